Context: an optimization exercise on an open-source flow, tuned for small area. The choices shown serve that exercise and are no tape-out recipe.
In this exercise RTL edits were held to simulation tests only and were not proved equivalent to the original.
Runs are listed by start time; runs that overlapped did not see each other's results, and the first one shown may already differ from the original design.
The series may have gaps, and a smaller design here may also do less where the tests do not look.

==> flow/design.v <==
module Comparator(in1, in2, comparison);
  parameter WIDTH_IN1 = 6;
  parameter WIDTH_IN2 = 6;
  input [WIDTH_IN1-1:0] in1;
  input [WIDTH_IN2-1:0] in2;
  output comparison;
  reg comparison;
  always @ (in1 or in2)
  begin
      comparison = (in1 >= in2);
  end
endmodule
`timescale 1ns / 1ps
module Dead_Time_Generator(clk, rst, dt, gi, go);
	input               	clk;         
	input               	rst;         
	input   	[4:0]   	dt;          
	input               	gi;          
	output reg          	go;          
	wire             		dt_end;    	 
	reg     [4:0]       	count_dt;    
	assign dt_end = ( count_dt >= dt ) ? 1 : 0;
	always @(posedge clk or posedge rst) begin
	  if (rst)
			count_dt <= 0;
	  else if (gi == 0)
			count_dt <= 0;
	  else
			if (!dt_end)
				 count_dt <= count_dt + 1;
	end
	always @(posedge clk or posedge rst) begin
	  if (rst)
			go <= 0;
	  else if (gi == 0)
			go <= 0;
	  else
			if (dt_end)
				 go <= 1;
			else
				 go <= 0;
	end
endmodule
`timescale 1ns / 1ps
module Shift_Register(
  input wire clk,
  input wire RST,
  input wire CLK_SR,
  input wire data_in,
  output wire [17:0] data_out
);
  reg [17:0] internal_data;
  reg [4:0] shift_state;
  reg clk_sr_q;
  always @(posedge clk or posedge RST) begin
    if (RST) begin
      internal_data <= 18'd0;
      shift_state <= 0;
      clk_sr_q <= 1'b1;
    end else begin
      clk_sr_q <= CLK_SR;
      if (CLK_SR && !clk_sr_q && shift_state < 5'd18) begin
        internal_data[shift_state] <= data_in;
        shift_state <= shift_state + 1;
      end
    end
  end
  assign data_out = internal_data;
endmodule
`timescale 1ns / 1ps
module Signal_Generator_0phase #(parameter WIDTH_TRIANG = 6)(
    input clk,         
    input rst,         
    output reg [WIDTH_TRIANG-1:0] count  
);
reg direction;
always @(posedge clk or posedge rst) begin
    if (rst) begin
        count <= 0;
        direction <= 1;
    end
    else begin
        if (direction) begin
            if (count == 6'b111111) begin  
                direction <= 0;
                count <= 6'b111110 ; end 
            else
                count <= count + 1;
        end
        else begin
            if (count == 6'b000000) begin 
                direction <= 1;
                count <= 6'b000001; end
            else
                count <= count - 1;
        end
    end
end
endmodule
`timescale 1ns / 1ps
module Signal_Generator_90phase #(parameter WIDTH_TRIANG = 6)(
    input clk,         
    input rst,         
    output reg [WIDTH_TRIANG-1:0] count  
);
reg direction;
always @(posedge clk or posedge rst) begin
    if (rst) begin
        count <= 6'b00011111;
        direction <= 1;
    end
    else begin
        if (direction) begin
            if (count == 6'b111111) begin  
                direction <= 0;
                count <= 6'b111110 ; end 
            else
                count <= count + 1;
        end
        else begin
            if (count == 6'b000000) begin 
                direction <= 1;
                count <= 6'b000001; end
            else
                count <= count - 1;
        end
    end
end
endmodule
`timescale 1ns / 1ps
module Signal_Generator_180phase #(parameter WIDTH_TRIANG = 6)(
    input clk,         
    input rst,         
    output reg [WIDTH_TRIANG-1:0] count  
);
reg direction;
always @(posedge clk or posedge rst) begin
    if (rst) begin
        count <= 6'b111111;
        direction <= 1;
    end
    else begin
        if (direction) begin
            if (count == 6'b111111) begin  
                direction <= 0;
                count <= 6'b111110 ; end 
            else
                count <= count + 1;
        end
        else begin
            if (count == 6'b000000) begin 
                direction <= 1;
                count <= 6'b000001; end
            else
                count <= count - 1;
        end
    end
end
endmodule
`timescale 1ns / 1ps
module Signal_Generator_270phase #(parameter WIDTH_TRIANG = 6)(
    input clk,         
    input rst,         
    output reg [WIDTH_TRIANG-1:0] count  
);
reg direction;
always @(posedge clk or posedge rst) begin
    if (rst) begin
        count <= 6'b00100000;
        direction <= 0;
    end
    else begin
        if (direction) begin
            if (count == 6'b111111) begin  
                direction <= 0;
                count <= 6'b111110 ; end 
            else
                count <= count + 1;
        end
        else begin
            if (count == 6'b000000) begin 
                direction <= 1;
                count <= 6'b000001; end
            else
                count <= count - 1;
        end
    end
end
endmodule
`timescale 1ns / 1ps
module Top(
    input CLK_PLL,         
    input CLK_SR,          
    input Data_SR,         
    input RST,             
    input [5:0] d1,        
    input [5:0] d2,        
    output wire PMOS1_PS1,       
    output wire NMOS2_PS1,       
    output wire PMOS2_PS1,       
    output wire NMOS1_PS1,       
    output wire PMOS1_PS2,       
    output wire NMOS2_PS2,       
    output wire PMOS2_PS2,       
    output wire NMOS1_PS2,       
    output wire PMOS_PS3,       
    output wire NMOS_PS3,       
    output reg SIGNAL_OUTPUT    
);
wire clk;
wire CLK_SELECTOR;
wire INPUT_SELECTOR;
wire [4:0] dt;
wire [1:0] SELECTOR_SIGNAL_GENERATOR_1;  
wire [1:0] SELECTOR_SIGNAL_GENERATOR_2;  
wire [3:0]OUTPUT_SELECTOR_EXTERNAL;
wire ENABLE_OUTPUT;
wire PS_SELECTOR;
wire PS3_SELECTOR;
Shift_Register Shift_Register_Inst(
    clk,
    RST,
    CLK_SR,
    Data_SR,
    {ENABLE_OUTPUT, PS3_SELECTOR, PS_SELECTOR, CLK_SELECTOR, INPUT_SELECTOR, OUTPUT_SELECTOR_EXTERNAL[3], OUTPUT_SELECTOR_EXTERNAL[2], OUTPUT_SELECTOR_EXTERNAL[1], OUTPUT_SELECTOR_EXTERNAL[0],SELECTOR_SIGNAL_GENERATOR_2[1],SELECTOR_SIGNAL_GENERATOR_2[0],SELECTOR_SIGNAL_GENERATOR_1[1],SELECTOR_SIGNAL_GENERATOR_1[0], dt[4], dt[3], dt[2], dt[1], dt[0]}
);
wire d1_0;
wire d1_1;
wire d1_2;
wire d1_3;
wire NMOS2_EXT_IN;
wire PMOS2_EXT_IN;
wire NMOS1_EXT_IN;
wire PMOS1_EXT_IN;
assign d1_0         = INPUT_SELECTOR ? 0 : d1[0];
assign NMOS2_EXT_IN = INPUT_SELECTOR ? d1[0] : 0;
assign d1_1         = INPUT_SELECTOR ? 0 : d1[1];
assign PMOS2_EXT_IN = INPUT_SELECTOR ? d1[1] : 0;
assign d1_2         = INPUT_SELECTOR ? 0 : d1[2];
assign NMOS1_EXT_IN = INPUT_SELECTOR ? d1[2] : 0;
assign d1_3         = INPUT_SELECTOR ? 0 : d1[3];
assign PMOS1_EXT_IN = INPUT_SELECTOR ? d1[3] : 0;
wire d1_4;
wire d1_5;
wire INPUT_PMOS_PS3;
wire INPUT_NMOS_PS3;
assign d1_4           = PS3_SELECTOR ? 0 : d1[4];
assign INPUT_PMOS_PS3 = PS3_SELECTOR ? d1[4] : 1;
assign d1_5           = PS3_SELECTOR ? 0 : d1[5];
assign INPUT_NMOS_PS3 = PS3_SELECTOR ? d1[5] : 0;
wire Not_PMOS_PS3;
wire Not_NMOS_PS3;
assign Not_PMOS_PS3 = ~INPUT_PMOS_PS3;
assign Not_NMOS_PS3 = ~INPUT_NMOS_PS3;
assign PMOS_PS3 = ~Not_PMOS_PS3;
assign NMOS_PS3 = ~Not_NMOS_PS3;
assign clk = CLK_PLL;
wire [5:0] triangular_1_0;
Signal_Generator_0phase Signal_Generator_1_0phase_inst(
    clk,
    RST,
    triangular_1_0
);
wire [5:0] triangular_1_90;
Signal_Generator_90phase Signal_Generator_1_90phase_inst(
    clk,
    RST,
    triangular_1_90
);
wire [5:0] triangular_1_180;
Signal_Generator_180phase Signal_Generator_1_180phase_inst(
    clk,
    RST,
    triangular_1_180
);
wire [5:0] triangular_1_270;
Signal_Generator_270phase Signal_Generator_1_270phase_inst(
    clk,
    RST,
    triangular_1_270
);
wire [5:0] triangular_2_0;
Signal_Generator_0phase Signal_Generator_2_0phase_inst(
    clk,
    RST,
    triangular_2_0
);
wire [5:0] triangular_2_90;
Signal_Generator_90phase Signal_Generator_2_90phase_inst(
    clk,
    RST,
    triangular_2_90
);
wire [5:0] triangular_2_180;
Signal_Generator_180phase Signal_Generator_2_180phase_inst(
    clk,
    RST,
    triangular_2_180
);
wire [5:0] triangular_2_270;
Signal_Generator_270phase Signal_Generator_2_270phase_inst(
    clk,
    RST,
    triangular_2_270
);
reg [5:0] triangular_1;
always @(*) begin
    case(SELECTOR_SIGNAL_GENERATOR_1)           
           2'd0  : triangular_1 = triangular_1_0;
           2'd1  : triangular_1 = triangular_1_90;
           2'd2  : triangular_1 = triangular_1_180;
           2'd3  : triangular_1 = triangular_1_270;
           default : triangular_1 = 0;
       endcase
end
reg [5:0] triangular_2;
always @(*) begin
    case(SELECTOR_SIGNAL_GENERATOR_2)           
           2'd0  : triangular_2 = triangular_2_0;
           2'd1  : triangular_2 = triangular_2_90;
           2'd2  : triangular_2 = triangular_2_180;
           2'd3  : triangular_2 = triangular_2_270;
           default : triangular_2 = 0;
       endcase
end
wire Output_Comparison_1;
Comparator Comparator_Inst_1(
    {d1_5, d1_4, d1_3, d1_2, d1_1, d1_0},
    triangular_1,
    Output_Comparison_1
);
wire Output_Comparison_2;
Comparator Comparator_Inst_2(
    d2,
    triangular_2,
    Output_Comparison_2
);
wire pmos1_int; 
Dead_Time_Generator Dead_Time_Generator_inst_1(
    clk,
    RST,
    dt,
    Output_Comparison_1,
    pmos1_int
);
wire Not_Output_Comparison_1;
wire nmos2_int;
assign Not_Output_Comparison_1 = ~Output_Comparison_1;
Dead_Time_Generator Dead_Time_Generator_inst_2(
    clk,
    RST,
    dt,
    Not_Output_Comparison_1,
    nmos2_int
);
wire pmos2_int;
Dead_Time_Generator Dead_Time_Generator_inst_3(
    clk,
    RST,
    dt,
    Output_Comparison_2,
    pmos2_int
);
wire Not_Output_Comparison_2;
wire nmos1_int;
assign Not_Output_Comparison_2 = ~Output_Comparison_2;
Dead_Time_Generator Dead_Time_Generator_inst_4(
    clk,
    RST,
    dt,
    Not_Output_Comparison_2,
    nmos1_int
);
wire PMOS1_prev, NMOS2_prev, PMOS2_prev, NMOS1_prev;
assign PMOS1_prev = INPUT_SELECTOR ? PMOS1_EXT_IN : ~pmos1_int;  
assign NMOS2_prev = INPUT_SELECTOR ? NMOS2_EXT_IN : nmos2_int;
assign PMOS2_prev = INPUT_SELECTOR ? PMOS2_EXT_IN : ~pmos2_int;  
assign NMOS1_prev = INPUT_SELECTOR ? NMOS1_EXT_IN : nmos1_int;
always @(*) begin
    case(OUTPUT_SELECTOR_EXTERNAL)         
           4'd0  : SIGNAL_OUTPUT = PMOS1_PS1;
           4'd1  : SIGNAL_OUTPUT = NMOS2_PS1;
           4'd2  : SIGNAL_OUTPUT = PMOS2_PS1;
           4'd3  : SIGNAL_OUTPUT = NMOS1_PS1;
           4'd4  : SIGNAL_OUTPUT = PMOS1_PS2;
           4'd5  : SIGNAL_OUTPUT = NMOS2_PS2;
           4'd6  : SIGNAL_OUTPUT = PMOS2_PS2;
           4'd7  : SIGNAL_OUTPUT = NMOS1_PS2;
           4'd8  : SIGNAL_OUTPUT = PMOS_PS3;
           4'd9   : SIGNAL_OUTPUT = NMOS_PS3;
           default : SIGNAL_OUTPUT = 0;
       endcase
end
reg PMOS1_PS1_prev_reg, NMOS2_PS1_prev_reg, PMOS2_PS1_prev_reg, NMOS1_PS1_prev_reg;
reg PMOS1_PS2_prev_reg, NMOS2_PS2_prev_reg, PMOS2_PS2_prev_reg, NMOS1_PS2_prev_reg;
always @(posedge clk or posedge RST) begin
    if (RST) begin
        PMOS1_PS1_prev_reg <= 1'b1;
        NMOS2_PS1_prev_reg <= 1'b0;
        PMOS2_PS1_prev_reg <= 1'b1;
        NMOS1_PS1_prev_reg <= 1'b0;
        PMOS1_PS2_prev_reg <= 1'b1;
        NMOS2_PS2_prev_reg <= 1'b0;
        PMOS2_PS2_prev_reg <= 1'b1;
        NMOS1_PS2_prev_reg <= 1'b0;
    end else begin
        PMOS1_PS1_prev_reg <= PS_SELECTOR ? PMOS1_prev : 1'b1;
        NMOS2_PS1_prev_reg <= PS_SELECTOR ? NMOS2_prev : 1'b0;
        PMOS2_PS1_prev_reg <= PS_SELECTOR ? PMOS2_prev : 1'b1;
        NMOS1_PS1_prev_reg <= PS_SELECTOR ? NMOS1_prev : 1'b0;
        PMOS1_PS2_prev_reg <= PS_SELECTOR ? 1'b1 : PMOS1_prev;
        NMOS2_PS2_prev_reg <= PS_SELECTOR ? 1'b0 : NMOS2_prev;
        PMOS2_PS2_prev_reg <= PS_SELECTOR ? 1'b1 : PMOS2_prev;
        NMOS1_PS2_prev_reg <= PS_SELECTOR ? 1'b0 : NMOS1_prev;
    end
end
assign PMOS1_PS1_prev = PMOS1_PS1_prev_reg;
assign NMOS2_PS1_prev = NMOS2_PS1_prev_reg;
assign PMOS2_PS1_prev = PMOS2_PS1_prev_reg;
assign NMOS1_PS1_prev = NMOS1_PS1_prev_reg;
assign PMOS1_PS2_prev = PMOS1_PS2_prev_reg;
assign NMOS2_PS2_prev = NMOS2_PS2_prev_reg;
assign PMOS2_PS2_prev = PMOS2_PS2_prev_reg;
assign NMOS1_PS2_prev = NMOS1_PS2_prev_reg;
wire ENABLE_OUTPUT_FINAL;
assign ENABLE_OUTPUT_FINAL= PS3_SELECTOR ? 0 : ENABLE_OUTPUT; 
assign PMOS1_PS1 = ENABLE_OUTPUT_FINAL ? PMOS1_PS1_prev : 1; 
assign NMOS2_PS1 = ENABLE_OUTPUT_FINAL ? NMOS2_PS1_prev : 0;
assign PMOS2_PS1 = ENABLE_OUTPUT_FINAL ? PMOS2_PS1_prev : 1;
assign NMOS1_PS1 = ENABLE_OUTPUT_FINAL ? NMOS1_PS1_prev : 0;
assign PMOS1_PS2 = ENABLE_OUTPUT_FINAL ? PMOS1_PS2_prev : 1; 
assign NMOS2_PS2 = ENABLE_OUTPUT_FINAL ? NMOS2_PS2_prev : 0;
assign PMOS2_PS2 = ENABLE_OUTPUT_FINAL ? PMOS2_PS2_prev : 1;
assign NMOS1_PS2 = ENABLE_OUTPUT_FINAL ? NMOS1_PS2_prev : 0;
endmodule
==> flow/run.sh <==
#!/bin/bash
# synth_recipe.tcl (not shown) runs the flow's synth.tcl, then flattens the netlist and writes it again
# the make line also repeats each setting of config.mk as NAME=value (left out here)
make -C /OpenROAD-flow-scripts/flow DESIGN_CONFIG=/design/flow/config.mk WORK_HOME=/design/flow/orfs CLKGATE_MAP_FILE= SYNTH_SCRIPT=/design/flow/synth_recipe.tcl finish
==> flow/config.mk <==
export PLATFORM = sky130hd
export DESIGN_NAME = Top
export DESIGN_NICKNAME = Top
export VERILOG_FILES = /design/flow/design.v
export SDC_FILE = /design/flow/constraint.sdc
export NUM_CORES = 4
export LEC_CHECK = 0
export CAP_MARGIN = 20
export CORE_MARGIN = 2
export CORE_UTILIZATION = 40
export SLEW_MARGIN = 20
==> flow/constraint.sdc <==
create_clock -name core_clock -period 5.0 [get_ports {CLK_PLL}]
set_input_delay 1.0000 -clock core_clock [delete_from_list [all_inputs] [get_ports {CLK_PLL}]]
set_output_delay 1.0000 -clock core_clock [all_outputs]
set_load 0.01 [all_outputs]
==> results.rst, run 1 <==
.. list-table::
   :header-rows: 1

   * - Metric
     - Value
   * - I/O pins
     - 27
   * - Total congestion overflow after global routing
     - 0
   * - Post-CTS Setup Bufs
     - 0
   * - Final Max Slew Viols
     - 0
   * - Largest family of logic cells by synthesized area
     - simple AND/OR/NAND/NOR gates
   * - Max reg flops
     - 17
   * - Total area of multi-input combinational cells
     - 4200 um^2
   * - Worst setup timing slack at the placement stage
     - 1.31 ns
   * - Clock tree from TritonCTS
     - yes
   * - Critical path endpoint category
     - primary output
   * - Fill cells
     - 1723
   * - Final critical-path share of the clock period
     - 73.5%
   * - Global-route usage over all layers
     - 16.1%
   * - Commonest register cell after synthesis
     - sky130_fd_sc_hd__dfrtp_1
   * - Worst Path Arrival
     - 2.67 ns
   * - Syn avg cell area
     - 9.21 um^2
   * - Xor-xnor portion of the synthesized cell area
     - 2.24%
   * - Wire length reported by the detailed router
     - 15.1 mm
   * - Number of clock buffers inserted by TritonCTS
     - 9
   * - Vias after detailed routing
     - 5702
   * - FFs w/ async S/R, synth
     - 100%
   * - Largest driver fanout on the critical path
     - 2
   * - Mapped cell area
     - 7370 um^2
   * - Nets in the synthesized netlist
     - 880
   * - Highest-count cells in the layout ignoring fill and taps
     - sky130_fd_sc_hd__dfrtp_1 (76), sky130_fd_sc_hd__ha_1 (64), sky130_fd_sc_hd__nand2_1 (62), sky130_fd_sc_hd__a21oi_1 (59), sky130_fd_sc_hd__nor2_1 (55)
   * - Worst-case headroom to the max-slew limit
     - 53.6%
   * - Post-synthesis cell type with the largest combined area
     - sky130_fd_sc_hd__dfrtp_1
   * - Most frequent standard cell in the layout excluding fill and tap cells
     - sky130_fd_sc_hd__dfrtp_1
   * - Cell at the root of the clock tree
     - sky130_fd_sc_hd__clkbuf_16
   * - Area used by sequential logic in the layout
     - 2820 um^2
   * - Worst hold stages
     - 2
   * - Fin Clk Skew
     - 0.0174 ns
   * - Fraction of final layout cells with drive strength greater than 1
     - 11.1%
   * - Time the worst path needs with I/O delays and setup
     - 3.67 ns
   * - Setup crit start kind
     - input port
   * - Portion of synthesized cell area occupied by the leading cell type
     - 25.8%
   * - Number of antenna violations at the first check in global routing
     - 0
   * - Number of buffers added to fix hold violations after cts
     - 0
   * - Worst R2R Path Depth
     - 7
   * - Register bank with the most flops
     - Shift_Register_Inst.internal_data
   * - Post-CTS Resized
     - 0
   * - Nets@finish
     - 886
   * - Post-synthesis simple-gate area fraction
     - 19.5%
   * - Detail Placement HPWL
     - 10.8 mm
   * - Synthesis warning total
     - 16
   * - Area growth, synth to finish
     - 9.95%
   * - N_diodes
     - 0
   * - Die area
     - 19500 um^2
   * - Clk slew on worst S/H paths
     - 0.09 ns
   * - Worst-margin pin slew
     - 0.691 ns
   * - Fmax
     - 272 MHz
   * - Gate Count Post-Synth
     - 800
   * - Post-Route Hold Slack
     - 0.510 ns
   * - Final antenna-violating net count
     - 0
   * - Setup total negative slack
     - 0 ns
   * - Share of the synthesized area in compound gates (AO/OA/AOI/OAI)
     - 17.6%
   * - RSZ-0062 raised after global routing
     - false
   * - Cell row count
     - 49
   * - Max-Cap Viols
     - 0
   * - Clock net sink count
     - 111
   * - Number of enable flip-flop cells after synthesis
     - 0
   * - Iteration-0 DRC count of the detailed router
     - 333
   * - Vert. Die Dim
     - 140 um
   * - Die X-Extent
     - 140 um
   * - Req. time, crit path
     - 4.00 ns
   * - Via-per-instance ratio
     - 5.48
   * - Buffer depth of the longest clock path
     - 2
   * - Sequential cell area fraction in the yosys report
     - 38.3%
   * - Port buffer count
     - 26
   * - Class of the most critical hold timing path
     - reg2reg
   * - Number of distinct library cells after synthesis
     - 68
   * - Final setup viols
     - 0
   * - Pin count of the biggest net entering global routing
     - 59
   * - CORE AREA
     - 18000 um^2
   * - Count of H-tree levels built during CTS
     - 3
   * - Initial Util
     - 40.9%
   * - Average detailed-routed wire length per instance
     - 14.5 um
   * - Result of the run
     - complete, no violations
   * - Post-detailed-route DRC marker count
     - 0
   * - Ranking of synthesized cells by area
     - sky130_fd_sc_hd__dfrtp_1 (26%), sky130_fd_sc_hd__dfstp_2 (12%), sky130_fd_sc_hd__ha_1 (11%)
   * - Adder-cell share of the synthesized area
     - 10.9%
   * - PnR worst setup slack
     - 1.33 ns
   * - Share of cell area taken by muxes after synthesis
     - 6.86%
   * - Crit Path Category
     - in2out
   * - Hold violation total from the final report
     - 0
   * - Number of search-and-repair iterations in the first detailed-routing pass
     - 5
   * - Final GP Congestion
     - 0.807
   * - Synthesized flop and latch total
     - 111
   * - Clock insertion delay at the later pin of the skew report
     - 0.36 ns
   * - Cell area reported after detailed placement
     - 7800 um^2
   * - Number of global-route vias before repair
     - 5311
   * - Area of all placed cells without fillers
     - 8100 um^2
   * - Wire length of the first global-routing pass
     - 26.2 mm
-- kinds of logic after synthesis --
family / count (synthesis)
AO/OA/AOI/OAI: 210
buffers and inverters: 87
adder cells (fa/ha/maj): 64
multiplexers: 34
AND/OR/NAND/NOR: 276
flip-flops: 111
XOR/XNOR: 18
-- Yosys cell counts (5+ instances only) --
library cell               instances
sky130_fd_sc_hd__a21oi_1          59
sky130_fd_sc_hd__inv_1            55
sky130_fd_sc_hd__or4_1             5
sky130_fd_sc_hd__xnor2_1          10
sky130_fd_sc_hd__nor3_1           15
sky130_fd_sc_hd__mux2_2            6
sky130_fd_sc_hd__o21ai_0          51
sky130_fd_sc_hd__nand4_1          11
sky130_fd_sc_hd__a22oi_1           7
sky130_fd_sc_hd__clkbuf_1         24
sky130_fd_sc_hd__o22ai_1           7
sky130_fd_sc_hd__nand2b_1         24
sky130_fd_sc_hd__o21ai_1           8
sky130_fd_sc_hd__nand2_1          62
sky130_fd_sc_hd__mux2i_1          13
sky130_fd_sc_hd__and2_1           14
sky130_fd_sc_hd__xor2_1            7
sky130_fd_sc_hd__nand3_1          24
sky130_fd_sc_hd__a21o_1           12
sky130_fd_sc_hd__mux4_2           12
sky130_fd_sc_hd__o211ai_1         11
sky130_fd_sc_hd__and3_1           10
sky130_fd_sc_hd__nor3b_1           5
sky130_fd_sc_hd__nor2b_1          16
sky130_fd_sc_hd__dfstp_2          35
sky130_fd_sc_hd__ha_1             64
sky130_fd_sc_hd__dfrtp_1          76
sky130_fd_sc_hd__nor2_1           55
sky130_fd_sc_hd__a31oi_1          17
sky130_fd_sc_hd__or3_1            14
-- cell type report --
class / instances / share of cell area [%]
well taps: 229 / 3.54
flip-flops and latches: 111 / 34.8
multi-input cells: 602 / 51.9
clock inverters: 7 / 0.957
clock buffers: 9 / 2.78
inverters: 55 / 2.58
repair buffers: 27 / 3.46
-- metal layers --
metal / up-vias / global-route usage [%] / part of all wire [%] / wire (um)
li1: 2889 / - / - / -
met1: 2720 / 22.8 / 49 / 7420
met2: 83 / 25.5 / 46 / 6950
met3: 10 / 3.27 / 3.5 / 526
met4: 0 / 3.74 / 1.1 / 162
met5: - / 0 / 0 / 0
-- stage by stage --
stage          utilization [%]  cells
4_1_cts                   45.0   1040
3_5_place_dp              43.3   1024
6_report                  45.0   1040
5_1_grt                   45.0   1040
3_3_place_gp              43.3   1024
2_1_floorplan                -    800
-- critical path, cell delays in order --
cell and delay [ns]:
sky130_fd_sc_hd__clkdlybuf4s50_1 0.46, sky130_fd_sc_hd__and2_1 0.13, sky130_fd_sc_hd__nand2b_1 0.10, sky130_fd_sc_hd__o2111ai_1 0.11
sky130_fd_sc_hd__a31oi_1 0.16, sky130_fd_sc_hd__a2bb2oi_1 0.17, sky130_fd_sc_hd__clkdlybuf4s50_1 0.55
-- path summary, 6_finish.rpt --
check / end / slack (ns) / start
max in group asynchronous: Signal_Generator_1_270phase_inst.count[5] / 3.10 / RST
min: NMOS1_PS2_prev_reg / 0.51 / Dead_Time_Generator_inst_4.go
max reg2reg: Dead_Time_Generator_inst_3.count_dt[2] / 2.31 / Shift_Register_Inst.internal_data[7]
min in group asynchronous: Shift_Register_Inst.shift_state[2] / 1.08 / RST
max: SIGNAL_OUTPUT / 1.33 / d1[5]
min reg2reg: NMOS1_PS2_prev_reg / 0.51 / Dead_Time_Generator_inst_4.go
Power of run 1 is not shown: the default activity estimate is doubtful for this run.
==> run 2: changes to the inputs <==
==> flow/design.v (replaced) <==
`timescale 1ns / 1ps
module Top(
    input CLK_PLL,
    input CLK_SR,
    input Data_SR,
    input RST,
    input [5:0] d1,
    input [5:0] d2,
    output wire PMOS1_PS1,
    output wire NMOS2_PS1,
    output wire PMOS2_PS1,
    output wire NMOS1_PS1,
    output wire PMOS1_PS2,
    output wire NMOS2_PS2,
    output wire PMOS2_PS2,
    output wire NMOS1_PS2,
    output wire PMOS_PS3,
    output wire NMOS_PS3,
    output reg SIGNAL_OUTPUT
);
reg [4:0] n;
reg       srq;
reg [4:0] dt;
reg [1:0] ph1, ph2;
reg [3:0] osel;
reg       insel, pssel, ps3, en;
wire cap = CLK_SR & ~srq & ~(n[4] & n[1]);
wire wd  = cap & Data_SR;
wire [3:0] lo = {wd &  n[1] &  n[0], wd &  n[1] & ~n[0],
                 wd & ~n[1] &  n[0], wd & ~n[1] & ~n[0]};
wire h0 = ~n[4] & ~n[3] & ~n[2];
wire h1 = ~n[3] &  n[2];
wire h2 =  n[3] & ~n[2];
wire h3 =  n[3] &  n[2];
wire h4 =  n[4];
wire [17:0] w = {h4 & lo[1], h4 & lo[0],
                 h3 & lo[3], h3 & lo[2], h3 & lo[1], h3 & lo[0],
                 h2 & lo[3], h2 & lo[2], h2 & lo[1], h2 & lo[0],
                 h1 & lo[3], h1 & lo[2], h1 & lo[1], h1 & lo[0],
                 h0 & lo[3], h0 & lo[2], h0 & lo[1], h0 & lo[0]};
always @(posedge CLK_PLL or posedge RST) begin
    if (RST) begin
        n <= 5'd0;
        srq <= 1'b1;
        dt <= 5'd0;
        ph1 <= 2'd0;
        ph2 <= 2'd0;
        osel <= 4'd0;
        insel <= 1'b0;
        pssel <= 1'b0;
        ps3 <= 1'b0;
        en <= 1'b0;
    end else begin
        srq <= CLK_SR;
        if (cap) n <= n + 5'd1;
        dt    <= dt    | w[4:0];
        ph1   <= ph1   | w[6:5];
        ph2   <= ph2   | w[8:7];
        osel  <= osel  | w[12:9];
        insel <= insel | w[13];
        pssel <= pssel | w[15];
        ps3   <= ps3   | w[16];
        en    <= en    | w[17];
    end
end
reg       h;
reg [5:0] u;
wire wrap = &u[5:1];
always @(posedge CLK_PLL or posedge RST) begin
    if (RST) begin
        h <= 1'b0;
        u <= 6'd0;
    end else begin
        h <= h ^ wrap;
        u <= wrap ? 6'd0 : u + 6'd1;
    end
end
wire [4:0] ul  = u[4:0] - {4'd0, ~u[5]};
wire [5:0] u90 = {~u[5] & (|u[4:0]), ul};
wire       h90 = h ^ u[5];
wire [5:0] uu1 = ph1[0] ? u90 : u;
wire       m1  = (ph1[0] ? h90 : h) ^ ph1[1];
wire [5:0] uu2 = ph2[0] ? u90 : u;
wire       m2  = (ph2[0] ? h90 : h) ^ ph2[1];
wire [5:0] car1 = uu1 ^ {6{m1}};
wire [5:0] car2 = uu2 ^ {6{m2}};
wire c1 = d1 >= car1;
wire c2 = d2 >= car2;
reg       s1, s2, qq1, qq2;
reg [4:0] k1, k2;
wire [4:0] kk1 = (c1 == s1) ? k1 : 5'd0;
wire [4:0] kk2 = (c2 == s2) ? k2 : 5'd0;
wire       lt1 = kk1 < dt;
wire       lt2 = kk2 < dt;
always @(posedge CLK_PLL or posedge RST) begin
    if (RST) begin
        s1 <= 1'b0; s2 <= 1'b0; qq1 <= 1'b0; qq2 <= 1'b0;
        k1 <= 5'd0; k2 <= 5'd0;
    end else begin
        s1 <= c1; s2 <= c2;
        qq1 <= ~lt1; qq2 <= ~lt2;
        k1 <= lt1 ? kk1 + 5'd1 : kk1;
        k2 <= lt2 ? kk2 + 5'd1 : kk2;
    end
end
wire q1 = s1 & qq1;
wire q2 = ~s1 & qq1;
wire q3 = s2 & qq2;
wire q4 = ~s2 & qq2;
reg xp1, xn2, xp2, xn1;
always @(posedge CLK_PLL or posedge RST) begin
    if (RST) begin
        xp1 <= 1'b1; xn2 <= 1'b0; xp2 <= 1'b1; xn1 <= 1'b0;
    end else begin
        xp1 <= insel ? d1[3] : ~q1;
        xn2 <= insel ? d1[0] : q2;
        xp2 <= insel ? d1[1] : ~q3;
        xn1 <= insel ? d1[2] : q4;
    end
end
wire on = en & ~ps3;
wire g1 = on & pssel;
wire g2 = on & ~pssel;
assign PMOS1_PS1 = ~g1 | xp1;
assign NMOS2_PS1 =  g1 & xn2;
assign PMOS2_PS1 = ~g1 | xp2;
assign NMOS1_PS1 =  g1 & xn1;
assign PMOS1_PS2 = ~g2 | xp1;
assign NMOS2_PS2 =  g2 & xn2;
assign PMOS2_PS2 = ~g2 | xp2;
assign NMOS1_PS2 =  g2 & xn1;
assign PMOS_PS3 = ~ps3 | d1[4];
assign NMOS_PS3 =  ps3 & d1[5];
always @(*) begin
    case (osel)
        4'd0: SIGNAL_OUTPUT = PMOS1_PS1;
        4'd1: SIGNAL_OUTPUT = NMOS2_PS1;
        4'd2: SIGNAL_OUTPUT = PMOS2_PS1;
        4'd3: SIGNAL_OUTPUT = NMOS1_PS1;
        4'd4: SIGNAL_OUTPUT = PMOS1_PS2;
        4'd5: SIGNAL_OUTPUT = NMOS2_PS2;
        4'd6: SIGNAL_OUTPUT = PMOS2_PS2;
        4'd7: SIGNAL_OUTPUT = NMOS1_PS2;
        4'd8: SIGNAL_OUTPUT = PMOS_PS3;
        4'd9: SIGNAL_OUTPUT = NMOS_PS3;
        default: SIGNAL_OUTPUT = 1'b0;
    endcase
end
endmodule
==> run 2 against run 1 <==
Still clean. Sequential share of layout area decreased by 1.2 points. Synthesized area decreased by 58%. Critical path depth up 11. Non-clock buffer count shrank 1. Core utilization rose by 2.1 points. Register-to-register slack got worse by 1.7 ns. Synthesized cell count shrank 62%. Critical endpoint is now k1[1].
==> results.rst, run 2 <==
.. list-table::
   :header-rows: 1

   * - Metric
     - Value
   * - Result of the run
     - complete, no violations
   * - Most frequent cells after synthesis
     - sky130_fd_sc_hd__dfrtp_1 (45), sky130_fd_sc_hd__ha_1 (27), sky130_fd_sc_hd__xnor2_1 (27)
   * - Vias after detailed routing
     - 2208
   * - Time the worst path needs with I/O delays and setup
     - 4.35 ns
   * - Vert. Die Dim
     - 91.8 um
   * - Clock tree from TritonCTS
     - yes
   * - Worst-case headroom to the max-slew limit
     - 44.0%
   * - CORE AREA
     - 7610 um^2
   * - Iteration-0 DRC count of the detailed router
     - 122
   * - Share of the synthesized area in compound gates (AO/OA/AOI/OAI)
     - 15.0%
   * - Max reg flops
     - 6
   * - Synthesis warning total
     - 1
   * - Setup crit start kind
     - register
   * - Hold violation total from the final report
     - 0
   * - Final Max Slew Viols
     - 0
   * - N_diodes
     - 0
   * - Post-detailed-route DRC marker count
     - 0
   * - Wire length reported by the detailed router
     - 6.23 mm
   * - Via-per-instance ratio
     - 5.06
   * - Req. time, crit path
     - 5.19 ns
   * - Xor-xnor portion of the synthesized cell area
     - 10.7%
   * - Share of cell area taken by muxes after synthesis
     - 4.67%
   * - Buffer depth of the longest clock path
     - 2
   * - Syn avg cell area
     - 10.0 um^2
   * - Cell row count
     - 32
   * - Die area
     - 8430 um^2
   * - Fraction of final layout cells with drive strength greater than 1
     - 9.28%
   * - Nets in the synthesized netlist
     - 351
   * - Wire length of the first global-routing pass
     - 10.9 mm
   * - Sequential cell area fraction in the yosys report
     - 39.1%
   * - Setup total negative slack
     - 0 ns
   * - Worst Path Arrival
     - 4.54 ns
   * - Register bank with the most flops
     - u
   * - Average detailed-routed wire length per instance
     - 14.3 um
   * - Highest-count cells in the layout ignoring fill and taps
     - sky130_fd_sc_hd__dfrtp_1 (45), sky130_fd_sc_hd__xnor2_1 (27), sky130_fd_sc_hd__ha_1 (27), sky130_fd_sc_hd__clkdlybuf4s50_1 (26), sky130_fd_sc_hd__nand2_1 (21)
   * - Number of enable flip-flop cells after synthesis
     - 0
   * - Synthesized flop and latch total
     - 48
   * - Post-CTS Resized
     - 0
   * - RSZ-0062 raised after global routing
     - false
   * - Post-synthesis simple-gate area fraction
     - 16.1%
   * - Crit Path Category
     - reg2reg
   * - Final antenna-violating net count
     - 0
   * - Area growth, synth to finish
     - 16.1%
   * - Adder-cell share of the synthesized area
     - 11.0%
   * - Clk slew on worst S/H paths
     - 0.09 ns
   * - Total congestion overflow after global routing
     - 0
   * - Number of search-and-repair iterations in the first detailed-routing pass
     - 4
   * - I/O pins
     - 27
   * - Number of antenna violations at the first check in global routing
     - 0
   * - Post-CTS Setup Bufs
     - 0
   * - Worst-margin pin slew
     - 0.839 ns
   * - Final critical-path share of the clock period
     - 86.9%
   * - Cell at the root of the clock tree
     - sky130_fd_sc_hd__clkbuf_8
   * - FFs w/ async S/R, synth
     - 100%
   * - Count of H-tree levels built during CTS
     - 2
   * - Fin Clk Skew
     - 0.00555 ns
   * - Portion of synthesized cell area occupied by the leading cell type
     - 36.5%
   * - Detail Placement HPWL
     - 4.76 mm
   * - Number of buffers added to fix hold violations after cts
     - 0
   * - Number of distinct library cells after synthesis
     - 47
   * - Most frequent standard cell in the layout excluding fill and tap cells
     - sky130_fd_sc_hd__dfrtp_1
   * - Critical path endpoint category
     - register
   * - Gate Count Post-Synth
     - 308
   * - Number of clock buffers inserted by TritonCTS
     - 5
   * - Mapped cell area
     - 3080 um^2
   * - Port buffer count
     - 26
   * - Largest driver fanout on the critical path
     - 7
   * - Initial Util
     - 40.5%
   * - Global-route usage over all layers
     - 15.8%
   * - Clock insertion delay at the later pin of the skew report
     - 0.30 ns
   * - Clock net sink count
     - 48
   * - Largest family of logic cells by synthesized area
     - simple AND/OR/NAND/NOR gates
   * - Most numerous cell in the Yosys netlist
     - sky130_fd_sc_hd__dfrtp_1
   * - Final GP Congestion
     - 0.880
   * - Commonest register cell after synthesis
     - sky130_fd_sc_hd__dfrtp_1
   * - Nets@finish
     - 376
   * - Die X-Extent
     - 91.8 um
   * - Final setup viols
     - 0
   * - Ranking of synthesized cells by area
     - sky130_fd_sc_hd__dfrtp_1 (37%), sky130_fd_sc_hd__ha_1 (11%), sky130_fd_sc_hd__xnor2_1 (7.7%)
   * - Pin count of the biggest net entering global routing
     - 49
   * - Class of the most critical hold timing path
     - reg2reg
   * - Fmax
     - 230 MHz
   * - Post-synthesis cell type with the largest combined area
     - sky130_fd_sc_hd__dfrtp_1
   * - Number of global-route vias before repair
     - 2269
   * - Max-Cap Viols
     - 0
-- run 2: critical path: stages (launching register included) --
cell	delay, ns
sky130_fd_sc_hd__dfrtp_1	0.47
sky130_fd_sc_hd__inv_1	0.12
sky130_fd_sc_hd__ha_1	0.20
sky130_fd_sc_hd__ha_1	0.24
sky130_fd_sc_hd__nand3_1	0.11
sky130_fd_sc_hd__xnor2_1	0.22
sky130_fd_sc_hd__xnor2_1	0.18
sky130_fd_sc_hd__ha_1	0.30
sky130_fd_sc_hd__and3_1	0.15
sky130_fd_sc_hd__a22oi_1	0.16
sky130_fd_sc_hd__o31a_1	0.23
sky130_fd_sc_hd__and2_4	0.22
sky130_fd_sc_hd__nor2_1	0.08
sky130_fd_sc_hd__ha_1	0.29
sky130_fd_sc_hd__a21o_1	0.16
sky130_fd_sc_hd__a21o_1	0.18
sky130_fd_sc_hd__a221oi_2	0.46
sky130_fd_sc_hd__o21ai_4	0.13
sky130_fd_sc_hd__mux2_4	0.32
-- run 2: final cells by class --
type,instances,area (um^2)
Tap cell,102,128
Timing Repair Buffer,26,260
Sequential cell,48,1200
Inverter,21,80.1
Clock inverter,3,68.8
Fill cell,732,4030
Clock buffer,5,68.8
Multi-Input combinational cell,231,1770
-- run 2: kinds of logic after synthesis --
| group | Yosys count |
|---|---|
| adder cells (fa/ha/maj) | 27 |
| multiplexers | 13 |
| XOR/XNOR | 36 |
| AO/OA/AOI/OAI | 63 |
| buffers and inverters | 29 |
| AND/OR/NAND/NOR | 92 |
| flip-flops | 48 |
-- run 2: path summary, 6_finish.rpt --
path                       from  endpoint  slack [ns]  cells past startpoint
max reg2reg                u[5]     k1[1]        0.65                     18
max in group asynchronous   RST      u[4]        3.35                      2
max                        u[5]     k1[1]        0.65                     18
min                         qq1       xn2        0.51                      1
min reg2reg                 qq1       xn2        0.51                      1
min in group asynchronous   RST      n[0]        1.14                      2
-- run 2: layer usage --
| metal | wire length, um | GRT usage [%] |
|---|---|---|
| met5 | 0 | 0 |
| met4 | 80 | 3.73 |
| met3 | 155 | 2.38 |
| met2 | 2960 | 26.8 |
| met1 | 3030 | 21.3 |
-- run 2: per-stage QoR --
step / hold WS (ns) / worst slack (ns) / utilization [%] / std cells / area (um^2)
detailed placement: 0.486 / 0.524 / 45.2 / 428 / 3440
floorplan: 0.438 / 1.13 / - / 308 / 3080
global placement: 0.477 / 0.687 / 45.2 / 428 / 3440
finish: 0.508 / 0.653 / 47.1 / 436 / 3580
CTS: 0.508 / 0.696 / 47.0 / 436 / 3580
global route: 0.525 / 0.330 / 47.1 / 436 / 3580
Power of run 2 is not shown: the default activity estimate is doubtful for this run.
==> run 3: changes to the inputs <==
==> flow/flow/run.sh (new file) <==
#!/bin/bash
# Standard ORFS layout, with smaller port buffers and no CTS dummy loads.
set -euo pipefail
export BUFFER_PORTS_ARGS="-buffer_cell sky130_fd_sc_hd__buf_1"
export CTS_ARGS="-sink_clustering_enable -repair_clock_nets -dont_use_dummy_load"
bash standard.sh finish > standard_finish.log 2>&1
==> flow/standard.sh (new file) <==
#!/bin/bash
# synth_recipe.tcl (not shown) runs the flow's synth.tcl, then flattens the netlist and writes it again
# the make line also repeats each setting of config.mk as NAME=value (left out here)
make -C /OpenROAD-flow-scripts/flow DESIGN_CONFIG=/design/flow/config.mk WORK_HOME=/design/flow/orfs CLKGATE_MAP_FILE= SYNTH_SCRIPT=/design/flow/synth_recipe.tcl "${@:-finish}"
removed: flow/run.sh
==> run 3 against run 2 <==
Largest cell class unchanged. Final area down 6.5%. Hold slack worse by 0.016 ns. Register-to-register slack better by 0.14 ns. Setup slack improved by 0.14 ns. Still clean. Sequential cell count did not move. Non-clock buffer count stayed put. Clock-buffer cell count stayed put.
==> results.rst, run 3 <==
.. list-table::
   :header-rows: 1

   * - Metric
     - Value
   * - Result of the run
     - complete, no violations
   * - Number of clock buffers inserted by TritonCTS
     - 5
   * - Synthesis warning total
     - 1
   * - I/O pins
     - 27
   * - Syn avg cell area
     - 10.0 um^2
   * - Critical path endpoint category
     - register
   * - Global-route usage over all layers
     - 15.7%
   * - Most numerous cell in the Yosys netlist
     - sky130_fd_sc_hd__dfrtp_1
   * - Worst-margin pin slew
     - 0.830 ns
   * - Synthesized flop and latch total
     - 48
   * - Post-detailed-route DRC marker count
     - 0
   * - Total congestion overflow after global routing
     - 0
   * - Highest-count cells in the layout ignoring fill and taps
     - sky130_fd_sc_hd__dfrtp_1 (45), sky130_fd_sc_hd__xnor2_1 (27), sky130_fd_sc_hd__ha_1 (27), sky130_fd_sc_hd__buf_1 (26), sky130_fd_sc_hd__nand2_1 (21)
   * - Sequential cell area fraction in the yosys report
     - 39.1%
   * - RSZ-0062 raised after global routing
     - false
   * - Largest driver fanout on the critical path
     - 6
   * - CORE AREA
     - 7610 um^2
   * - Die X-Extent
     - 91.8 um
   * - Wire length reported by the detailed router
     - 6.03 mm
   * - Most frequent standard cell in the layout excluding fill and tap cells
     - sky130_fd_sc_hd__dfrtp_1
   * - Number of enable flip-flop cells after synthesis
     - 0
   * - Cell row count
     - 32
   * - Req. time, crit path
     - 5.18 ns
   * - Post-synthesis cell type with the largest combined area
     - sky130_fd_sc_hd__dfrtp_1
   * - Clock insertion delay at the later pin of the skew report
     - 0.30 ns
   * - Final GP Congestion
     - 0.836
   * - Post-CTS Setup Bufs
     - 0
   * - Worst-case headroom to the max-slew limit
     - 44.6%
   * - FFs w/ async S/R, synth
     - 100%
   * - Clock tree from TritonCTS
     - yes
   * - Port buffer count
     - 26
   * - Time the worst path needs with I/O delays and setup
     - 4.20 ns
   * - Fill cells
     - 778
   * - Fin util
     - 44.0%
   * - Crit Path Category
     - reg2reg
   * - Nets in the synthesized netlist
     - 351
   * - Gate Count Post-Synth
     - 308
   * - Number of search-and-repair iterations in the first detailed-routing pass
     - 4
   * - Final setup viols
     - 0
   * - Number of antenna violations at the first check in global routing
     - 0
   * - Cell at the root of the clock tree
     - sky130_fd_sc_hd__clkbuf_8
   * - Die area
     - 8430 um^2
   * - Hold violation total from the final report
     - 0
   * - Vias after detailed routing
     - 2218
   * - Worst Path Arrival
     - 4.39 ns
   * - Number of global-route vias before repair
     - 2276
   * - Mapped cell area
     - 3080 um^2
   * - Final Max Slew Viols
     - 0
   * - Commonest register cell after synthesis
     - sky130_fd_sc_hd__dfrtp_1
   * - Number of buffers added to fix hold violations after cts
     - 0
   * - Final antenna-violating net count
     - 0
   * - Pin count of the biggest net entering global routing
     - 49
   * - N_diodes
     - 0
   * - Buffer depth of the longest clock path
     - 2
   * - Detail Placement HPWL
     - 4.65 mm
   * - Clk slew on worst S/H paths
     - 0.08 ns
   * - Fraction of final layout cells with drive strength greater than 1
     - 8.46%
   * - Wire length of the first global-routing pass
     - 10.6 mm
   * - Ranking of synthesized cells by area
     - sky130_fd_sc_hd__dfrtp_1 (37%), sky130_fd_sc_hd__ha_1 (11%), sky130_fd_sc_hd__xnor2_1 (7.7%)
   * - Nets@finish
     - 376
   * - Via-per-instance ratio
     - 5.12
   * - Setup total negative slack
     - 0 ns
   * - Setup crit start kind
     - register
   * - Number of distinct library cells after synthesis
     - 47
   * - Register bank with the most flops
     - u
   * - Portion of synthesized cell area occupied by the leading cell type
     - 36.5%
   * - Iteration-0 DRC count of the detailed router
     - 50
   * - Max reg flops
     - 6
   * - Area growth, synth to finish
     - 8.56%
   * - Initial Util
     - 40.5%
   * - Count of H-tree levels built during CTS
     - 2
   * - Vert. Die Dim
     - 91.8 um
   * - Final critical-path share of the clock period
     - 84.1%
   * - Post-CTS Resized
     - 0
   * - Fmax
     - 238 MHz
   * - Class of the most critical hold timing path
     - reg2reg
   * - Average detailed-routed wire length per instance
     - 13.9 um
   * - Clock net sink count
     - 48
   * - Fin Clk Skew
     - 0.0211 ns
   * - Most frequent cells after synthesis
     - sky130_fd_sc_hd__dfrtp_1 (45), sky130_fd_sc_hd__ha_1 (27), sky130_fd_sc_hd__xnor2_1 (27)
   * - Max-Cap Viols
     - 0
## run 3: cell counts after synthesis
Identical to the previous run, type by type.
## run 3: critical path, stage by stage, from the launching register on
cell                       delay [ns]
sky130_fd_sc_hd__dfrtp_1         0.43
sky130_fd_sc_hd__inv_1           0.13
sky130_fd_sc_hd__ha_1            0.21
sky130_fd_sc_hd__ha_1            0.22
sky130_fd_sc_hd__nand3_1         0.10
sky130_fd_sc_hd__xnor2_1         0.21
sky130_fd_sc_hd__xnor2_1         0.14
sky130_fd_sc_hd__ha_1            0.27
sky130_fd_sc_hd__and3_1          0.15
sky130_fd_sc_hd__a22oi_1         0.16
sky130_fd_sc_hd__o31a_1          0.23
sky130_fd_sc_hd__and2_4          0.23
sky130_fd_sc_hd__nor2_1          0.09
sky130_fd_sc_hd__ha_1            0.29
sky130_fd_sc_hd__a21o_1          0.15
sky130_fd_sc_hd__a21o_1          0.18
sky130_fd_sc_hd__a221oi_2        0.47
sky130_fd_sc_hd__o21ai_4         0.13
sky130_fd_sc_hd__mux2_4          0.31
## run 3: per-stage QoR
| step | hold slack (ns) | cells | cell area (um^2) | setup slack [ns] |
|---|---|---|---|---|
| finish | 0.491 | 433 | 3350 | 0.796 |
| global placement | 0.475 | 428 | 3280 | 0.829 |
| CTS | 0.501 | 433 | 3350 | 0.780 |
| floorplan | 0.438 | 308 | 3080 | 1.13 |
| global route | 0.520 | 433 | 3350 | 0.472 |
| detailed placement | 0.482 | 428 | 3280 | 0.789 |
## run 3: worst paths after layout
check                      startpoint     to  slack, ns  cells past startpoint
min reg2reg                       qq1    xn2       0.49                      1
min                               qq1    xn2       0.49                      1
max in group asynchronous         RST   u[4]       3.68                      2
max                              u[0]  k1[1]       0.80                     18
max reg2reg                      u[0]  k1[1]       0.80                     18
min in group asynchronous         RST  dt[2]       0.81                      2
## run 3: area by class of cell
cell class,count,area (um^2),share of cell area [%]
flip-flops and latches,48,1200,36.0
multi-input cells,231,1770,52.8
inverters,21,80.1,2.39
repair buffers,26,97.6,2.91
clock buffers,5,68.8,2.06
well taps,102,128,3.81
## run 3: layer usage
metal  wire, um  track usage, %  up-vias
li1           -               -     1126
met4         85            4.85        0
met1       2910            20.1     1056
met2       2900            27.3       31
met3        133            2.55        5
met5          0               0        -
## run 3: logic make-up (layout without fill, tap and decap cells)
group           Yosys count  count (layout)  synth area share, %
fa+ha+maj                27              27                 11.0
compound gates           63              63                 15.0
buf+inv                  29              52                 3.57
mux                      13              13                 4.67
simple gates             92              92                 16.1
flops                    48              48                 39.1
xor+xnor                 36              36                 10.7
Power of run 3 is not shown: the default activity estimate is doubtful for this run.
==> run 4: changes to the inputs <==
--- a/flow/design.v
+++ b/flow/design.v
@@ -75,32 +75,29 @@
         u <= wrap ? 6'd0 : u + 6'd1;
     end
 end
-wire [4:0] ul  = u[4:0] - {4'd0, ~u[5]};
-wire [5:0] u90 = {~u[5] & (|u[4:0]), ul};
-wire       h90 = h ^ u[5];
-wire [5:0] uu1 = ph1[0] ? u90 : u;
-wire       m1  = (ph1[0] ? h90 : h) ^ ph1[1];
-wire [5:0] uu2 = ph2[0] ? u90 : u;
-wire       m2  = (ph2[0] ? h90 : h) ^ ph2[1];
-wire [5:0] car1 = uu1 ^ {6{m1}};
-wire [5:0] car2 = uu2 ^ {6{m2}};
+wire       nz  = |u[4:0];
+wire [4:0] l1  = u[4:0] - {4'd0, ph1[0] & ~u[5]};
+wire [4:0] l2  = u[4:0] - {4'd0, ph2[0] & ~u[5]};
+wire [5:0] car1 = {ph1[0] ? (~u[5] & nz) : u[5], l1} ^ {6{h ^ (ph1[0] & u[5]) ^ ph1[1]}};
+wire [5:0] car2 = {ph2[0] ? (~u[5] & nz) : u[5], l2} ^ {6{h ^ (ph2[0] & u[5]) ^ ph2[1]}};
 wire c1 = d1 >= car1;
 wire c2 = d2 >= car2;
 reg       s1, s2, qq1, qq2;
 reg [4:0] k1, k2;
-wire [4:0] kk1 = (c1 == s1) ? k1 : 5'd0;
-wire [4:0] kk2 = (c2 == s2) ? k2 : 5'd0;
-wire       lt1 = kk1 < dt;
-wire       lt2 = kk2 < dt;
+wire      dz   = dt == 5'd0;
+wire      sm1  = c1 == s1;
+wire      sm2  = c2 == s2;
+wire      eq1  = sm1 ? (k1 == dt) : dz;
+wire      eq2  = sm2 ? (k2 == dt) : dz;
 always @(posedge CLK_PLL or posedge RST) begin
     if (RST) begin
         s1 <= 1'b0; s2 <= 1'b0; qq1 <= 1'b0; qq2 <= 1'b0;
         k1 <= 5'd0; k2 <= 5'd0;
     end else begin
         s1 <= c1; s2 <= c2;
-        qq1 <= ~lt1; qq2 <= ~lt2;
-        k1 <= lt1 ? kk1 + 5'd1 : kk1;
-        k2 <= lt2 ? kk2 + 5'd1 : kk2;
+        qq1 <= eq1; qq2 <= eq2;
+        k1 <= sm1 ? k1 + {4'd0, ~eq1} : {4'd0, ~eq1};
+        k2 <= sm2 ? k2 + {4'd0, ~eq2} : {4'd0, ~eq2};
     end
 end
 wire q1 = s1 & qq1;
==> flow/flow/run.sh (replaced) <==
#!/bin/bash
# Layout flow: the standard synthesis, then an area-oriented re-mapping of the
# combinational logic only (registers are kept as synthesised, same names and cells),
# then the standard ORFS layout with buf_1 port buffers and no CTS dummy loads.
set -euo pipefail
WORK=$(pwd)
R=$WORK/orfs/results/$FLOW_PLATFORM/Top/base
LIB=$FLOW_HOME/platforms/$FLOW_PLATFORM/lib/sky130_fd_sc_hd__tt_025C_1v80.lib
YOSYS=$FLOW_HOME/../tools/install/yosys/bin/yosys

export BUFFER_PORTS_ARGS="-buffer_cell sky130_fd_sc_hd__buf_1"
export CTS_ARGS="-sink_clustering_enable -repair_clock_nets -dont_use_dummy_load"

bash standard.sh synth > $WORK/1_standard_synth.log 2>&1

cp $R/1_2_yosys.v $WORK/std_synth.v
DU=""
for c in $(sed -n '/DONT_USE_CELLS +=/,/^$/p' $FLOW_HOME/platforms/$FLOW_PLATFORM/config.mk | grep -o 'sky130_fd_sc_hd__[a-z0-9_]*'); do
  DU="$DU -dont_use $c"
done
cat > $WORK/reopt.abc <<EOT
strash
dc2
dch -f
amap -m -F 4 -A 10
EOT
cat > $WORK/reopt.ys <<EOT
read_liberty -ignore_miss_func $LIB
read_verilog $WORK/std_synth.v
hierarchy -top $FLOW_TOP
setattr -mod -set keep_hierarchy 1 sky130_fd_sc_hd__df*
flatten
opt_clean -purge
abc -liberty $LIB $DU -script $WORK/reopt.abc
opt_clean -purge
hilomap -singleton -hicell sky130_fd_sc_hd__conb_1 HI -locell sky130_fd_sc_hd__conb_1 LO

splitnets
opt_clean -purge
rename -enumerate -pattern _ro%_
stat -liberty $LIB
select $FLOW_TOP
write_verilog -noattr -noexpr -nohex -nodec -selected $WORK/reopt.v
EOT
$YOSYS -l $WORK/1_reopt_yosys.log -q $WORK/reopt.ys > /dev/null 2>&1
cp $WORK/reopt.v $R/1_2_yosys.v
rm -f $R/1_synth.odb $R/1_synth.sdc
bash standard.sh finish > $WORK/2_standard_finish.log 2>&1
==> run 4 against run 3 <==
Still clean. Sequential cell count unchanged. Synthesized area shrank 20%. Highest routed layer unchanged. Register-to-register slack worse by 0.05 ns. Clock skew shrank 0.0064 ns. Synthesized cell count unchanged.
==> results.rst, run 4 <==
.. list-table::
   :header-rows: 1

   * - Metric
     - Value
   * - Post-CTS Setup Bufs
     - 0
   * - I/O pins
     - 27
   * - N_diodes
     - 0
   * - Fmax
     - 235 MHz
   * - Port buffer count
     - 26
   * - Iteration-0 DRC count of the detailed router
     - 118
   * - CP bufs+invs
     - 2
   * - Gate Count Post-Synth
     - 308
   * - Total placed cells including tap cells
     - 409
   * - Pin count of the biggest net entering global routing
     - 49
   * - Nets in the synthesized netlist
     - 324
   * - Count of H-tree levels built during CTS
     - 2
   * - Worst-case headroom to the max-slew limit
     - 44.2%
   * - Initial Util
     - 41.4%
   * - Stages on worst setup path
     - 20
   * - Setup total negative slack
     - 0 ns
   * - Global-route usage over all layers
     - 17.8%
   * - Number of search-and-repair iterations in the first detailed-routing pass
     - 5
   * - Highest-count cells in the layout ignoring fill and taps
     - sky130_fd_sc_hd__nor2_1 (57), sky130_fd_sc_hd__clkinv_1 (47), sky130_fd_sc_hd__dfrtp_1 (45), sky130_fd_sc_hd__o21ai_0 (39), sky130_fd_sc_hd__nand2_1 (27)
   * - Critical-path cell list
     - clkinv_1 -> o22ai_1 -> nor2_1 -> a21oi_1 -> clkinv_1 -> nor2_1 -> a21oi_1 -> a222oi_1 -> a211oi_1 -> nor3_1 -> a211oi_1 -> a21oi_1 -> nor2_1 -> a21oi_2 -> o21ai_0 -> nor3_1 -> nand2_1 -> nor2_1 -> nor2_1 -> a211oi_1
   * - Register bank with the most flops
     - u
   * - Worst R2R End
     - k2[4]
   * - Post-detailed-route DRC marker count
     - 0
   * - Final Max Slew Viols
     - 0
   * - Final setup viols
     - 0
   * - Clock tree from TritonCTS
     - yes
   * - CORE AREA
     - 5960 um^2
   * - Number of global-route vias before repair
     - 1875
   * - Average detailed-routed wire length per instance
     - 13.6 um
   * - Most frequent standard cell in the layout excluding fill and tap cells
     - sky130_fd_sc_hd__nor2_1
   * - Largest driver fanout on the critical path
     - 8
   * - Worst setup timing slack at the placement stage
     - 0.518 ns
   * - Critical path capture point
     - k2[4]
   * - Largest incremental delay on the critical path
     - 0.37 ns
   * - Worst R2R Path Depth
     - 20
   * - Total congestion overflow after global routing
     - 0
   * - Via-per-instance ratio
     - 5.24
   * - Nets@finish
     - 357
   * - Critical path launch point
     - h
   * - Result of the run
     - complete, no violations
   * - Fin Clk Skew
     - 0.0147 ns
   * - Slowest library cell on the worst path
     - sky130_fd_sc_hd__dfrtp_1
   * - Number of antenna violations at the first check in global routing
     - 0
   * - Die X-Extent
     - 82.6 um
   * - Launch instance of the worst register-to-register path
     - h
   * - Final critical-path share of the clock period
     - 85.1%
   * - Hold violation total from the final report
     - 0
   * - Mapped cell area
     - 2470 um^2
   * - Vias after detailed routing
     - 2168
   * - Die area
     - 6820 um^2
   * - Fill cells
     - 593
   * - Internal reg-to-reg setup slack
     - 0.74 ns
   * - Buffer depth of the longest clock path
     - 2
   * - Cell at the root of the clock tree
     - sky130_fd_sc_hd__clkbuf_8
   * - Detail Placement HPWL
     - 4.39 mm
   * - Vert. Die Dim
     - 82.6 um
   * - Wire length of the first global-routing pass
     - 8.99 mm
   * - Fraction of final layout cells with drive strength greater than 1
     - 2.95%
   * - Non-filler instance count after layout
     - 414
   * - Crit-path most repeated cell
     - sky130_fd_sc_hd__nor2_1
   * - Class of the most critical hold timing path
     - reg2reg
   * - Wire length reported by the detailed router
     - 5.61 mm
   * - Time the worst path needs with I/O delays and setup
     - 4.26 ns
   * - Synthesis warning total
     - 1
   * - PnR worst setup slack
     - 0.744 ns
   * - Fin util
     - 45.9%
   * - Max-Cap Viols
     - 0
   * - Worst Path Arrival
     - 4.45 ns
   * - Gate family responsible for the most delay along the worst path
     - compound AO/OA/AOI/OAI gates
   * - Final antenna-violating net count
     - 0
   * - Setup crit start kind
     - register
   * - RSZ-0062 raised after global routing
     - false
   * - Cell row count
     - 28
   * - Clock net sink count
     - 48
   * - Clk slew on worst S/H paths
     - 0.08 ns
   * - Max reg flops
     - 6
   * - Syn avg cell area
     - 8.01 um^2
   * - Final GP Congestion
     - 0.835
   * - Worst-margin pin slew
     - 0.836 ns
   * - Critical path endpoint category
     - register
   * - Area growth, synth to finish
     - 10.7%
   * - Req. time, crit path
     - 5.19 ns
   * - Crit Path Category
     - reg2reg
   * - Clock insertion delay at the later pin of the skew report
     - 0.30 ns
   * - Number of clock buffers inserted by TritonCTS
     - 5
-- run 4: how the worst min path moves through the flow --
stage	startpoint	end	depth (start not counted)	slack (ns)
after floorplan	qq1	xp1	1	0.40
after global placement	s1	xp1	1	0.42
after detailed placement	s1	xp1	1	0.44
after CTS	s1	xp1	1	0.45
after global routing	qq2	xp2	1	0.47
final	s1	xp1	1	0.45
-- run 4: final cells by class --
cell class,instances,area [um^2],area share [%]
sequential,48,1200,44.1
multi-input combinational,212,1090,39.8
inverter,48,181,6.64
timing repair buffer,26,97.6,3.57
tap,75,93.8,3.43
clock buffer,5,68.8,2.52
-- run 4: stage by stage --
stage	cell area, um^2	hold slack (ns)
2_1_floorplan	2470	0.402
3_3_place_gp	2660	0.420
3_5_place_dp	2660	0.438
4_1_cts	2730	0.450
5_1_grt	2730	0.468
6_report	2730	0.449
-- run 4: metal layers --
metal | up-vias | global-route usage (%) | wire (um)
li1 | 1137 | - | -
met1 | 981 | 25.9 | 2860
met2 | 45 | 27.0 | 2430
met3 | 5 | 3.26 | 269
met4 | 0 | 4.92 | 47
met5 | - | 0 | 0
-- run 4: repair_timing --
action / CTS / global route
setup endpoints to repair: 0 / 1
gates resized for setup: 0 / 1
hold buffers: 0 / 0
Power of run 4 is not shown: the default activity estimate is doubtful for this run.
==> run 5: changes to the inputs <==
--- a/flow/flow/run.sh
+++ b/flow/flow/run.sh
@@ -9,7 +9,7 @@
 YOSYS=$FLOW_HOME/../tools/install/yosys/bin/yosys
 
 export BUFFER_PORTS_ARGS="-buffer_cell sky130_fd_sc_hd__buf_1"
-export CTS_ARGS="-sink_clustering_enable -repair_clock_nets -dont_use_dummy_load"
+export CTS_ARGS="-sink_clustering_enable -repair_clock_nets -dont_use_dummy_load -buf_list {sky130_fd_sc_hd__clkbuf_4 sky130_fd_sc_hd__clkbuf_8} -sink_clustering_size 30 -sink_clustering_max_diameter 200"
 
 bash standard.sh synth > $WORK/1_standard_synth.log 2>&1
 
==> run 5 against run 4 <==
Critical path depth is the same. Via count is the same. Hold slack unchanged. Clock-buffer cell count unchanged. Synthesized cell count unchanged. First-iteration DRC count is the same. Die area unchanged. Critical path type unchanged.
==> results.rst, run 5 <==
.. list-table::
   :header-rows: 1

   * - Metric
     - Value
   * - Final setup viols
     - 0
   * - Post-CTS Setup Bufs
     - 0
   * - Mapped cell area
     - 2470 um^2
   * - Largest incremental delay on the critical path
     - 0.37 ns
   * - Fin Clk Skew
     - 0.0147 ns
   * - Die X-Extent
     - 82.6 um
   * - Met2 routing resource usage after global routing
     - 27.0%
   * - Detail Placement HPWL
     - 4.39 mm
   * - Syn avg cell area
     - 8.01 um^2
   * - Nets in the synthesized netlist
     - 324
   * - Cell at the root of the clock tree
     - sky130_fd_sc_hd__clkbuf_8
   * - Worst Path Arrival
     - 4.45 ns
   * - Number of antenna violations at the first check in global routing
     - 0
   * - Critical-path cell list
     - clkinv_1 -> o22ai_1 -> nor2_1 -> a21oi_1 -> clkinv_1 -> nor2_1 -> a21oi_1 -> a222oi_1 -> a211oi_1 -> nor3_1 -> a211oi_1 -> a21oi_1 -> nor2_1 -> a21oi_2 -> o21ai_0 -> nor3_1 -> nand2_1 -> nor2_1 -> nor2_1 -> a211oi_1
   * - Most frequent standard cell in the layout excluding fill and tap cells
     - sky130_fd_sc_hd__nor2_1
   * - Final Max Slew Viols
     - 0
   * - Nets@finish
     - 357
   * - Number of buffers added to fix hold violations after cts
     - 0
   * - Hold violation total from the final report
     - 0
   * - Setup crit start kind
     - register
   * - Port buffer count
     - 26
   * - Average detailed-routed wire length per instance
     - 13.6 um
   * - Initial Util
     - 41.4%
   * - Worst-case headroom to the max-slew limit
     - 44.2%
   * - Met3 Resource Use GR
     - 3.26%
   * - Fmax
     - 235 MHz
   * - Time the worst path needs with I/O delays and setup
     - 4.26 ns
   * - Max reg flops
     - 6
   * - Global-route usage over all layers
     - 17.8%
   * - Wire length reported by the detailed router
     - 5.61 mm
   * - Slowest library cell on the worst path
     - sky130_fd_sc_hd__dfrtp_1
   * - Crit-path most repeated cell
     - sky130_fd_sc_hd__nor2_1
   * - Vert. Die Dim
     - 82.6 um
   * - Count of H-tree levels built during CTS
     - 2
   * - Result of the run
     - complete, no violations
   * - RSZ-0062 raised after global routing
     - false
   * - Fraction of final layout cells with drive strength greater than 1
     - 2.95%
   * - Pin count of the biggest net entering global routing
     - 49
   * - Req. time, crit path
     - 5.19 ns
   * - Number of global-route vias before repair
     - 1875
   * - Total congestion overflow after global routing
     - 0
   * - Highest-count cells in the layout ignoring fill and taps
     - sky130_fd_sc_hd__nor2_1 (57), sky130_fd_sc_hd__clkinv_1 (47), sky130_fd_sc_hd__dfrtp_1 (45), sky130_fd_sc_hd__o21ai_0 (39), sky130_fd_sc_hd__nand2_1 (27)
   * - Clock insertion delay at the later pin of the skew report
     - 0.30 ns
   * - Vias after detailed routing
     - 2168
   * - Final GP Congestion
     - 0.835
   * - Number of search-and-repair iterations in the first detailed-routing pass
     - 5
   * - Gr busiest metal
     - met2
   * - Crit Path Category
     - reg2reg
   * - Number of clock buffers inserted by TritonCTS
     - 5
   * - Via-per-instance ratio
     - 5.24
   * - Die area
     - 6820 um^2
   * - Final antenna-violating net count
     - 0
   * - Iteration-0 DRC count of the detailed router
     - 118
   * - Clk slew on worst S/H paths
     - 0.08 ns
   * - Class of the most critical hold timing path
     - reg2reg
   * - I/O pins
     - 27
   * - Setup total negative slack
     - 0 ns
   * - Area growth, synth to finish
     - 10.7%
   * - Post-detailed-route DRC marker count
     - 0
   * - Critical path endpoint category
     - register
   * - Wire length of the first global-routing pass
     - 8.99 mm
   * - N_diodes
     - 0
   * - Largest driver fanout on the critical path
     - 8
   * - CORE AREA
     - 5960 um^2
   * - Synthesis warning total
     - 1
   * - Clock tree from TritonCTS
     - yes
   * - Met1 Use GR
     - 25.9%
   * - Cell row count
     - 28
   * - Buffer depth of the longest clock path
     - 2
   * - Max-Cap Viols
     - 0
   * - Clock net sink count
     - 48
   * - Post-CTS Resized
     - 0
   * - Register bank with the most flops
     - u
   * - Gate Count Post-Synth
     - 308
   * - Worst-margin pin slew
     - 0.836 ns
   * - Final critical-path share of the clock period
     - 85.1%
[run 5: critical path: cells and delay by family (launching register included)]
family                 cells  cell delay, ns
DFF                        1            0.37
AOI/OAI and AO/OA         10            2.25
buffers and inverters      2            0.35
and+or+nand+nor            8            1.18
[run 5: area by class of cell]
type / instances / area [um^2]
fill: 593 / 3220
timing repair buffer: 26 / 97.6
multi-input combinational: 212 / 1090
inverter: 48 / 181
sequential: 48 / 1200
tap: 75 / 93.8
clock buffer: 5 / 68.8
[run 5: per-stage QoR]
| stage | cell area, um^2 | util, % | hold slack [ns] | instances | worst slack (ns) |
|---|---|---|---|---|---|
| CTS | 2730 | 45.8 | 0.450 | 414 | 0.499 |
| floorplan | 2470 | - | 0.402 | 308 | 1.32 |
| finish | 2730 | 45.9 | 0.449 | 414 | 0.744 |
| global route | 2730 | 45.9 | 0.468 | 414 | 0.197 |
| detailed placement | 2660 | 44.7 | 0.438 | 409 | 0.518 |
| global placement | 2660 | 44.7 | 0.420 | 409 | 0.703 |
[run 5: worst paths after layout]
kind	slack [ns]	start	cells after the start	end
min reg2reg	0.45	s1	1	xp1
min	0.45	s1	1	xp1
max	0.74	h	20	k2[4]
max in group asynchronous	3.68	RST	2	u[0]
max reg2reg	0.74	h	20	k2[4]
min in group asynchronous	0.81	RST	2	en
[run 5: layer usage]
layer | part of all wire [%] | vias up
li1 | - | 1137
met2 | 43 | 45
met5 | 0 | -
met4 | 0.84 | 0
met3 | 4.8 | 5
met1 | 51 | 981
Power of run 5 is not shown: the default activity estimate is doubtful for this run.
==> run 6: changes to the inputs <==
--- a/flow/design.v
+++ b/flow/design.v
@@ -19,12 +19,12 @@
     output reg SIGNAL_OUTPUT
 );
 reg [4:0] n;
-reg       srq;
+reg       nsrq;   
 reg [4:0] dt;
 reg [1:0] ph1, ph2;
 reg [3:0] osel;
 reg       insel, pssel, ps3, en;
-wire cap = CLK_SR & ~srq & ~(n[4] & n[1]);
+wire cap = CLK_SR & nsrq & ~(n[4] & n[1]);
 wire wd  = cap & Data_SR;
 wire [3:0] lo = {wd &  n[1] &  n[0], wd &  n[1] & ~n[0],
                  wd & ~n[1] &  n[0], wd & ~n[1] & ~n[0]};
@@ -41,7 +41,7 @@
 always @(posedge CLK_PLL or posedge RST) begin
     if (RST) begin
         n <= 5'd0;
-        srq <= 1'b1;
+        nsrq <= 1'b0;
         dt <= 5'd0;
         ph1 <= 2'd0;
         ph2 <= 2'd0;
@@ -51,7 +51,7 @@
         ps3 <= 1'b0;
         en <= 1'b0;
     end else begin
-        srq <= CLK_SR;
+        nsrq <= ~CLK_SR;
         if (cap) n <= n + 5'd1;
         dt    <= dt    | w[4:0];
         ph1   <= ph1   | w[6:5];
@@ -87,8 +87,8 @@
 wire      dz   = dt == 5'd0;
 wire      sm1  = c1 == s1;
 wire      sm2  = c2 == s2;
-wire      eq1  = sm1 ? (k1 == dt) : dz;
-wire      eq2  = sm2 ? (k2 == dt) : dz;
+wire      eq1  = sm1 ? ~|(dt & ~k1) : dz;
+wire      eq2  = sm2 ? ~|(dt & ~k2) : dz;
 always @(posedge CLK_PLL or posedge RST) begin
     if (RST) begin
         s1 <= 1'b0; s2 <= 1'b0; qq1 <= 1'b0; qq2 <= 1'b0;
@@ -104,27 +104,27 @@
 wire q2 = ~s1 & qq1;
 wire q3 = s2 & qq2;
 wire q4 = ~s2 & qq2;
-reg xp1, xn2, xp2, xn1;
+reg xp1n, xn2, xp2n, xn1;
 always @(posedge CLK_PLL or posedge RST) begin
     if (RST) begin
-        xp1 <= 1'b1; xn2 <= 1'b0; xp2 <= 1'b1; xn1 <= 1'b0;
+        xp1n <= 1'b0; xn2 <= 1'b0; xp2n <= 1'b0; xn1 <= 1'b0;
     end else begin
-        xp1 <= insel ? d1[3] : ~q1;
-        xn2 <= insel ? d1[0] : q2;
-        xp2 <= insel ? d1[1] : ~q3;
-        xn1 <= insel ? d1[2] : q4;
+        xp1n <= insel ? ~d1[3] : q1;
+        xn2  <= insel ?  d1[0] : q2;
+        xp2n <= insel ? ~d1[1] : q3;
+        xn1  <= insel ?  d1[2] : q4;
     end
 end
 wire on = en & ~ps3;
 wire g1 = on & pssel;
 wire g2 = on & ~pssel;
-assign PMOS1_PS1 = ~g1 | xp1;
+assign PMOS1_PS1 = ~(g1 & xp1n);
 assign NMOS2_PS1 =  g1 & xn2;
-assign PMOS2_PS1 = ~g1 | xp2;
+assign PMOS2_PS1 = ~(g1 & xp2n);
 assign NMOS1_PS1 =  g1 & xn1;
-assign PMOS1_PS2 = ~g2 | xp1;
+assign PMOS1_PS2 = ~(g2 & xp1n);
 assign NMOS2_PS2 =  g2 & xn2;
-assign PMOS2_PS2 = ~g2 | xp2;
+assign PMOS2_PS2 = ~(g2 & xp2n);
 assign NMOS1_PS2 =  g2 & xn1;
 assign PMOS_PS3 = ~ps3 | d1[4];
 assign NMOS_PS3 =  ps3 & d1[5];
==> flow/flow/run.sh (replaced) <==
#!/bin/bash
# Layout flow:
#  1. the standard synthesis (standard.sh synth), unchanged;
#  2. the combinational logic of that netlist is re-mapped by ABC for area with a few
#     scripts and the smallest result is kept; every register stays as synthesised
#     (same instance names and cells), so the netlist is the same circuit;
#  3. the standard ORFS layout of that netlist, with buf_1 port buffers and a
#     clock tree without dummy loads.
# Each tool's output goes to a log file in this folder.
set -euo pipefail
WORK=$(pwd)
R=$WORK/orfs/results/$FLOW_PLATFORM/Top/base
LIB=$FLOW_HOME/platforms/$FLOW_PLATFORM/lib/sky130_fd_sc_hd__tt_025C_1v80.lib
YOSYS=$FLOW_HOME/../tools/install/yosys/bin/yosys

export BUFFER_PORTS_ARGS="-buffer_cell sky130_fd_sc_hd__buf_1"
export CTS_ARGS="$(cat $WORK/flow/cts_args.txt)"

bash standard.sh synth > $WORK/1_standard_synth.log 2>&1

cp $R/1_2_yosys.v $WORK/std_synth.v
DU=""
for c in $(sed -n '/DONT_USE_CELLS +=/,/^$/p' $FLOW_HOME/platforms/$FLOW_PLATFORM/config.mk | grep -o 'sky130_fd_sc_hd__[a-z0-9_]*'); do
  DU="$DU -dont_use $c"
done

n=0
while IFS= read -r script; do
  [[ -z "$script" || "$script" == \#* ]] && continue
  n=$((n + 1))
  echo "$script" | tr ';' '\n' > $WORK/reopt_$n.abc
  cat > $WORK/reopt_$n.ys <<EOT
read_liberty -ignore_miss_func $LIB
read_verilog $WORK/std_synth.v
hierarchy -top $FLOW_TOP
setattr -mod -set keep_hierarchy 1 sky130_fd_sc_hd__df*
flatten
opt_clean -purge
abc -liberty $LIB $DU -script $WORK/reopt_$n.abc
opt_clean -purge
hilomap -singleton -hicell sky130_fd_sc_hd__conb_1 HI -locell sky130_fd_sc_hd__conb_1 LO
splitnets
opt_clean -purge
rename -enumerate -pattern _ro%_
tee -o $WORK/reopt_$n.area stat -liberty $LIB
select $FLOW_TOP
write_verilog -noattr -noexpr -nohex -nodec -selected $WORK/reopt_$n.v
EOT
  ( timeout 600 $YOSYS -l $WORK/1_reopt_yosys_$n.log -q $WORK/reopt_$n.ys > /dev/null 2>&1 || true ) &
  if (( n % ${NUM_CORES:-4} == 0 )); then wait; fi
done < $WORK/flow/abc_scripts.txt
wait

best=""; besta=""
for i in $(seq 1 $n); do
  [[ -s $WORK/reopt_$i.v && -s $WORK/reopt_$i.area ]] || continue
  a=$(grep -i 'chip area for top module' $WORK/reopt_$i.area | awk '{print $NF}')
  [[ -n "$a" ]] || continue
  echo "script $i area $a" >> $WORK/reopt_summary.txt
  if [[ -z "$besta" ]] || awk "BEGIN{exit !($a < $besta)}"; then best=$i; besta=$a; fi
done
echo "best $best $besta" >> $WORK/reopt_summary.txt
if [[ -n "$best" ]]; then
  cp $WORK/reopt_$best.v $R/1_2_yosys.v
  rm -f $R/1_synth.odb $R/1_synth.sdc
fi
bash standard.sh finish > $WORK/2_standard_finish.log 2>&1
==> flow/flow/abc_scripts.txt (new file) <==
# one ABC script per line, commands separated by ';'
strash;dch -f;amap
strash;dc2;dch -f;amap -m -F 4 -A 10
strash;dc2;dc2;dch -f;amap
strash;&get -n;&deepsyn -T 60;&put;dch -f;amap
strash;dch -f;amap;strash;dch -f;amap;strash;dch -f;amap
strash;balance;rewrite;refactor;balance;rewrite;rewrite -z;balance;refactor -z;rewrite -z;balance;dch -f;amap
strash;&get -n;&deepsyn -T 60;&put;dc2;dch -f;amap -m -F 4 -A 10
strash;dc2;dch -f;amap -F 2 -A 20
==> flow/flow/cts_args.txt (new file) <==
-sink_clustering_enable -repair_clock_nets -dont_use_dummy_load
==> run 6 against run 5 <==
Core utilization down 0.72 points. Synthesized cell count fell by 5.2%. First-iteration DRC count fell by 18%. Wire length down 9.4%. Final area decreased by 3.3%. Clock skew rose by 0.014 ns. Sequential share of layout area is 1.4 points higher. Critical path type unchanged.
==> results.rst, run 6 <==
.. list-table::
   :header-rows: 1

   * - Metric
     - Value
   * - Result of the run
     - complete, no violations
   * - Final antenna-violating net count
     - 0
   * - Cell row count
     - 28
   * - Largest driver fanout on the critical path
     - 10
   * - Vias after detailed routing
     - 2048
   * - Highest-count cells in the layout ignoring fill and taps
     - sky130_fd_sc_hd__nor2_1 (49), sky130_fd_sc_hd__dfrtp_1 (48), sky130_fd_sc_hd__clkinv_1 (46), sky130_fd_sc_hd__o21ai_0 (43), sky130_fd_sc_hd__nand2_1 (28)
   * - Fin util
     - 45.2%
   * - Fin Clk Skew
     - 0.0289 ns
   * - Time the worst path needs with I/O delays and setup
     - 4.16 ns
   * - Fmax
     - 240 MHz
   * - Iteration-0 DRC count of the detailed router
     - 97
   * - Number of buffers added to fix hold violations after cts
     - 0
   * - Max-Cap Viols
     - 0
   * - Vert. Die Dim
     - 81.2 um
   * - Req. time, crit path
     - 5.25 ns
   * - Clock net sink count
     - 48
   * - Post-CTS Setup Bufs
     - 0
   * - Die area
     - 6590 um^2
   * - Hold violation total from the final report
     - 0
   * - Clock insertion delay at the later pin of the skew report
     - 0.31 ns
   * - Post-detailed-route DRC marker count
     - 0
   * - Count of H-tree levels built during CTS
     - 2
   * - Mapped cell area
     - 2380 um^2
   * - Average detailed-routed wire length per instance
     - 12.8 um
   * - Worst R2R End
     - k1[3]
   * - Global-route usage over all layers
     - 16.9%
   * - HP Start
     - s2
   * - Initial Util
     - 40.7%
   * - Number of clock buffers inserted by TritonCTS
     - 5
   * - Crit Path Category
     - reg2reg
   * - Area of all placed cells without fillers
     - 2640 um^2
   * - Fraction of final layout cells with drive strength greater than 1
     - 1.86%
   * - Gate Count Post-Synth
     - 292
   * - Nets in the synthesized netlist
     - 308
   * - Nets@finish
     - 341
   * - N_diodes
     - 0
   * - Launch instance of the worst register-to-register path
     - h
   * - Setup crit start kind
     - register
   * - Final critical-path share of the clock period
     - 83.2%
   * - Final setup viols
     - 0
   * - RSZ-0062 raised after global routing
     - false
   * - Most frequent standard cell in the layout excluding fill and tap cells
     - sky130_fd_sc_hd__nor2_1
   * - Wire length of the first global-routing pass
     - 8.41 mm
   * - Endpoint of the worst hold-timing path
     - xn1
   * - Worst-margin pin slew
     - 0.883 ns
   * - Clock tree from TritonCTS
     - yes
   * - Number of search-and-repair iterations in the first detailed-routing pass
     - 4
   * - Port buffer count
     - 26
   * - Worst Path Arrival
     - 4.41 ns
   * - Pin count of the biggest net entering global routing
     - 49
   * - Area growth, synth to finish
     - 11.0%
   * - Max reg flops
     - 6
   * - Synthesis warning total
     - 1
   * - Final Max Slew Viols
     - 0
   * - Number of antenna violations at the first check in global routing
     - 0
   * - Via-per-instance ratio
     - 5.15
   * - Cell at the root of the clock tree
     - sky130_fd_sc_hd__clkbuf_8
   * - Number of global-route vias before repair
     - 1864
   * - Syn avg cell area
     - 8.16 um^2
   * - Clk slew on worst S/H paths
     - 0.10 ns
   * - Setup total negative slack
     - 0 ns
   * - Total congestion overflow after global routing
     - 0
   * - Critical path endpoint category
     - register
   * - Final GP Congestion
     - 0.795
   * - CORE AREA
     - 5850 um^2
   * - Register bank with the most flops
     - u
   * - Class of the most critical hold timing path
     - reg2reg
   * - Worst-case headroom to the max-slew limit
     - 40.5%
   * - Worst hold stages
     - 1
   * - Die X-Extent
     - 81.2 um
   * - Worst R2R Path Depth
     - 18
   * - Internal reg-to-reg setup slack
     - 0.84 ns
   * - Wire length reported by the detailed router
     - 5.09 mm
   * - Buffer depth of the longest clock path
     - 2
   * - I/O pins
     - 27
   * - Cell area reported after detailed placement
     - 2570 um^2
   * - Detail Placement HPWL
     - 3.87 mm
   * - Post-CTS Resized
     - 0
## run 6: routing by layer
metal	up-vias	part of all wire, %	routed length, um	global-route usage [%]
met3	4	4.4	225	4.11
met1	921	49	2490	22.3
li1	1089	-	-	-
met4	0	0.94	48	5.59
met2	34	46	2320	27.4
met5	-	0	0	0
## run 6: per-stage QoR
| stage | setup slack (ns) | hold WS, ns | std cells |
|---|---|---|---|
| after floorplan | 1.49 | 0.450 | 292 |
| after global placement | 1.13 | 0.468 | 393 |
| after detailed placement | 0.939 | 0.468 | 393 |
| after CTS | 0.924 | 0.485 | 398 |
| after global routing | 0.368 | 0.491 | 398 |
| final | 0.840 | 0.476 | 398 |
## run 6: worst max-delay path by stage
stage               start    end  slack (ns)  cells after the start
floorplan               h  k1[4]        1.49                     18
global placement        h  k1[4]        1.13                     18
detailed placement      h  k1[4]        0.94                     18
CTS                     h  k1[4]        0.92                     18
global route            h  k1[3]        0.37                     18
finish                  h  k1[3]        0.84                     18
## run 6: critical path: stages, from the launching register on
cell and delay, ns:
sky130_fd_sc_hd__dfrtp_1 0.40, sky130_fd_sc_hd__clkinv_1 0.08, sky130_fd_sc_hd__o22ai_1 0.12, sky130_fd_sc_hd__o21ai_0 0.73
sky130_fd_sc_hd__a21oi_1 0.19, sky130_fd_sc_hd__a221oi_1 0.33, sky130_fd_sc_hd__a211oi_1 0.08, sky130_fd_sc_hd__o21ai_0 0.17
sky130_fd_sc_hd__a21boi_0 0.19, sky130_fd_sc_hd__o22ai_1 0.13, sky130_fd_sc_hd__o21ai_0 0.49, sky130_fd_sc_hd__clkinv_1 0.21
sky130_fd_sc_hd__o211ai_1 0.15, sky130_fd_sc_hd__o21ai_0 0.17, sky130_fd_sc_hd__nor2_1 0.14, sky130_fd_sc_hd__nand2_1 0.09
sky130_fd_sc_hd__nor2_1 0.20, sky130_fd_sc_hd__o21ai_0 0.10, sky130_fd_sc_hd__a21oi_1 0.12
## run 6: final cells by class
type | count | area [um^2]
clock buffer | 5 | 68.8
multi-input combinational | 197 | 1000
tap | 75 | 93.8
inverter | 47 | 178
fill | 570 | 3210
timing repair buffer | 26 | 97.6
sequential | 48 | 1200
Power of run 6 is not shown: the default activity estimate is doubtful for this run.
==> run 7: changes to the inputs <==
--- a/flow/design.v
+++ b/flow/design.v
@@ -91,29 +91,26 @@
 wire      eq2  = sm2 ? ~|(dt & ~k2) : dz;
 always @(posedge CLK_PLL or posedge RST) begin
     if (RST) begin
-        s1 <= 1'b0; s2 <= 1'b0; qq1 <= 1'b0; qq2 <= 1'b0;
         k1 <= 5'd0; k2 <= 5'd0;
     end else begin
-        s1 <= c1; s2 <= c2;
-        qq1 <= eq1; qq2 <= eq2;
         k1 <= sm1 ? k1 + {4'd0, ~eq1} : {4'd0, ~eq1};
         k2 <= sm2 ? k2 + {4'd0, ~eq2} : {4'd0, ~eq2};
     end
+end
+always @(posedge CLK_PLL) begin
+    s1 <= c1; s2 <= c2;
+    qq1 <= eq1; qq2 <= eq2;
 end
 wire q1 = s1 & qq1;
 wire q2 = ~s1 & qq1;
 wire q3 = s2 & qq2;
 wire q4 = ~s2 & qq2;
 reg xp1n, xn2, xp2n, xn1;
-always @(posedge CLK_PLL or posedge RST) begin
-    if (RST) begin
-        xp1n <= 1'b0; xn2 <= 1'b0; xp2n <= 1'b0; xn1 <= 1'b0;
-    end else begin
-        xp1n <= insel ? ~d1[3] : q1;
-        xn2  <= insel ?  d1[0] : q2;
-        xp2n <= insel ? ~d1[1] : q3;
-        xn1  <= insel ?  d1[2] : q4;
-    end
+always @(posedge CLK_PLL) begin
+    xp1n <= insel ? ~d1[3] : q1;
+    xn2  <= insel ?  d1[0] : q2;
+    xp2n <= insel ? ~d1[1] : q3;
+    xn1  <= insel ?  d1[2] : q4;
 end
 wire on = en & ~ps3;
 wire g1 = on & pssel;
==> flow/flow/abc_scripts.txt (replaced) <==
# one ABC script per line, commands separated by ';'
strash;dch -f;amap
strash;dc2;dch -f;amap -m -F 4 -A 10
strash;dc2;dc2;dch -f;amap
strash;dch -f;amap;strash;dch -f;amap;strash;dch -f;amap
strash;dc2;dch -f;amap -F 2 -A 20
strash;dc2;dch -f;amap -F 8 -A 40
strash;dc2;dch -f;amap -F 1 -A 100
strash;dc2;dc2;dch -f;amap -F 8 -A 40
strash;&get -n;&deepsyn -T 60;&put;dch -f;amap
strash;&get -n;&deepsyn -T 60;&put;dc2;dch -f;amap -F 8 -A 40
strash;dc2;dch -f;amap -m -F 8 -A 40
strash;dch -f;amap -F 8 -A 40
==> run 7 against run 6 <==
First-iteration DRC count shrank 24%. Critical path depth grew 1. Non-clock buffer count up 1. Critical endpoint is now k2[3]. Cell count up 1.8%. Synthesized area down 0.84%. Critical path type unchanged. Final area is 0.66% lower. Fmax up 0.56%.
==> results.rst, run 7 <==
.. list-table::
   :header-rows: 1

   * - Metric
     - Value
   * - Fin Clk Skew
     - 0.0148 ns
   * - Largest driver fanout on the critical path
     - 10
   * - Number of global-route vias before repair
     - 1852
   * - Nets@finish
     - 351
   * - Fmax
     - 242 MHz
   * - Most frequent standard cell in the layout excluding fill and tap cells
     - sky130_fd_sc_hd__nor2_1
   * - Setup crit start kind
     - register
   * - Count of H-tree levels built during CTS
     - 2
   * - Critical path endpoint category
     - register
   * - Nets in the synthesized netlist
     - 317
   * - Synthesis warning total
     - 1
   * - I/O pins
     - 27
   * - Register bank with the most flops
     - u
   * - Clock net sink count
     - 48
   * - RSZ-0062 raised after global routing
     - false
   * - Post-CTS Setup Bufs
     - 0
   * - HP Start
     - s2
   * - Final Max Slew Viols
     - 0
   * - Result of the run
     - complete, no violations
   * - Pin count of the biggest net entering global routing
     - 41
   * - Critical path launch point
     - h
   * - Time the worst path needs with I/O delays and setup
     - 4.14 ns
   * - Clock tree from TritonCTS
     - yes
   * - Worst-margin pin slew
     - 0.775 ns
   * - Hold violation total from the final report
     - 0
   * - Fill cells
     - 580
   * - Wire length reported by the detailed router
     - 5.15 mm
   * - Worst Path Arrival
     - 4.34 ns
   * - Worst R2R Path Depth
     - 19
   * - Syn avg cell area
     - 7.85 um^2
   * - Post-CTS Resized
     - 0
   * - Internal reg-to-reg setup slack
     - 0.86 ns
   * - Final critical-path share of the clock period
     - 82.7%
   * - Cell row count
     - 27
   * - Max reg flops
     - 6
   * - Gate Count Post-Synth
     - 301
   * - Vias after detailed routing
     - 2052
   * - Class of the most critical hold timing path
     - reg2reg
   * - Fraction of final layout cells with drive strength greater than 1
     - 1.80%
   * - Iteration-0 DRC count of the detailed router
     - 74
   * - Buffer depth of the longest clock path
     - 2
   * - CORE AREA
     - 5610 um^2
   * - Number of search-and-repair iterations in the first detailed-routing pass
     - 4
   * - Highest-count cells in the layout ignoring fill and taps
     - sky130_fd_sc_hd__nor2_1 (50), sky130_fd_sc_hd__clkinv_1 (47), sky130_fd_sc_hd__dfrtp_1 (40), sky130_fd_sc_hd__o21ai_0 (36), sky130_fd_sc_hd__nand2_1 (33)
   * - N_diodes
     - 0
   * - Req. time, crit path
     - 5.20 ns
   * - Final GP Congestion
     - 0.795
   * - Cell at the root of the clock tree
     - sky130_fd_sc_hd__clkbuf_8
   * - Via-per-instance ratio
     - 5.07
   * - Post-detailed-route DRC marker count
     - 0
   * - Die X-Extent
     - 80.9 um
   * - Area growth, synth to finish
     - 11.2%
   * - Crit Path Category
     - reg2reg
   * - Number of buffers added to fix hold violations after cts
     - 0
   * - Total congestion overflow after global routing
     - 0
   * - Clk slew on worst S/H paths
     - 0.09 ns
   * - Mapped cell area
     - 2360 um^2
   * - Setup total negative slack
     - 0 ns
   * - Average detailed-routed wire length per instance
     - 12.7 um
   * - Number of antenna violations at the first check in global routing
     - 0
   * - Number of clock buffers inserted by TritonCTS
     - 5
   * - Final antenna-violating net count
     - 0
   * - Clock insertion delay at the later pin of the skew report
     - 0.30 ns
   * - Wire length of the first global-routing pass
     - 8.80 mm
   * - Initial Util
     - 42.1%
   * - Vert. Die Dim
     - 80.9 um
   * - Final setup viols
     - 0
   * - Worst-case headroom to the max-slew limit
     - 47.8%
   * - Die area
     - 6540 um^2
   * - Port buffer count
     - 26
   * - Detail Placement HPWL
     - 4.04 mm
   * - Critical path capture point
     - k2[3]
   * - Launch instance of the worst register-to-register path
     - h
   * - Max-Cap Viols
     - 0
   * - Global-route usage over all layers
     - 17.7%
   * - Worst R2R End
     - k2[3]
## run 7: worst min path at each step
stage | end | slack, ns | depth (start not counted)
after floorplan | xn1 | 0.43 | 1
after global placement | xn2 | 0.46 | 1
after detailed placement | xn1 | 0.44 | 1
after CTS | xn1 | 0.46 | 1
after global routing | xn1 | 0.49 | 1
final | xn1 | 0.45 | 1
## run 7: through the flow
| step | worst slack (ns) | hold WS (ns) | std cells | utilization (%) | area (um^2) |
|---|---|---|---|---|---|
| floorplan | 1.44 | 0.430 | 301 | - | 2360 |
| global placement | 1.06 | 0.455 | 400 | 45.6 | 2560 |
| detailed placement | 0.845 | 0.444 | 400 | 45.6 | 2560 |
| CTS | 0.844 | 0.456 | 405 | 46.8 | 2630 |
| global route | 0.219 | 0.495 | 405 | 46.8 | 2630 |
| finish | 0.863 | 0.452 | 405 | 46.8 | 2630 |
## run 7: cell type report
cell class,instances,area (um^2),area share (%)
Inverter,47,176,6.72
Timing Repair Buffer,27,105,4.00
Sequential cell,48,1160,44.2
Tap cell,72,90.1,3.43
Multi-Input combinational cell,206,1020,39.0
Clock buffer,5,68.8,2.62
## run 7: worst max-delay path, stage by stage (launching register included)
cell and delay, ns:
sky130_fd_sc_hd__dfrtp_1 0.39, sky130_fd_sc_hd__clkinv_1 0.12, sky130_fd_sc_hd__o22ai_1 0.29, sky130_fd_sc_hd__nor2_1 0.08, sky130_fd_sc_hd__a21oi_1 0.48, sky130_fd_sc_hd__nor2_1 0.11
sky130_fd_sc_hd__a211oi_1 0.24, sky130_fd_sc_hd__a21oi_1 0.09, sky130_fd_sc_hd__a221oi_1 0.20, sky130_fd_sc_hd__nor2_1 0.06, sky130_fd_sc_hd__a21oi_1 0.10, sky130_fd_sc_hd__o21ai_0 0.13
sky130_fd_sc_hd__o21ai_0 0.64, sky130_fd_sc_hd__clkinv_1 0.19, sky130_fd_sc_hd__o22ai_1 0.28, sky130_fd_sc_hd__nor2_1 0.08, sky130_fd_sc_hd__and2_0 0.20, sky130_fd_sc_hd__nand2_1 0.10
sky130_fd_sc_hd__nor2_1 0.05, sky130_fd_sc_hd__a211oi_1 0.21
## run 7: metal layers
layer	track usage [%]	up-vias	routed length, um	part of all wire [%]
met3	2.78	7	176	3.4
met4	7.63	0	95	1.8
met5	0	-	0	0
li1	-	1118	-	-
met2	27.4	41	2180	42
met1	24.7	886	2690	52
Power of run 7 is not shown: the default activity estimate is doubtful for this run.

-- afterwards: timing with drivers on the ports --
Ports are ideal in the flow. The routed layouts listed here were re-timed in OpenROAD. Step 1, drivers: a clkbuf_16 drives CLK_PLL and a buf_2 each remaining input, both assumed. Step 2, shift: input delay + t, output delay - t, t = (earliest + latest rising clock arrival at the registers) / 2. This alone moves slack from input paths to output paths. Slacks: no drivers / after step 1 / after step 2; pairs: no drivers / after step 1.
run | t (ns) | setup WS [ns] | worst hold slack (ns) | worst setup path after step 2 | worst register clock-pin slew, ns
run 1 | 0.395 | 1.325 / 1.296 / 1.296 | 0.510 / 0.510 / 0.510 | input to output | 0.09 / 0.09
run 2 | 0.331 | 0.653 / 0.653 / 0.483 | 0.508 / 0.508 / 0.508 | input to register | 0.10 / 0.10
run 3 | 0.325 | 0.796 / 0.796 / 0.796 | 0.491 / 0.491 / 0.491 | register to register | 0.09 / 0.09
run 4 | 0.318 | 0.744 / 0.744 / 0.744 | 0.449 / 0.449 / 0.449 | register to register | 0.09 / 0.09
run 5 | 0.318 | 0.744 / 0.744 / 0.744 | 0.449 / 0.449 / 0.449 | register to register | 0.09 / 0.09
run 6 | 0.323 | 0.840 / 0.840 / 0.840 | 0.476 / 0.476 / 0.476 | register to register | 0.10 / 0.10
run 7 | 0.324 | 0.863 / 0.863 / 0.863 | 0.452 / 0.452 / 0.452 | register to register | 0.09 / 0.09
After both steps every run listed still meets setup and hold. For run 2, which loses most, drivers alone change the setup slack by 0.000 ns; drivers and shift together by -0.170 ns.
